Context: an optimization exercise on an open-source flow, tuned for small area, a short achievable clock period and few clock cycles. The choices shown serve that exercise and are no tape-out recipe.
RTL that was checked went through simulation tests only; none was proved equivalent to the original.
Runs are listed by start time; runs that overlapped did not see each other's results, and the first one shown may already differ from the original design.
Some runs may be left out. An edit can pass the tests and still lose a function that they never use.
No functional check of the RTL was part of runs 2 to 4.
Power and IR drop assume default switching activity.

**flow/run.sh**
```bash
#!/bin/bash
# synth_recipe.tcl (not shown) runs the flow's synth.tcl, then flattens the netlist and writes it again
# the make line also repeats each setting of config.mk as NAME=value (left out here)
make -C /OpenROAD-flow-scripts/flow DESIGN_CONFIG=/design/flow/config.mk WORK_HOME=/design/flow/orfs CLKGATE_MAP_FILE= SYNTH_SCRIPT=/design/flow/synth_recipe.tcl finish
```
**flow/config.mk**
```make
export PLATFORM = sky130hd
export DESIGN_NAME = cpu
export DESIGN_NICKNAME = cpu
export VERILOG_FILES = /design/flow/design.v
export SDC_FILE = /design/flow/constraint.sdc
export NUM_CORES = 4
export LEC_CHECK = 0
export CAP_MARGIN = 20
export CORE_MARGIN = 2
export CORE_UTILIZATION = 40
export PLACE_DENSITY = 0.6
export SLEW_MARGIN = 20
```
**flow/constraint.sdc**
```tcl
create_clock -name core_clock -period 11.0 [get_ports {clk}]
set_input_delay 2.2000 -clock core_clock [delete_from_list [all_inputs] [get_ports {clk}]]
set_output_delay 2.2000 -clock core_clock [all_outputs]
set_load 0.01 [all_outputs]
```
**flow/design.v**
```verilog
module pc (
           input wire clk,
           input wire rst,
           input wire[31:0] pc,
           input wire jump,
           input wire [31:0] jump_addr,
           output reg [31:0] next_pc,
           output reg [31:0] o_pc,
           output reg        inst_valid    
       );
always @(*) begin
    if(jump)
        next_pc <= jump_addr;
    else
        next_pc <= pc+4;
end
always @ (posedge clk) begin
    if (rst) begin
        o_pc       <= 32'h0-4;
        inst_valid <= 1'b0;
    end
    else begin
        o_pc       <= next_pc;
        inst_valid <= 1'b1;
    end
end
endmodule
module id (
           input wire clk,
           input wire rst,
           input wire[31:0] pc,
           input wire[31:0] inst,
           input wire inst_valid,
           output reg[4:0] opcode,   
           output wire[31:0] reg_addr1,  
           output wire[31:0] reg_addr2,  
           input wire[31:0] reg_data1,
           input wire[31:0] reg_data2,
           input wire[31:0] last_data,
           input wire[4:0] last_rd,
           input wire last_we,
           output reg o_jump,
           output reg[4:0] rd,
           output reg[31:0] jump_addr,
           output reg[31:0] op1,
           output reg[31:0] op2,
           output reg[4:0] o_opcode
       );
assign reg_addr1 = inst[19:15];
assign reg_addr2 = inst[24:20];
always @(*) begin
    casex(inst)
        32'bxxxxxxxxxxxxxxxxxxxxxxxxx1101111: opcode <= 5'b10000;   
        32'bxxxxxxxxxxxxxxxxx000xxxxx1100011: opcode <= 5'b10001;   
        32'bxxxxxxxxxxxxxxxxx010xxxxx0000011: opcode <= 5'b10100;   
        32'bxxxxxxxxxxxxxxxxx010xxxxx0100011: opcode <= 5'b10101;   
        32'bxxxxxxxxxxxxxxxxx000xxxxx0010011: opcode <= 5'b01100;   
        32'b0000000xxxxxxxxxx000xxxxx0110011: opcode <= 5'b01101;   
        32'b0100000xxxxxxxxxx000xxxxx0110011: opcode <= 5'b01110;   
        32'b0000000xxxxxxxxxx001xxxxx0110011: opcode <= 5'b01000;   
        32'b0000000xxxxxxxxxx100xxxxx0110011: opcode <= 5'b00110;   
        32'b0000000xxxxxxxxxx101xxxxx0110011: opcode <= 5'b01001;   
        32'b0000000xxxxxxxxxx110xxxxx0110011: opcode <= 5'b00101;   
        32'b0000000xxxxxxxxxx111xxxxx0110011: opcode <= 5'b00100;   
        default:  opcode <= 5'b11111;   
    endcase
end
reg[31:0] tmp_pc;
reg[4:0] tmp_reg1;
reg[4:0] tmp_reg2;
reg[31:0] imm_I;
reg[31:0] imm_B;
reg[31:0] imm_S;
reg[31:0] imm_J;
always @(posedge clk) begin
    tmp_pc   <= pc;
    tmp_reg1 <= reg_addr1;
    tmp_reg2 <= reg_addr2;
    imm_I <= {{21{inst[31:31]}}, inst[30:20]};
    imm_B <= {{20{inst[31:31]}}, inst[ 7: 7], inst[30:25], inst[11:8], 1'b0};
    imm_S <= {{21{inst[31:31]}}, inst[30:25], inst[11:7]};
    imm_J <= {{12{inst[31:31]}}, inst[19:12], inst[20:20], inst[30:25], inst[24:21], 1'b0};
    if (rst || o_jump || !inst_valid)
        o_opcode <= 5'b11111;
    else
        o_opcode <= opcode;
    rd       <= inst[11:7];
end
reg[31:0] r1;
reg[31:0] r2;
always @(*) begin
    if(tmp_reg1==last_rd && last_we && last_rd!=5'd0) begin
        r1 <= last_data;
    end
    else
        r1 <= reg_data1;
    if(tmp_reg2==last_rd && last_we && last_rd!=5'd0) begin
        r2 <= last_data;
    end
    else
        r2 <= reg_data2;
end
always @(*) begin
    if (o_opcode == 5'b10000) begin       
        o_jump    <= 1;
        jump_addr <= tmp_pc + imm_J;
        op1       <= tmp_pc;
        op2       <= 4;
    end
    else if (o_opcode == 5'b10001) begin  
        if (r1==r2)
            o_jump    <= 1;
        else
            o_jump    <= 0;
        jump_addr <= tmp_pc + imm_B;
        op1       <= 0;
        op2       <= 0;
    end
    else if (o_opcode == 5'b10101) begin  
        o_jump    <= 0;
        jump_addr <= 0;
        op1       <= r1+imm_S;
        op2       <= r2;        
    end
    else if (o_opcode == 5'b10100) begin  
        o_jump    <= 0;
        jump_addr <= 0;
        op1       <= r1+imm_I;      
        op2       <= 0;
    end
    else if (o_opcode==5'b01100 ) begin  
        o_jump    <= 0;
        jump_addr <= 0;
        op1       <= r1;
        op2       <= imm_I;
    end
    else begin  
        o_jump    <= 0;
        jump_addr <= 0;
        op1       <= r1;
        op2       <= r2;
    end
end
endmodule
module micro_inst (
           input  wire          clk,
           input  wire          rst,
           input  wire[4:0]     opcode,
           input wire jump,
           input wire inst_valid,
           output reg          mem_re,
           output reg          mem_we,
           output reg          reg_we
       );
always @(posedge clk) begin
    if (rst || jump || !inst_valid) begin
        mem_re <= 0;
        mem_we <= 0;
        reg_we <= 0;
    end
    else begin
        if (opcode == 5'b10100)   
            mem_re <= 1;
        else
            mem_re <= 0;
        if (opcode == 5'b10101)   
            mem_we <= 1;
        else
            mem_we <= 0;
        case (opcode)
            5'b10000: reg_we <= 1; 			 
            5'b10001: reg_we <= 0; 		     
            5'b10100: reg_we <= 1; 			 
            5'b10101: reg_we <= 0; 			 
            5'b01100: reg_we <= 1;  		 
            5'b01101: reg_we <= 1;  		 
            5'b01110: reg_we <= 1;  		 
            5'b01000: reg_we <= 1;	         
            5'b00110: reg_we <= 1; 		     
            5'b01001: reg_we <= 1;  	     
            5'b00101: reg_we <= 1;  		 
            5'b00100: reg_we <= 1;  		 
            default:  reg_we <= 0;
        endcase
    end
end
endmodule
module register(
           input   wire        clk,                   
           input   wire        reg_we,                   
           input   wire[4:0]   write_addr,             
           input   wire[31:0]  write_data,            
           input   wire[4:0]   read_addr1,             
           input   wire[4:0]   read_addr2,            
           output  reg [31:0]  read_data1,             
           output  reg [31:0]  read_data2             
       );
reg [31:0] reg_file [1:31];
reg[4:0]  r1;
reg[4:0]  r2;
always @ (posedge clk) begin
    if (reg_we && write_addr != 5'd0) begin
        reg_file[write_addr] <= write_data;
    end
    r1 <= read_addr1;
    r2 <= read_addr2;
end
always @(*) begin
    read_data1 <= (r1 == 5'd0) ? 32'b0 : reg_file[r1];
    read_data2 <= (r2 == 5'd0) ? 32'b0 : reg_file[r2];
end
endmodule
module alu (
           input wire clk,
           input wire [31:0] op1,
           input wire [31:0] op2,
           input wire [4:0] op,
           output reg [31:0] alu_out
       );
always @(posedge clk) begin
    case (op)
        5'b10000: alu_out <= op1 +  op2; 		 
        5'b10001: alu_out <= 32'b0; 		     
        5'b10100: alu_out <= 32'b0; 			 
        5'b10101: alu_out <= 32'b0; 			 
        5'b01100: alu_out <= op1 +  op2;  		 
        5'b01101: alu_out <= op1 +  op2;  		 
        5'b01110: alu_out <= op1 -  op2;  		 
        5'b01000: alu_out <= op1 << op2[4:0];	 
        5'b00110: alu_out <= op1 ^  op2; 		 
        5'b01001: alu_out <= op1 >> op2[4:0];  	 
        5'b00101: alu_out <= op1 |  op2;  		 
        5'b00100: alu_out <= op1 &  op2;  		 
        default:  alu_out <= 32'b0;
    endcase
end
endmodule
module mem(
           input	wire		clk,
           input	wire		rst,
           input	wire		mem_re,
           input	wire		mem_we,
           input	wire[31:0]	mem_addr,
           input	wire[31:0]	mem_data_in,
           output	wire[31:0]	mem_data_out,
           output	reg		    o_mem_re,
           output	wire		dmem_re,
           output	wire		dmem_we,
           output	wire[31:0]	dmem_addr,
           output	wire[31:0]	dmem_wdata,
           input	wire[31:0]	dmem_rdata
       );
assign dmem_re      = mem_re;
assign dmem_we      = mem_we;
assign dmem_addr    = mem_addr;
assign dmem_wdata   = mem_data_in;
assign mem_data_out = dmem_rdata;
always @ (posedge clk) begin
    if (rst)
        o_mem_re <= 1'b0;
    else
        o_mem_re <= mem_re;
end
endmodule
module pre_wb (
           input   wire         clk,
           input   wire         rst,
           input   wire         mem_re,
           input   wire         reg_we,
           input   wire[31:0]   alu_out,
           input   wire[31:0]   mem_data_out,
           input   wire[4:0]    reg_addr,
           output  reg[4:0]    o_reg_addr,
           output  reg[31:0]    mem_out,
           output  reg          o_reg_we
       );
always @(*) begin
    if (mem_re) begin
        mem_out <= mem_data_out;
    end else begin
        mem_out <= alu_out;
    end
end
always @(posedge clk) begin
    o_reg_addr <= reg_addr;
    if (rst)
        o_reg_we <= 1'b0;
    else
        o_reg_we <= reg_we;
end
endmodule
module cpu (
           input  wire        clk,
           input  wire        rst,
           output wire [31:0] imem_addr,
           input  wire [31:0] imem_rdata,
           output wire        dmem_re,
           output wire        dmem_we,
           output wire [31:0] dmem_addr,
           output wire [31:0] dmem_wdata,
           input  wire [31:0] dmem_rdata
       );
wire jump;
wire inst_valid;
wire mem_re, o_mem_re, mem_we, reg_we, o_reg_we;
wire[31:0] pc, next_pc;  
wire[31:0] jump_addr, inst;
wire[31:0] reg_data1, reg_data2, reg_addr1, reg_addr2;
wire[31:0] op1, op2, alu_out, mem_data_out, mem_out;
wire[4:0] opcode, o_opcode;
wire[4:0] rd, o_rd;
pc the_pc(
       .clk(clk), .rst(rst), .pc(pc), .jump(jump), .jump_addr(jump_addr),
       .next_pc(next_pc),
       .o_pc(pc), .inst_valid(inst_valid)  
   );
assign imem_addr = next_pc;
assign inst      = imem_rdata;
id the_id(
       .clk(clk), .rst(rst), .pc(pc), .inst(inst), .inst_valid(inst_valid),
       .reg_data1(reg_data1), .reg_data2(reg_data2), .last_rd(o_rd), .last_data(mem_out), .last_we(o_reg_we),
       .opcode(opcode),.reg_addr1(reg_addr1), .reg_addr2(reg_addr2),
       .o_jump(jump), .jump_addr(jump_addr), .rd(rd), .op1(op1), .op2(op2), .o_opcode(o_opcode) 
   );
micro_inst the_micro_inst(
               .clk(clk), .rst(rst), .opcode(opcode),.jump(jump), .inst_valid(inst_valid),
               .mem_re(mem_re), .mem_we(mem_we), .reg_we(reg_we)  
           );
register the_register(
             .clk(clk), .read_addr1(reg_addr1[4:0]), .read_addr2(reg_addr2[4:0]), .reg_we(o_reg_we), .write_addr(o_rd), .write_data(mem_out),
             .read_data1(reg_data1), .read_data2(reg_data2)  
         );
alu the_alu(
        .clk(clk), .op1(op1), .op2(op2), .op(o_opcode),
        .alu_out(alu_out)  
    );
mem the_mem(
        .clk(clk), .rst(rst), .mem_re(mem_re), .mem_we(mem_we), .mem_addr(op1), .mem_data_in(op2),
        .mem_data_out(mem_data_out), .o_mem_re(o_mem_re), 
        .dmem_re(dmem_re), .dmem_we(dmem_we), .dmem_addr(dmem_addr), .dmem_wdata(dmem_wdata), .dmem_rdata(dmem_rdata)
    );
pre_wb the_pre_wb(
           .clk(clk), .rst(rst), .alu_out(alu_out), .mem_re(o_mem_re), .mem_data_out(mem_data_out), .reg_addr(rd), .reg_we(reg_we),
           .mem_out(mem_out),  
           .o_reg_addr(o_rd), .o_reg_we(o_reg_we)   
       );
endmodule
```
==> impl_metrics.json, run 1 <==
{
  "syn_area_um2": 66200,
  "syn_area_per_cell_um2": 12.6,
  "register_area_um2": 32600,
  "final_antenna_net_count": 0,
  "numPortBuffers": 163,
  "drcViolationCount": 0,
  "maxCapViolCount": 0,
  "multi_input_area_um2": 31800,
  "cp-start-kind": "register",
  "pre_cts_ws_ps": 996,
  "ios": 164,
  "htree_levels": 3,
  "clk_pin_slew_ps": 60,
  "rr_worst_depth": 27,
  "async_flop_share": 0,
  "path_class": "register to primary output",
  "hold_viol": 0,
  "die-area_um2": 169000,
  "synth_seq_cells": 1129,
  "cts_tree": "yes",
  "cts_setup_buffers": 0,
  "setup_ws_ps": 666,
  "antenna_found_initial": 14,
  "worst_pin_slew_ps": 1200,
  "dpl.hpwl_um": 191000,
  "final.min_clock_period_ps": 10330,
  "wire_per_inst_um": 36.0,
  "start_util": 0.402,
  "post_dp_cell_area_um2": 70800,
  "viasPerCell": 6.74,
  "crit_path_max_fanout": 27,
  "grt_pass1_wl_um": 383000,
  "core-area_um2": 165000,
  "synth_cells": 5244,
  "cts_resized": 0,
  "ys.flop_type": "edfxtp_1",
  "synth_top_cells_by_area": "edfxtp_1 (45%), mux4_2 (13%), mux2i_1 (4.3%), dfxtp_1 (4.1%), ha_1 (3.4%)",
  "first_pass_iters": 7,
  "reg2reg_slack_ps": 1880,
  "seq_area_frac_synth": 0.491,
  "rsz0062_at_grt": "no",
  "place_congestion": 1.01,
  "final_area_um2": 75000,
  "drive_above_1_share": 0.180,
  "final_nets": 5631,
  "synth_cell_type_count": 108,
  "grt_max_degree": 91,
  "synth_edf_count": 992,
  "crit_arrival_ps": 8130,
  "finalCritPeriodShare": 0.939,
  "crit_start": "the_register.r1[0]$_DFF_P_",
  "timing.rr.start": "the_register.r1[1]$_DFF_P_",
  "clock_latency_ps": 800,
  "yosys_warnings": 7,
  "setup_viol": 0,
  "drv_slew": 0,
  "final.setup.tns_ps": 0,
  "area_delta_synth_final_pct": 13.2,
  "chipWidth_um": 411,
  "synth_top_area_share": 0.450,
  "final_common_cell": "edfxtp_1",
  "grt.total_usage": 0.320,
  "cts.sinks": 1129,
  "wl_um": 277000,
  "clockBufferDepth": 3,
  "layout_common_cells": "edfxtp_1 (992), mux4_2 (393), nor2_1 (349)",
  "status": "timing/DRC/antenna clean",
  "power.leakage_nw": 24.3,
  "slew_headroom": 0.192,
  "holdBufCountCts": 0,
  "cp.required_ps": 8800,
  "grt_overflow_total": 0,
  "synth_area_leader_cell": "edfxtp_1",
  "cts_made_buffers": 121,
  "clock_skew_ps": 81.7,
  "drt_iter0_drc": 7896,
  "max_clock_freq_mhz": 96.8,
  "vias": 51800,
  "rr_endpoint": "the_alu.alu_out[28]$_DFF_P_",
  "endpoint_kind": "primary output",
  "hold_path.class": "register to register",
  "grt_pass1_vias": 49300,
  "p_per_area_nw_per_um2": 156,
  "ir_drop_mv": 0.245,
  "fillers": 14800,
  "die_h_um": 411,
  "crit_end": "dmem_addr[30]",
  "hold_slack_ps": 360,
  "cts_root_buf": "clkbuf_16",
  "rows": 149
}
-- per-layer routing --
metal  vias up  global-route usage  wire (um)
li1      21200                   -          -
met2      3477               0.489     123000
met1     26300               0.418     104000
met3       749              0.0813      31100
met4        12               0.177      18300
met5         -                   0         79
-- synthesized netlist by cell type (67+ instances only) --
cell type / instances
dfxtp_1: 137
o21ai_0: 179
buf_2: 71
mux4_2: 393
o22ai_1: 75
xnor2_1: 109
a21o_1: 86
a21oi_1: 302
a211oi_1: 111
mux2i_1: 283
xor2_1: 67
a22oi_1: 131
inv_1: 108
clkbuf_1: 188
nor2_1: 385
edfxtp_1: 992
ha_1: 181
nand2_1: 284
nand3_1: 102
-- power by group --
part	internal [mW]	leakage (nW)	switching (mW)
Sequential	4.69	8.84	0.176
Clock	2.43	2.02	1.81
Combinational	1.05	13.4	1.56
Total	8.17	24.3	3.55
-- per-stage QoR --
stage          utilization  power, mW  cells
2_1_floorplan            -       6.51   5244
3_3_place_gp         0.430       7.50   7444
3_5_place_dp         0.430       7.49   7444
4_1_cts              0.455       11.7   7673
5_1_grt              0.455       12.1   7674
6_report             0.455       11.7   7681
-- worst min path at each step --
stage                                    startpoint                        to  slack [ps]  cells past startpoint
after floorplan           the_pc.o_pc[0]$_SDFF_PP0_  the_id.tmp_pc[0]$_DFF_P_         330                      0
after global placement    the_pc.o_pc[0]$_SDFF_PP0_  the_id.tmp_pc[0]$_DFF_P_         340                      0
after detailed placement  the_pc.o_pc[0]$_SDFF_PP0_  the_id.tmp_pc[0]$_DFF_P_         350                      0
after CTS                 the_pc.o_pc[0]$_SDFF_PP0_  the_id.tmp_pc[0]$_DFF_P_         360                      0
after global routing      the_pc.o_pc[0]$_SDFF_PP0_  the_id.tmp_pc[0]$_DFF_P_         370                      0
final                     the_pc.o_pc[0]$_SDFF_PP0_  the_id.tmp_pc[0]$_DFF_P_         360                      0
-- layout make-up --
class                           count  area share
Antenna cell                        7    0.000233
Clock buffer                      141      0.0419
Clock inverter                     88      0.0131
Inverter                          117     0.00585
Multi-Input combinational cell   3641       0.423
Sequential cell                  1129       0.434
Tap cell                         2189      0.0365
Timing Repair Buffer              369      0.0450
-- registers in the layout, summed over array words and instances (netlist names), 5 cells and up --
signal	flops
the_alu.alu_out	32
the_id.imm_I	7
the_id.o_opcode	5
the_id.tmp_pc	32
the_pc.o_pc	32
the_pre_wb.o_reg_addr	5
the_register.reg_file	992
-- logic make-up after synthesis --
group           count (synthesis)  synth area share
simple gates                 1156            0.0836
flops                        1129             0.491
xor+xnor                      176            0.0233
buf+inv                       474            0.0346
mux                           735             0.187
fa+ha+maj                     186            0.0357
compound gates               1388             0.145
-- critical path, cell delays in order, from the launching register on --
cell	delay [ps]
dfxtp_4	820
buf_4	510
mux4_2	550
a22o_1	250
a221o_1	420
a221oi_1	640
inv_2	110
ha_1	600
nand4_1	320
nor4_1	900
nand2_1	210
a31o_2	310
a21boi_0	180
o31ai_1	90
o22ai_1	620
inv_1	200
clkdlybuf4s50_1	530
Testbench counts, summed over its fixed seeds: cycles 25,263.
==> inputs of run 2 (changes only) <==
==> flow/design.v (replaced) <==
module cpu (
    input  wire        clk,
    input  wire        rst,
    output wire [31:0] imem_addr,
    input  wire [31:0] imem_rdata,
    output wire        dmem_re,
    output wire        dmem_we,
    output wire [31:0] dmem_addr,
    output wire [31:0] dmem_wdata,
    input  wire [31:0] dmem_rdata
);
reg  [31:2] pcf;             
reg  [31:2] pc_f2;           
reg         v_f2;
reg  [31:0] ir;              
reg  [31:2] pc_d;
reg  [31:2] tgt_d;
reg         unc_d;           
reg         v_d;
reg         stall;           
reg  [31:0] op1, op2;        
reg  [31:2] tgt_e;
reg         v_e, bq_e, ld_e, wr_e, st_e;
reg  [4:0]  rd_e;
reg         sub_e;
reg  [5:0]  sel_e;           
reg  [31:0] res_m;           
reg  [4:0]  rd_m;
reg         wr_m, ld_m;
reg  [31:0] rf [1:31];
wire [31:0] sum  = op1 + op2 + {31'b0, sub_e};
wire [31:0] shl  = op1 << op2[4:0];
wire [31:0] shr  = op1 >> op2[4:0];
wire [31:0] alu  = ({32{sel_e[0]}} & sum) | ({32{sel_e[1]}} & shl) |
                   ({32{sel_e[2]}} & shr) | ({32{sel_e[3]}} & (op1 ^ op2)) |
                   ({32{sel_e[4]}} & (op1 | op2)) | ({32{sel_e[5]}} & (op1 & op2));
wire        misp = v_e & bq_e & (op1 == op2);
assign dmem_addr  = op1;
assign dmem_wdata = op2;
assign dmem_we    = st_e;
assign dmem_re    = ld_e;
wire [6:0] opc = ir[6:0];
wire d_jal = ir[3];
wire d_beq = ir[6] & ~ir[2];
wire d_ld  = ~ir[5] & ~ir[4];
wire d_st  = ~ir[6] & ir[5] & ~ir[4];
wire d_imm = ~ir[5] & ir[4];                   
wire d_r   = ir[5] & ir[4];                    
wire d_wr  = (~ir[5] | ir[4] | ir[2]) & (ir[11:7] != 5'd0);
wire [4:0] rs1 = ir[19:15];
wire [4:0] rs2 = ir[24:20];
wire [4:0] rd  = ir[11:7];
wire [2:0] f3  = ir[14:12];
wire e_fw = v_e & wr_e;                        
function [31:0] rdreg(input [4:0] a);
    rdreg = (a == 5'd0) ? 32'b0 : rf[a];
endfunction
wire [31:0] rf1 = rdreg(rs1);
wire [31:0] rf2 = rdreg(rs2);
wire [31:0] m_val = ld_m ? dmem_rdata : res_m;
wire hit_e1 = e_fw & (rd_e == rs1);
wire hit_e2 = e_fw & (rd_e == rs2);
wire hit_m1 = wr_m & (rd_m == rs1);
wire hit_m2 = wr_m & (rd_m == rs2);
wire [31:0] v1 = hit_e1 ? alu : hit_m1 ? m_val : rf1;
wire [31:0] v2 = hit_e2 ? alu : hit_m2 ? m_val : rf2;
wire [31:0] base = hit_m1 ? res_m : rf1;       
wire [31:0] imm_i = {{20{ir[31]}}, ir[31:20]};
wire [31:0] imm_s = {{20{ir[31]}}, ir[31:25], ir[11:7]};
wire [31:0] addr  = base + (d_st ? imm_s : imm_i);
wire [31:2] link  = pc_d + 30'd1;
wire        d_sub = d_r & ir[30] & (f3 == 3'b000);
wire go_d = v_d & ~stall & ~misp;              
wire [31:0] in = imem_rdata;
wire f_jal = in[3];
wire f_beq = in[6] & ~in[2];
wire f_unc = f_jal | (f_beq & (in[19:15] == in[24:20]));
wire [31:0] imm_j = {{12{in[31]}}, in[19:12], in[20], in[30:21], 1'b0};
wire [31:0] imm_b = {{20{in[31]}}, in[7], in[30:25], in[11:8], 1'b0};
wire [31:2] f_tgt = pc_f2 + (f_jal ? imm_j[31:2] : imm_b[31:2]);
wire redir = v_d & unc_d;
wire [31:2] fa = redir ? tgt_d : pcf;
assign imem_addr = {fa, 2'b00};
wire [31:0] nx_ir  = stall ? ir : in;
wire        nx_v   = stall ? (v_d & ~misp) : (v_f2 & ~redir & ~misp);
wire        nx_jal = nx_ir[3];
wire        nx_unc = stall ? unc_d : f_unc;
wire        nx_mem = ~nx_ir[6] & ~nx_ir[4];    
wire        nx_u2  = nx_ir[5] & ~nx_ir[4] | nx_ir[5] & ~nx_ir[2];  
wire [4:0]  nx_rs1 = nx_ir[19:15];
wire [4:0]  nx_rs2 = nx_ir[24:20];
wire        e_ld_nx = go_d & d_ld & d_wr;
wire        e_wr_nx = go_d & d_wr;
wire stall_nx = nx_v & ~nx_unc & (
      (e_ld_nx & ((~nx_jal & nx_rs1 == rd) | (nx_u2 & nx_rs2 == rd))) |
      (e_wr_nx & nx_mem & nx_rs1 == rd) |
      (v_e & ld_e & wr_e & nx_mem & nx_rs1 == rd_e));
always @(posedge clk) begin
    if (wr_m)
        rf[rd_m] <= m_val;
    pc_f2 <= fa;
    pcf   <= misp ? tgt_e : stall_nx ? fa : fa + 30'd1;
    if (!stall) begin
        ir    <= in;
        pc_d  <= pc_f2;
        tgt_d <= f_tgt;
        unc_d <= f_unc;
    end
    op1   <= d_jal ? {link, 2'b00} : (d_ld | d_st) ? addr : v1;
    op2   <= d_imm ? imm_i : d_jal ? 32'b0 : d_sub ? ~v2 : v2;
    tgt_e <= tgt_d;
    bq_e  <= d_beq & ~unc_d;
    rd_e  <= rd;
    sub_e <= d_sub;
    sel_e <= {d_r & f3 == 3'b111, d_r & f3 == 3'b110, d_r & f3 == 3'b100,
              d_r & f3 == 3'b101, d_r & f3 == 3'b001,
              d_jal | d_imm | d_r & f3 == 3'b000};
    wr_e  <= d_wr;
    st_e  <= go_d & d_st & ~rst;
    ld_e  <= go_d & d_ld & ~rst;
    res_m <= alu;
    rd_m  <= rd_e;
    ld_m  <= ld_e;
    wr_m  <= v_e & wr_e & ~rst;
    if (rst) begin
        pcf   <= 30'd0;
        v_f2  <= 1'b0;
        v_d   <= 1'b0;
        v_e   <= 1'b0;
        stall <= 1'b0;
    end else begin
        v_f2  <= ~misp;
        v_d   <= nx_v;
        v_e   <= go_d;
        stall <= stall_nx;
    end
end
endmodule
--- a/flow/config.mk
+++ b/flow/config.mk
@@ -5,8 +5,10 @@
 export SDC_FILE = /design/flow/constraint.sdc
 export NUM_CORES = 4
 export LEC_CHECK = 0
+export ABC_CLOCK_PERIOD_IN_PS = 3000
 export CAP_MARGIN = 20
 export CORE_MARGIN = 2
 export CORE_UTILIZATION = 40
 export PLACE_DENSITY = 0.6
+export SETUP_SLACK_MARGIN = 5
 export SLEW_MARGIN = 20
==> run 2 against run 1 <==
Compared with the run above:
- still clean on timing, DRC and antenna
- final cell count is 6.1% lower
- routed wire length down 16%
- sequential cell count is 167 higher
- first-iteration DRC count shrank 26%
- die area is 3.6% higher
- via count fell by 11%
- critical path type is now register to register
==> impl_metrics.json, run 2 <==
{
  "grt_pass1_vias": 45000,
  "synth_cells": 4805,
  "finalCritPeriodShare": 0.538,
  "htree_levels": 4,
  "power.leakage_nw": 26.4,
  "async_flop_share": 0,
  "setup_viol": 0,
  "multi_input_area_um2": 30000,
  "wire_per_inst_um": 32.0,
  "synth_seq_cells": 1296,
  "crit_arrival_ps": 6600,
  "seq_area_frac_synth": 0.533,
  "vias": 46200,
  "synth_top_cells_by_area": "edfxtp_1 (47%), mux4_2 (20%), dfxtp_1 (6.7%), mux2i_1 (3.3%), ha_1 (2.3%)",
  "fillers": 15000,
  "cts_tree": "yes",
  "grt_max_degree": 99,
  "drv_slew": 0,
  "first_pass_iters": 6,
  "drt_iter0_drc": 5826,
  "hold_slack_ps": 369,
  "synth_common_cells": "edfxtp_1 (1067), mux4_2 (615), nand2_1 (308), nor2_1 (286), a21oi_1 (236)",
  "path_class": "register to register",
  "cp-start-kind": "register",
  "synth_most_common_cell": "edfxtp_1",
  "cts_made_buffers": 137,
  "largest_register_ffs": 992,
  "max_clock_freq_mhz": 169,
  "place_congestion": 0.950,
  "clock_latency_ps": 800,
  "crit_path_max_fanout": 75,
  "endpoint_kind": "register",
  "drive_above_1_share": 0.213,
  "worst_pin_slew_ps": 1080,
  "slew_headroom": 0.279,
  "final.setup.tns_ps": 0,
  "p_per_area_nw_per_um2": 178,
  "chipWidth_um": 418,
  "top_register": "rf",
  "cts.sinks": 1296,
  "syn_area_per_cell_um2": 14.3,
  "final.min_clock_period_ps": 5920,
  "ys.flop_type": "edfxtp_1",
  "syn_area_um2": 68700,
  "die-area_um2": 175000,
  "cp.required_ps": 11680,
  "wl_um": 231000,
  "clk_pin_slew_ps": 60,
  "final_nets": 5072,
  "totalPowerFinal_mw": 13.8,
  "dpl.hpwl_um": 149000,
  "die_h_um": 418,
  "synth_cell_type_count": 96,
  "ios": 164,
  "setup_ws_ps": 5080,
  "grt.total_usage": 0.260,
  "clock_skew_ps": 38.1,
  "rsz0062_at_grt": "no",
  "ir_drop_mv": 0.124,
  "cts_root_buf": "clkbuf_16",
  "hold_path.class": "register to register",
  "start_util": 0.401,
  "drcViolationCount": 0,
  "maxCapViolCount": 0,
  "synth_top_area_share": 0.467,
  "num_antenna_cells": 0,
  "grt_pass1_wl_um": 328000,
  "final_common_cell": "edfxtp_1",
  "clockBufferDepth": 3,
  "numPortBuffers": 159,
  "antenna_found_initial": 4,
  "rows": 152,
  "synth_area_leader_cell": "edfxtp_1",
  "viasPerCell": 6.40,
  "final_antenna_net_count": 0,
  "layout_common_cells": "edfxtp_1 (1067), mux4_2 (615), nand2_1 (308)",
  "hold_viol": 0,
  "grt_overflow_total": 0,
  "yosys_warnings": 1,
  "core-area_um2": 171000,
  "area_delta_synth_final_pct": 12.4,
  "register_area_um2": 36700,
  "synth_edf_count": 1067,
  "pre_cts_ws_ps": 4160,
  "status": "timing/DRC/antenna clean"
}
## run 2: changes by cell type after synthesis, moves of 54 or more
cell	before	now
mux4_2	393	615
a22oi_1	131	16
nor2_1	385	286
dfxtp_1	137	229
edfxtp_1	992	1067
inv_1	108	180
a21oi_1	302	236
mux2i_1	283	224
ha_1	181	127
## run 2: area by class of cell
cell class                      count  share of cell area
Clock buffer                      178              0.0483
Clock inverter                     68             0.00869
Inverter                          183             0.00891
Multi-Input combinational cell   2989               0.389
Sequential cell                  1296               0.475
Tap cell                         2233              0.0362
Timing Repair Buffer              268              0.0340
## run 2: timing repair
item / 4_1_cts / 5_1_grt
pin swaps: 0 / 1
gates resized for setup: 8 / 16
gates cloned: 1 / 2
setup buffers: 1 / 2
endpoints found under the setup margin: 16 / 11
hold buffers: 0 / 0
## run 2: path summary, 6_finish.rpt
path         cells past startpoint            endpoint           startpoint  slack (ps)
max                             13  pcf[15]$_SDFF_PP0_       op2[2]$_DFF_P_        5080
min                              0   tgt_e[16]$_DFF_P_  tgt_d[16]$_DFFE_PN_         370
max reg2reg                     13  pcf[15]$_SDFF_PP0_       op2[2]$_DFF_P_        5080
min reg2reg                      0   tgt_e[16]$_DFF_P_  tgt_d[16]$_DFFE_PN_         370
## run 2: worst max-delay path, stage by stage (launching register included)
cell and delay [ps]:
dfxtp_1 290, buf_4 280, inv_2 90, buf_4 570, ha_1 440, nor4_1 850
nand4_1 720, nor3_4 300, buf_4 650, nor3_1 140, o21a_1 310, or4_1 590
nor4b_1 160, a311o_1 330
## run 2: cells by family (layout without fill, tap and decap cells)
group	Yosys count	in the layout	share of synthesized area
and+or+nand+nor	988	988	0.0673
DFF	1296	1296	0.533
adders and majority gates	131	131	0.0243
muxes	893	893	0.244
AOI/OAI and AO/OA	852	852	0.0822
other	1	2	0.0000546
xor gates and xnor gates	123	123	0.0157
buffers and inverters	521	697	0.0336
## run 2: metrics by stage
stage	instance area (um2)	utilization	std cells
floorplan	68700	-	4806
global placement	72600	0.424	6963
detailed placement	72600	0.424	6963
CTS	77100	0.450	7211
global route	77200	0.451	7215
finish	77200	0.451	7215
## run 2: per-layer routing
layer | global-route usage | vias up | part of all wire
met5 | 0 | - | 0.000056
met1 | 0.352 | 23900 | 0.39
met3 | 0.0388 | 448 | 0.082
li1 | - | 19400 | -
met2 | 0.418 | 2426 | 0.48
met4 | 0.114 | 2 | 0.047
## run 2: report_power, final
group / leakage, nW / switching [mW] / internal (mW)
logic: 12.5 / 1.83 / 1.02
registers: 11.7 / 0.302 / 5.98
clock network: 2.14 / 1.98 / 2.66
==> inputs of run 3 (changes only) <==
==> flow/design.v (replaced) <==
module ks_add #(parameter W = 32) (
    input  wire [W-1:0] a,
    input  wire [W-1:0] b,
    input  wire         cin,
    output wire [W-1:0] s
);
localparam L = $clog2(W);
wire [W-1:0] g [0:L];
wire [W-1:0] p [0:L];
wire [W-1:0] p0 = a ^ b;
assign g[0] = (a & b) | {{(W-1){1'b0}}, p0[0] & cin};
assign p[0] = p0;
genvar k, i;
generate
    for (k = 0; k < L; k = k + 1) begin : lvl
        for (i = 0; i < W; i = i + 1) begin : bt
            if (i >= (1 << k)) begin : m
                assign g[k+1][i] = g[k][i] | (p[k][i] & g[k][i-(1<<k)]);
                assign p[k+1][i] = p[k][i] & p[k][i-(1<<k)];
            end else begin : c
                assign g[k+1][i] = g[k][i];
                assign p[k+1][i] = p[k][i];
            end
        end
    end
endgenerate
assign s = p0 ^ {g[L][W-2:0], cin};
endmodule
module cpu (
    input  wire        clk,
    input  wire        rst,
    output wire [31:0] imem_addr,
    input  wire [31:0] imem_rdata,
    output wire        dmem_re,
    output wire        dmem_we,
    output wire [31:0] dmem_addr,
    output wire [31:0] dmem_wdata,
    input  wire [31:0] dmem_rdata
);
reg  [31:2] pcf;             
reg  [31:2] pc_f2;           
reg         v_f2;
reg  [31:0] ir;              
reg  [31:2] pc_d;
reg  [31:2] tgt_d;
reg         unc_d;           
reg         v_d;
reg  [31:1] s1_d, s2_d;      
reg         stall;           
reg  [31:0] op1, op2, sd_e;  
reg  [31:2] tgt_e;
reg         v_e, bq_e, ld_e, st_e, wr_e;
reg  [4:0]  rd_e;
reg         sub_e;
reg  [5:0]  sel_e;           
reg  [31:0] res_m, wd_m;     
reg         re_m, we_m, ld_m, wr_m;
reg  [4:0]  rd_m;
reg  [31:0] res_w;           
reg         ld_w, wr_w;
reg  [4:0]  rd_w;
reg  [31:0] rf [1:31];
assign dmem_addr  = res_m;
assign dmem_wdata = wd_m;
assign dmem_we    = we_m;
assign dmem_re    = re_m;
wire [31:0] sum;
ks_add #(32) u_sum (.a(op1), .b(op2), .cin(sub_e), .s(sum));
wire [31:0] shl  = op1 << op2[4:0];
wire [31:0] shr  = op1 >> op2[4:0];
wire [31:0] alu  = ({32{sel_e[0]}} & sum) | ({32{sel_e[1]}} & shl) |
                   ({32{sel_e[2]}} & shr) | ({32{sel_e[3]}} & (op1 ^ op2)) |
                   ({32{sel_e[4]}} & (op1 | op2)) | ({32{sel_e[5]}} & (op1 & op2));
wire        misp = v_e & bq_e & (op1 == op2);
wire d_jal = ir[3];
wire d_beq = ir[6] & ~ir[2];
wire d_ld  = ~ir[5] & ~ir[4];
wire d_st  = ~ir[6] & ir[5] & ~ir[4];
wire d_imm = ~ir[5] & ir[4];                   
wire d_r   = ir[5] & ir[4];                    
wire d_wr  = (~ir[5] | ir[4] | ir[2]) & (ir[11:7] != 5'd0);
wire [4:0] rs1 = ir[19:15];
wire [4:0] rs2 = ir[24:20];
wire [4:0] rd  = ir[11:7];
wire [2:0] f3  = ir[14:12];
reg  [31:0] rf1, rf2;
integer j;
always @(*) begin
    rf1 = 32'b0;
    rf2 = 32'b0;
    for (j = 1; j < 32; j = j + 1) begin
        rf1 = rf1 | ({32{s1_d[j]}} & rf[j]);
        rf2 = rf2 | ({32{s2_d[j]}} & rf[j]);
    end
end
wire [31:0] w_val = ld_w ? dmem_rdata : res_w;
wire e_fw   = v_e & wr_e;
wire hit_e1 = e_fw & (rd_e == rs1);
wire hit_e2 = e_fw & (rd_e == rs2);
wire hit_m1 = wr_m & (rd_m == rs1);
wire hit_m2 = wr_m & (rd_m == rs2);
wire hit_w1 = wr_w & (rd_w == rs1);
wire hit_w2 = wr_w & (rd_w == rs2);
wire [31:0] v1 = hit_e1 ? alu : hit_m1 ? res_m : hit_w1 ? w_val : rf1;
wire [31:0] v2 = hit_e2 ? alu : hit_m2 ? res_m : hit_w2 ? w_val : rf2;
wire [31:0] imm_i = {{20{ir[31]}}, ir[31:20]};
wire [31:0] imm_s = {{20{ir[31]}}, ir[31:25], ir[11:7]};
wire [31:2] link;
ks_add #(30) u_link (.a(pc_d), .b(30'd0), .cin(1'b1), .s(link));
wire        d_sub = d_r & ir[30] & (f3 == 3'b000);
wire go_d = v_d & ~stall & ~misp;              
wire [31:0] in = imem_rdata;
wire f_jal = in[3];
wire f_beq = in[6] & ~in[2];
wire f_unc = f_jal | (f_beq & (in[19:15] == in[24:20]));
wire [31:0] imm_j = {{12{in[31]}}, in[19:12], in[20], in[30:21], 1'b0};
wire [31:0] imm_b = {{20{in[31]}}, in[7], in[30:25], in[11:8], 1'b0};
wire [31:2] f_tgt;
ks_add #(30) u_tgt (.a(pc_f2), .b(f_jal ? imm_j[31:2] : imm_b[31:2]), .cin(1'b0), .s(f_tgt));
wire redir = v_d & unc_d;
wire [31:2] fa = redir ? tgt_d : pcf;
assign imem_addr = {fa, 2'b00};
wire [31:2] fa_inc;
ks_add #(30) u_inc (.a(fa), .b(30'd0), .cin(1'b1), .s(fa_inc));
wire [31:0] nx_ir  = stall ? ir : in;
wire        nx_v   = stall ? (v_d & ~misp) : (v_f2 & ~redir & ~misp);
wire        nx_unc = stall ? unc_d : f_unc;
wire        nx_u1  = ~nx_ir[3];                                    
wire        nx_u2  = nx_ir[5] & ~nx_ir[4] | nx_ir[5] & ~nx_ir[2];  
wire [4:0]  nx_rs1 = nx_ir[19:15];
wire [4:0]  nx_rs2 = nx_ir[24:20];
wire        ld_nx_e = go_d & d_ld & d_wr;      
wire        ld_nx_m = v_e & ld_e & wr_e;       
wire stall_nx = nx_v & ~nx_unc & (
      (ld_nx_e & ((nx_u1 & nx_rs1 == rd)   | (nx_u2 & nx_rs2 == rd))) |
      (ld_nx_m & ((nx_u1 & nx_rs1 == rd_e) | (nx_u2 & nx_rs2 == rd_e))));
always @(posedge clk) begin
    if (wr_w)
        rf[rd_w] <= w_val;
    pc_f2 <= fa;
    pcf   <= misp ? tgt_e : stall_nx ? fa : fa_inc;
    if (!stall) begin
        ir    <= in;
        pc_d  <= pc_f2;
        tgt_d <= f_tgt;
        unc_d <= f_unc;
        for (j = 1; j < 32; j = j + 1) begin
            s1_d[j] <= (in[19:15] == j);
            s2_d[j] <= (in[24:20] == j);
        end
    end
    op1   <= d_jal ? {link, 2'b00} : v1;
    op2   <= d_jal ? 32'b0 : d_imm | d_ld ? imm_i : d_st ? imm_s : d_sub ? ~v2 : v2;
    sd_e  <= v2;
    tgt_e <= tgt_d;
    bq_e  <= d_beq & ~unc_d;
    ld_e  <= d_ld;
    st_e  <= d_st;
    wr_e  <= d_wr;
    rd_e  <= rd;
    sub_e <= d_sub;
    sel_e <= {d_r & f3 == 3'b111, d_r & f3 == 3'b110, d_r & f3 == 3'b100,
              d_r & f3 == 3'b101, d_r & f3 == 3'b001,
              ~d_r | f3 == 3'b000};
    res_m <= alu;
    wd_m  <= sd_e;
    rd_m  <= rd_e;
    ld_m  <= ld_e;
    res_w <= res_m;
    rd_w  <= rd_m;
    ld_w  <= ld_m;
    if (rst) begin
        pcf   <= 30'd0;
        v_f2  <= 1'b0;
        v_d   <= 1'b0;
        v_e   <= 1'b0;
        stall <= 1'b0;
        re_m  <= 1'b0;
        we_m  <= 1'b0;
        wr_m  <= 1'b0;
        wr_w  <= 1'b0;
    end else begin
        v_f2  <= ~misp;
        v_d   <= nx_v;
        v_e   <= go_d;
        stall <= stall_nx;
        re_m  <= v_e & ld_e;
        we_m  <= v_e & st_e;
        wr_m  <= v_e & wr_e;
        wr_w  <= wr_m;
    end
end
endmodule
==> flow/flow/run.sh (new file) <==
#!/bin/bash
# Standard layout, with timing repair aimed below the design's period
# (a larger setup slack margin).  Each step's log is in orfs/logs/.
set -euo pipefail
bash standard.sh SETUP_SLACK_MARGIN=${MARGIN:-7.3} finish > run_make.log 2>&1
==> flow/standard.sh (new file) <==
#!/bin/bash
# synth_recipe.tcl (not shown) runs the flow's synth.tcl, then flattens the netlist and writes it again
# the make line also repeats each setting of config.mk as NAME=value (left out here)
make -C /OpenROAD-flow-scripts/flow DESIGN_CONFIG=/design/flow/config.mk WORK_HOME=/design/flow/orfs CLKGATE_MAP_FILE= SYNTH_SCRIPT=/design/flow/synth_recipe.tcl "${@:-finish}"
==> flow/config.mk (replaced) <==
export PLATFORM = sky130hd
export DESIGN_NAME = cpu
export DESIGN_NICKNAME = cpu
export VERILOG_FILES = /design/flow/design.v
export SDC_FILE = /design/flow/constraint.sdc
export NUM_CORES = 4
export LEC_CHECK = 0
export CAP_MARGIN = 20
export CORE_MARGIN = 2
export CORE_UTILIZATION = 40
export PLACE_DENSITY = 0.6
export SLEW_MARGIN = 20
removed: flow/run.sh
==> run 3 against run 2 <==
Compared with the run above:
- synthesized cell count increased by 6.4%
- sequential share of layout area up 3.9 points
- synthesized area decreased by 4.3%
- final cell count increased by 7.1%
- clock power is 14% higher
- cell area grew 2.8%
- non-clock buffer count rose by 239
- first-iteration DRC count rose by 120%
- sequential cell count increased by 167
- combinational power is 18% lower
- maximum frequency increased by 36%
==> impl_metrics.json, run 3 <==
{
  "chipWidth_um": 409,
  "setup_viol": 0,
  "largest_register_ffs": 992,
  "viasPerCell": 7.33,
  "multi_input_area_um2": 25300,
  "seq_area_frac_synth": 0.618,
  "grt_max_degree": 82,
  "numPortBuffers": 159,
  "grt_overflow_total": 0,
  "grt_use_met1": 0.471,
  "power.leakage_nw": 27.8,
  "final_common_cell": "edfxtp_1",
  "async_flop_share": 0,
  "synth_cells": 5111,
  "grtUsageMet3": 0.137,
  "synth_seq_cells": 1463,
  "cp.required_ps": 8800,
  "synth_most_common_cell": "edfxtp_1",
  "clockBufferDepth": 3,
  "ys.flop_type": "edfxtp_1",
  "final.setup.tns_ps": 0,
  "status": "timing/DRC/antenna clean",
  "gr-max-usage-layer": "met2",
  "timing.rr.start": "s1_d[20]$_DFFE_PN_",
  "grt_pass1_vias": 52400,
  "final_nets": 5575,
  "area_delta_synth_final_pct": 20.7,
  "synth_edf_count": 1130,
  "die-area_um2": 168000,
  "syn_area_per_cell_um2": 12.9,
  "maxCapViolCount": 0,
  "synth_top_cells_by_area": "edfxtp_1 (52%), dfxtp_1 (10%), a221oi_1 (6.0%), a22o_1 (6.0%), mux4_2 (1.9%)",
  "core-area_um2": 163000,
  "grt.total_usage": 0.359,
  "hold_viol": 0,
  "cts_tree": "yes",
  "place_congestion": 1.00,
  "drive_above_1_share": 0.207,
  "max_clock_freq_mhz": 230,
  "hold_slack_ps": 317,
  "drt_iter0_drc": 12900,
  "drcViolationCount": 0,
  "clock_latency_ps": 820,
  "cts_made_buffers": 155,
  "ios": 164,
  "yosys_warnings": 3,
  "antenna_found_initial": 13,
  "final_antenna_net_count": 0,
  "worst_pin_slew_ps": 1330,
  "cp-start-kind": "register",
  "rows": 148,
  "wl_um": 313000,
  "register_area_um2": 40700,
  "final_area_um2": 79300,
  "layout_common_cells": "edfxtp_1 (1130), a22o_1 (447), a221oi_1 (446)",
  "syn_area_um2": 65700,
  "hold_path.class": "register to register",
  "p_per_area_nw_per_um2": 183,
  "fillers": 14200,
  "final.min_clock_period_ps": 4350,
  "top_register": "rf",
  "crit_path_max_fanout": 7,
  "synth_cell_type_count": 88,
  "synth_area_leader_cell": "edfxtp_1",
  "reg2reg_slack_ps": 7050,
  "start_util": 0.403,
  "clock_skew_ps": 35.4,
  "post_dp_cell_area_um2": 70200,
  "synth_top_area_share": 0.516,
  "final_util": 0.487,
  "totalPowerFinal_mw": 14.5,
  "finalCritPeriodShare": 0.395,
  "synth_common_cells": "edfxtp_1 (1130), a221oi_1 (450), a22o_1 (447), dfxtp_1 (333), nor2_1 (328)",
  "slew_headroom": 0.104,
  "grt_pass1_wl_um": 421000,
  "crit_start": "unc_d$_DFF_P_",
  "die_h_um": 409,
  "path_class": "register to primary output",
  "clk_pin_slew_ps": 60,
  "vias": 56600,
  "htree_levels": 4,
  "first_pass_iters": 11,
  "drv_slew": 0,
  "worstHoldStart": "sd_e[17]$_DFF_P_",
  "dpl.hpwl_um": 175000,
  "wire_per_inst_um": 40.6,
  "crit_arrival_ps": 2150,
  "endpoint_kind": "primary output",
  "ir_drop_mv": 0.163,
  "cts_root_buf": "clkbuf_16",
  "rsz0062_at_grt": "yes",
  "met2_usage": 0.494,
  "cts.sinks": 1463
}
run 3: path summary, 6_finish.rpt:
kind                            to  depth (start not counted)
hold / removal    wd_m[17]$_DFF_P_                          0
setup / recovery      imem_addr[7]                          6
setup reg to reg   op1[23]$_DFF_P_                          9
hold reg to reg   wd_m[17]$_DFF_P_                          0
run 3: area by class of cell:
| cell class | count | area share |
|---|---|---|
| clock buffer | 199 | 0.0537 |
| tap | 2175 | 0.0343 |
| timing repair buffer | 507 | 0.0611 |
| antenna | 11 | 0.000347 |
| multi-input combinational | 3137 | 0.319 |
| clock inverter | 88 | 0.0103 |
| inverter | 146 | 0.00708 |
| sequential | 1463 | 0.514 |
run 3: through the flow:
stage               instances  worst slack, ps
floorplan                5112             6040
global placement         7237             5010
detailed placement       7237             5010
CTS                      7661             6640
global route             7716             6630
finish                   7726             6650
run 3: kinds of logic (layout without fill, tap and decap cells):
kind of cell    after synthesis  count (layout)  synth area share
compound gates             1587            1587             0.192
flops                      1463            1463             0.618
simple gates               1102            1105            0.0796
buf+inv                     518             940            0.0307
mux                         181             184            0.0392
xor+xnor                    160             160            0.0213
fa+ha+maj                    99              99            0.0192
other cells                   1              13         0.0000571
run 3: report_power, final:
part | internal (mW) | total, mW | switching, mW
Clock | 3.00 | 5.31 | 2.31
Sequential | 6.52 | 6.82 | 0.301
Combinational | 0.812 | 2.35 | 1.54
run 3: repair_timing:
action / 4_1_cts / 5_1_grt
setup buffers: 124 / 46
hold buffers: 0 / 0
setup endpoints to repair: 345 / 156
gates cloned: 13 / 6
pin swaps: 115 / 83
gates resized for setup: 723 / 183
run 3: metal layers:
layer / routed length, um / vias up
met3: 51100 / 1493
met1: 111000 / 27800
met4: 26100 / 10
met5: 80 / -
li1: - / 21300
met2: 125000 / 6014
run 3: critical path, stage by stage, from the launching register on:
cell and delay [ps]:
dfxtp_4 400, and2_4 220, buf_12 120, buf_16 130, mux2i_4 250, inv_2 80, buf_6 120
==> inputs of run 4 (changes only) <==
--- a/flow/design.v
+++ b/flow/design.v
@@ -4,7 +4,7 @@
     input  wire         cin,
     output wire [W-1:0] s
 );
-localparam L = $clog2(W);
+localparam L = (W > 16) ? 5 : (W > 8) ? 4 : (W > 4) ? 3 : (W > 2) ? 2 : 1;
 wire [W-1:0] g [0:L];
 wire [W-1:0] p [0:L];
 wire [W-1:0] p0 = a ^ b;
@@ -43,7 +43,6 @@
 reg  [31:0] ir;              
 reg  [31:2] pc_d;
 reg  [31:2] tgt_d;
-reg         unc_d;           
 reg         v_d;
 reg  [31:1] s1_d, s2_d;      
 reg         stall;           
@@ -117,14 +116,13 @@
 wire [31:0] imm_b = {{20{in[31]}}, in[7], in[30:25], in[11:8], 1'b0};
 wire [31:2] f_tgt;
 ks_add #(30) u_tgt (.a(pc_f2), .b(f_jal ? imm_j[31:2] : imm_b[31:2]), .cin(1'b0), .s(f_tgt));
-wire redir = v_d & unc_d;
-wire [31:2] fa = redir ? tgt_d : pcf;
-assign imem_addr = {fa, 2'b00};
-wire [31:2] fa_inc;
-ks_add #(30) u_inc (.a(fa), .b(30'd0), .cin(1'b1), .s(fa_inc));
+wire redir = v_f2 & f_unc & ~stall & ~misp;
+assign imem_addr = {pcf, 2'b00};
+wire [31:2] pcf_inc;
+ks_add #(30) u_inc (.a(pcf), .b(30'd0), .cin(1'b1), .s(pcf_inc));
 wire [31:0] nx_ir  = stall ? ir : in;
-wire        nx_v   = stall ? (v_d & ~misp) : (v_f2 & ~redir & ~misp);
-wire        nx_unc = stall ? unc_d : f_unc;
+wire        nx_v   = stall ? (v_d & ~misp) : (v_f2 & ~misp);
+wire        nx_unc = ~stall & f_unc;           
 wire        nx_u1  = ~nx_ir[3];                                    
 wire        nx_u2  = nx_ir[5] & ~nx_ir[4] | nx_ir[5] & ~nx_ir[2];  
 wire [4:0]  nx_rs1 = nx_ir[19:15];
@@ -137,13 +135,12 @@
 always @(posedge clk) begin
     if (wr_w)
         rf[rd_w] <= w_val;
-    pc_f2 <= fa;
-    pcf   <= misp ? tgt_e : stall_nx ? fa : fa_inc;
+    pc_f2 <= pcf;
+    pcf   <= misp ? tgt_e : redir ? f_tgt : stall_nx ? pcf : pcf_inc;
     if (!stall) begin
         ir    <= in;
         pc_d  <= pc_f2;
         tgt_d <= f_tgt;
-        unc_d <= f_unc;
         for (j = 1; j < 32; j = j + 1) begin
             s1_d[j] <= (in[19:15] == j);
             s2_d[j] <= (in[24:20] == j);
@@ -153,7 +150,7 @@
     op2   <= d_jal ? 32'b0 : d_imm | d_ld ? imm_i : d_st ? imm_s : d_sub ? ~v2 : v2;
     sd_e  <= v2;
     tgt_e <= tgt_d;
-    bq_e  <= d_beq & ~unc_d;
+    bq_e  <= d_beq & (rs1 != rs2);
     ld_e  <= d_ld;
     st_e  <= d_st;
     wr_e  <= d_wr;
@@ -180,7 +177,7 @@
         wr_m  <= 1'b0;
         wr_w  <= 1'b0;
     end else begin
-        v_f2  <= ~misp;
+        v_f2  <= ~misp & ~redir;
         v_d   <= nx_v;
         v_e   <= go_d;
         stall <= stall_nx;
==> flow/flow/run.sh (replaced) <==
#!/bin/bash
# Standard layout, with timing repair aimed below the design's period
# (a larger setup slack margin).  Each step's log is in orfs/logs/.
set -euo pipefail
bash standard.sh SETUP_SLACK_MARGIN=${MARGIN:-7.5} finish > run_make.log 2>&1
==> run 4 against run 3 <==
Compared with the run above:
- still clean
- register-to-register slack better by 190 ps
- clock skew is 18 ps higher
- maximum frequency is 1.1% lower
- critical path type is now input pin to register
- sequential cell count is 1 lower
- final cell count is 1.8% higher
- via count is 2.7% higher
==> impl_metrics.json, run 4 <==
{
  "status": "timing/DRC/antenna clean",
  "clk_pin_slew_ps": 60,
  "syn_area_per_cell_um2": 12.7,
  "hold_path.class": "register to register",
  "cts_root_buf": "clkbuf_16",
  "start_util": 0.403,
  "top_register": "rf",
  "synth_area_leader_cell": "edfxtp_1",
  "p_per_area_nw_per_um2": 180,
  "cp-start-kind": "input pin",
  "timing.rr.start": "s1_d[28]$_DFFE_PN_",
  "dpl.hpwl_um": 175000,
  "core-area_um2": 165000,
  "synth_seq_cells": 1462,
  "area_delta_synth_final_pct": 20.7,
  "cp_slowest_stage_delay_ps": 300,
  "max_clock_freq_mhz": 227,
  "grt.total_usage": 0.360,
  "setup_viol": 0,
  "yosys_warnings": 3,
  "die_h_um": 412,
  "cp_cell_sequence": "buf_12, buf_6, buf_6, buf_4, nand2_2, nand2_2, ha_4, buf_4, nand2_2, a21oi_1, o21ai_0, nand2_1, o311ai_4, a21boi_2, and4_4, mux2_4, nand2_2, a21oi_2",
  "cts_made_buffers": 154,
  "synth_top_cells_by_area": "edfxtp_1 (51%), dfxtp_1 (10%), a221oi_1 (6.0%), a22o_1 (5.9%), nor2_1 (2.1%)",
  "cts_tree": "yes",
  "grt_overflow_total": 0,
  "clock_skew_ps": 53.2,
  "grt_pass1_vias": 53500,
  "cts.sinks": 1462,
  "final_nets": 5706,
  "final_antenna_net_count": 0,
  "ios": 164,
  "final_common_cell": "edfxtp_1",
  "place_congestion": 1.01,
  "chipWidth_um": 412,
  "drive_above_1_share": 0.221,
  "drcViolationCount": 0,
  "wire_per_inst_um": 40.7,
  "slew_headroom": 0.140,
  "final.setup.tns_ps": 0,
  "cp.required_ps": 11630,
  "synth_top_area_share": 0.511,
  "syn_area_um2": 66500,
  "final_util": 0.486,
  "grt_pass1_wl_um": 427000,
  "ir_drop_mv": 0.135,
  "synth_edf_count": 1130,
  "worst_pin_slew_ps": 1290,
  "crit_arrival_ps": 5030,
  "seqPwrFrac": 0.468,
  "drt_iter0_drc": 14200,
  "layout_common_cells": "edfxtp_1 (1130), a221oi_1 (452), a22o_1 (448)",
  "htree_levels": 4,
  "crit_start": "imem_rdata[3]",
  "maxCapViolCount": 0,
  "crit_slowest_cell": "ha_4",
  "hold_viol": 0,
  "clockBufferDepth": 3,
  "finalCritPeriodShare": 0.400,
  "path_class": "input pin to register",
  "crit_path_max_fanout": 6,
  "power.leakage_nw": 27.8,
  "clock_latency_ps": 830,
  "synth_common_cells": "edfxtp_1 (1130), a221oi_1 (453), a22o_1 (448), nor2_1 (369), dfxtp_1 (332)",
  "synth_most_common_cell": "edfxtp_1",
  "ys.flop_type": "edfxtp_1",
  "cp_common_cell": "nand2_2",
  "synth_cell_type_count": 86,
  "rsz0062_at_grt": "yes",
  "rows": 149,
  "wl_um": 320000,
  "numPortBuffers": 159,
  "internal_power_mw": 10.3,
  "antenna_found_initial": 6,
  "vias": 58100,
  "holdBufCountCts": 0,
  "worstHoldStart": "sd_e[15]$_DFF_P_",
  "endpoint_kind": "register",
  "first_pass_iters": 11,
  "drv_slew": 0,
  "async_flop_share": 0,
  "clkPwrFrac": 0.364,
  "seq_area_frac_synth": 0.611,
  "grt_max_degree": 69,
  "largest_register_ffs": 992,
  "p_comb_frac": 0.168,
  "viasPerCell": 7.39,
  "synth_cells": 5253,
  "die-area_um2": 169000,
  "switching_share": 0.287,
  "net-switching-power_mw": 4.14,
  "final.min_clock_period_ps": 4400
}
run 4: path summary, 6_finish.rpt:
kind | to | depth (start not counted) | slack, ps
setup / recovery | pcf[31]$_SDFFE_PP0P_ | 18 | 6600
hold / removal | wd_m[15]$_DFF_P_ | 0 | 320
setup reg to reg | op1[21]$_DFF_P_ | 11 | 7240
hold reg to reg | wd_m[15]$_DFF_P_ | 0 | 320
run 4: area by class of cell:
type | count | area, um2
Fill cell | 14200 | 84800
Clock buffer | 198 | 4130
Antenna cell | 8 | 20.0
Clock inverter | 86 | 870
Timing Repair inverter | 2 | 16.3
Sequential cell | 1462 | 40900
Timing Repair Buffer | 528 | 4810
Multi-Input combinational cell | 3253 | 26200
Tap cell | 2189 | 2740
Inverter | 140 | 566
run 4: cell families (layout without fill, tap and decap cells):
group           Yosys count  in the layout  synth area share
xor+xnor                164            164            0.0216
compound gates         1664           1664             0.196
buf+inv                 551            954            0.0327
fa+ha+maj                99             99            0.0190
mux                     170            182            0.0386
other cells               1             10         0.0000564
flops                  1462           1462             0.611
simple gates           1142           1142            0.0816
run 4: what timing repair did:
item	in CTS	in global routing
buffers inserted	119	67
pin swaps	97	114
gates cloned	13	10
gates resized for setup	955	216
endpoints found under the setup margin	491	214
run 4: routing by layer:
layer  up-vias  share of wire  GRT usage
met4         8          0.091      0.239
met1     28200           0.34      0.463
met5         -        0.00046    0.00509
met2      6409           0.39      0.490
met3      1680           0.18      0.153
li1      21800              -          -
run 4: power groups by stage:
stage,combinational [mW],sequential (mW),clock (mW)
floorplan,1.11,6.71,0
global placement,1.88,6.84,0
detailed placement,1.89,6.84,0
CTS,2.16,6.74,5.26
global route,2.50,6.77,5.47
finish,2.42,6.77,5.27
run 4: critical path, delay by kind of cell:
kind	cells	cell delay, ps
adders and majority gates	1	300
and+or+nand+nor	6	770
AOI/OAI and AO/OA	5	860
buffers and inverters	5	580
muxes	1	300
run 4: through the flow:
| stage | std cells | setup slack (ps) | instance area [um2] | hold WS [ps] | power [mW] |
|---|---|---|---|---|---|
| after global placement | 7361 | 4780 | 70900 | 311 | 8.71 |
| after global routing | 7858 | 6600 | 80200 | 329 | 14.7 |
| after detailed placement | 7361 | 4810 | 70900 | 312 | 8.73 |
| after CTS | 7777 | 6820 | 78500 | 317 | 14.2 |
| after floorplan | 5254 | 5940 | 66800 | 310 | 7.82 |
| final | 7866 | 6600 | 80200 | 319 | 14.5 |
==> inputs of run 5 (changes only) <==
--- a/flow/design.v
+++ b/flow/design.v
@@ -42,7 +42,7 @@
 reg         v_f2;
 reg  [31:0] ir;              
 reg  [31:2] pc_d;
-reg  [31:2] tgt_d;
+reg         unc_d;           
 reg         v_d;
 reg  [31:1] s1_d, s2_d;      
 reg         stall;           
@@ -107,22 +107,23 @@
 wire [31:2] link;
 ks_add #(30) u_link (.a(pc_d), .b(30'd0), .cin(1'b1), .s(link));
 wire        d_sub = d_r & ir[30] & (f3 == 3'b000);
+wire [31:0] imm_j = {{12{ir[31]}}, ir[19:12], ir[20], ir[30:21], 1'b0};
+wire [31:0] imm_b = {{20{ir[31]}}, ir[7], ir[30:25], ir[11:8], 1'b0};
+wire [31:2] tgt_d;
+ks_add #(30) u_tgt (.a(pc_d), .b(d_jal ? imm_j[31:2] : imm_b[31:2]), .cin(1'b0), .s(tgt_d));
 wire go_d = v_d & ~stall & ~misp;              
 wire [31:0] in = imem_rdata;
 wire f_jal = in[3];
 wire f_beq = in[6] & ~in[2];
 wire f_unc = f_jal | (f_beq & (in[19:15] == in[24:20]));
-wire [31:0] imm_j = {{12{in[31]}}, in[19:12], in[20], in[30:21], 1'b0};
-wire [31:0] imm_b = {{20{in[31]}}, in[7], in[30:25], in[11:8], 1'b0};
-wire [31:2] f_tgt;
-ks_add #(30) u_tgt (.a(pc_f2), .b(f_jal ? imm_j[31:2] : imm_b[31:2]), .cin(1'b0), .s(f_tgt));
-wire redir = v_f2 & f_unc & ~stall & ~misp;
-assign imem_addr = {pcf, 2'b00};
-wire [31:2] pcf_inc;
-ks_add #(30) u_inc (.a(pcf), .b(30'd0), .cin(1'b1), .s(pcf_inc));
+wire redir = v_d & unc_d;
+wire [31:2] fa = pcf;
+assign imem_addr = {fa, 2'b00};
+wire [31:2] fa_inc;
+ks_add #(30) u_inc (.a(fa), .b(30'd0), .cin(1'b1), .s(fa_inc));
 wire [31:0] nx_ir  = stall ? ir : in;
-wire        nx_v   = stall ? (v_d & ~misp) : (v_f2 & ~misp);
-wire        nx_unc = ~stall & f_unc;           
+wire        nx_v   = stall ? (v_d & ~misp) : (v_f2 & ~redir & ~misp);
+wire        nx_unc = stall ? unc_d : f_unc;
 wire        nx_u1  = ~nx_ir[3];                                    
 wire        nx_u2  = nx_ir[5] & ~nx_ir[4] | nx_ir[5] & ~nx_ir[2];  
 wire [4:0]  nx_rs1 = nx_ir[19:15];
@@ -135,22 +136,22 @@
 always @(posedge clk) begin
     if (wr_w)
         rf[rd_w] <= w_val;
-    pc_f2 <= pcf;
-    pcf   <= misp ? tgt_e : redir ? f_tgt : stall_nx ? pcf : pcf_inc;
+    pc_f2 <= fa;
+    pcf   <= misp ? tgt_e : redir ? tgt_d : stall_nx ? fa : fa_inc;
     if (!stall) begin
         ir    <= in;
         pc_d  <= pc_f2;
-        tgt_d <= f_tgt;
-        for (j = 1; j < 32; j = j + 1) begin
-            s1_d[j] <= (in[19:15] == j);
-            s2_d[j] <= (in[24:20] == j);
-        end
+        unc_d <= f_unc;
+    end
+    for (j = 1; j < 32; j = j + 1) begin
+        s1_d[j] <= (nx_rs1 == j);
+        s2_d[j] <= (nx_rs2 == j);
     end
     op1   <= d_jal ? {link, 2'b00} : v1;
     op2   <= d_jal ? 32'b0 : d_imm | d_ld ? imm_i : d_st ? imm_s : d_sub ? ~v2 : v2;
     sd_e  <= v2;
     tgt_e <= tgt_d;
-    bq_e  <= d_beq & (rs1 != rs2);
+    bq_e  <= d_beq & ~unc_d;
     ld_e  <= d_ld;
     st_e  <= d_st;
     wr_e  <= d_wr;
==> flow/flow/run.sh (replaced) <==
#!/bin/bash
# Standard layout, with timing repair aimed below the design's period
# (a larger setup slack margin), and port buffers of a plain buffer cell.
# Each step's log is in orfs/logs/; make's own output is in run_make.log.
set -euo pipefail
bash standard.sh SETUP_SLACK_MARGIN=${MARGIN:-7.5} \
  "BUFFER_PORTS_ARGS=-buffer_cell sky130_fd_sc_hd__buf_4" finish > run_make.log 2>&1
--- a/flow/config.mk
+++ b/flow/config.mk
@@ -7,6 +7,8 @@
 export LEC_CHECK = 0
 export CAP_MARGIN = 20
 export CORE_MARGIN = 2
-export CORE_UTILIZATION = 40
-export PLACE_DENSITY = 0.6
+export CORE_UTILIZATION = 52
+export CTS_CLUSTER_DIAMETER = 150
+export CTS_CLUSTER_SIZE = 20
+export PLACE_DENSITY = 0.66
 export SLEW_MARGIN = 20
==> run 5 against run 4 <==
Compared with the run above:
- maximum frequency grew 15%
- clock skew shrank 7.9 ps
- count of clock-buffer cells in the layout shrank 85
- via count shrank 5.2%
- power shrank 18%
- global-route usage grew 9.8 points
- sequential power shrank 3.4%
- sequential cell count shrank 29
- first-iteration DRC count shrank 6.1%
- core utilization grew 10 points
- synthesized area shrank 2.7%
==> impl_metrics.json, run 5 <==
{
  "die-area_um2": 127000,
  "largest_register_ffs": 992,
  "drcViolationCount": 0,
  "cts.sinks": 1433,
  "grt_pass1_wl_um": 403000,
  "setup_viol": 0,
  "synth_edf_count": 1038,
  "grt_overflow_total": 0,
  "wire_per_inst_um": 43.5,
  "maxCapViolCount": 0,
  "synth_top_area_share": 0.482,
  "crit_end": "pcf[26]$_SDFFE_PP0P_",
  "final_antenna_net_count": 0,
  "syn_area_per_cell_um2": 12.6,
  "cp-start-kind": "input pin",
  "numPortBuffers": 159,
  "hold_slack_ps": 331,
  "synth_area_leader_cell": "edfxtp_1",
  "drv_slew": 0,
  "crit_path_max_fanout": 6,
  "endpoint_kind": "register",
  "grt_pass1_vias": 50700,
  "rsz0062_at_grt": "yes",
  "htree_levels": 3,
  "max_clock_freq_mhz": 262,
  "synth_seq_cells": 1433,
  "rows": 129,
  "hold_path.class": "register to register",
  "chipWidth_um": 357,
  "seq_area_frac_synth": 0.604,
  "clockBufferDepth": 3,
  "ios": 164,
  "timing.rr.start": "s1_d[16]$_DFF_P_",
  "final_nets": 5383,
  "cts_made_buffers": 82,
  "vias": 55100,
  "dpl.hpwl_um": 170000,
  "cp.required_ps": 11640,
  "ir_drop_mv": 0.134,
  "synth_cells": 5115,
  "top_register": "rf",
  "finalCritPeriodShare": 0.347,
  "totalPowerFinal_mw": 11.8,
  "rr_endpoint": "op1[24]$_DFF_P_",
  "synth_top_cells_by_area": "edfxtp_1 (48%), dfxtp_1 (12%), a221oi_1 (6.1%), a22o_1 (6.0%), nor2_1 (2.2%)",
  "syn_area_um2": 64700,
  "slew_headroom": 0.0846,
  "layout_common_cells": "edfxtp_1 (1038), a221oi_1 (446), a22o_1 (440)",
  "fillers": 9804,
  "start_util": 0.524,
  "worstHoldStart": "sd_e[8]$_DFF_P_",
  "clk_pin_slew_ps": 90,
  "wl_um": 300000,
  "final.min_clock_period_ps": 3810,
  "antenna_found_initial": 7,
  "setup_ws_ps": 7190,
  "synth_most_common_cell": "edfxtp_1",
  "worst_pin_slew_ps": 1360,
  "core-area_um2": 123000,
  "pre_cts_ws_ps": 5420,
  "p_per_area_nw_per_um2": 163,
  "rr_worst_depth": 10,
  "reg2reg_slack_ps": 7280,
  "die_h_um": 357,
  "clock_skew_ps": 45.3,
  "grt_max_degree": 76,
  "final.setup.tns_ps": 0,
  "yosys_warnings": 3,
  "path_class": "input pin to register",
  "cts_tree": "yes",
  "drive_above_1_share": 0.183,
  "power.leakage_nw": 24.8,
  "ys.flop_type": "edfxtp_1",
  "final_common_cell": "edfxtp_1",
  "status": "timing/DRC/antenna clean",
  "area_delta_synth_final_pct": 12.2,
  "async_flop_share": 0,
  "cts_root_buf": "clkbuf_16",
  "grt.total_usage": 0.458,
  "clock_latency_ps": 740,
  "holdBufCountCts": 0,
  "synth_cell_type_count": 100,
  "crit_arrival_ps": 4450,
  "hold_viol": 0,
  "crit_start": "imem_rdata[18]",
  "synth_common_cells": "edfxtp_1 (1038), a221oi_1 (447), a22o_1 (440), dfxtp_1 (395), nor2_1 (371)",
  "place_congestion": 1.06,
  "viasPerCell": 7.99,
  "drt_iter0_drc": 13300,
  "first_pass_iters": 13
}
==> run 5: changes by cell type after synthesis, moves of 14 or more <==
cell,delta
edfxtp_1,-92
a22oi_1,+23
clkbuf_1,-30
o21ai_0,-54
a21oi_1,-19
a211oi_1,+40
dfxtp_1,+63
xor2_1,-18
nand2_1,-35
o21ai_1,+14
xnor2_1,+20
==> run 5: worst min-delay path by stage <==
stage,endpoint,slack (ps),cells after the start
2_1_floorplan,ld_w$_DFF_P_,310,0
3_3_place_gp,wd_m[1]$_DFF_P_,310,0
3_5_place_dp,wd_m[29]$_DFF_P_,310,0
4_1_cts,ld_w$_DFF_P_,330,0
5_1_grt,ld_w$_DFF_P_,340,0
6_report,wd_m[8]$_DFF_P_,330,0
==> run 5: worst max-delay path: stages <==
cell	delay [ps]
buf_8	100
mux2i_4	200
inv_2	90
xnor2_1	190
nand4_1	120
or3_1	370
a21oi_2	150
o21bai_2	110
buf_4	150
a211oi_4	190
buf_6	180
buf_8	150
a21oi_2	40
a211oi_2	200
==> run 5: kinds of logic after synthesis <==
group | count (synthesis) | synth area share
AND/OR/NAND/NOR | 1091 | 0.0799
XOR/XNOR | 166 | 0.0225
AO/OA/AOI/OAI | 1643 | 0.201
adder cells (fa/ha/maj) | 99 | 0.0195
other | 1 | 0.0000580
flip-flops | 1433 | 0.604
buffers and inverters | 513 | 0.0329
multiplexers | 169 | 0.0397
==> run 5: repair_timing <==
item,4_1_cts,5_1_grt
pin swaps,35,41
resized for setup,253,157
cloned,10,3
setup endpoints to repair,221,183
setup buffers,60,30
==> run 5: report_power, final <==
part | total, mW | switching [mW] | internal (mW)
Combinational | 2.02 | 1.35 | 0.671
Sequential | 6.54 | 0.285 | 6.26
Clock | 3.25 | 1.84 | 1.40
Total | 11.8 | 3.48 | 8.33
==> run 5: through the flow <==
stage          std cells   util  cell area, um2
5_1_grt             6892  0.587           72500
3_3_place_gp        6665  0.548           67700
6_report            6896  0.587           72500
4_1_cts             6858  0.580           71600
2_1_floorplan       5116      -           64700
3_5_place_dp        6667  0.548           67700
==> run 5: metal layers <==
metal / track usage / vias to the layer above / wire length, um
met5: 0.0115 / - / 218
met4: 0.284 / 10 / 26600
met3: 0.196 / 1547 / 56300
li1: - / 20800 / -
met2: 0.609 / 6172 / 115000
met1: 0.611 / 26500 / 102000
==> run 5: final cells by class <==
type / count / area (um2) / share of cell area
Sequential cell: 1433 / 39400 / 0.544
Clock inverter: 8 / 105 / 0.00145
Multi-Input combinational cell: 3170 / 24700 / 0.341
Tap cell: 1637 / 2050 / 0.0282
Clock buffer: 113 / 2190 / 0.0302
Timing Repair Buffer: 397 / 3520 / 0.0486
Inverter: 134 / 515 / 0.00711
Antenna cell: 4 / 10.0 / 0.000138
Testbench counts for the RTL of run 5, summed over its fixed seeds: cycles 29,272.
==> inputs of run 6 (changes only) <==
--- a/flow/design.v
+++ b/flow/design.v
@@ -46,6 +46,7 @@
 reg         v_d;
 reg  [31:1] s1_d, s2_d;      
 reg         stall;           
+reg         stall1;          
 reg  [31:0] op1, op2, sd_e;  
 reg  [31:2] tgt_e;
 reg         v_e, bq_e, ld_e, st_e, wr_e;
@@ -118,6 +119,7 @@
 wire f_unc = f_jal | (f_beq & (in[19:15] == in[24:20]));
 wire redir = v_d & unc_d;
 wire [31:2] fa = pcf;
+wire restart = stall & ~stall1;
 assign imem_addr = {fa, 2'b00};
 wire [31:2] fa_inc;
 ks_add #(30) u_inc (.a(fa), .b(30'd0), .cin(1'b1), .s(fa_inc));
@@ -137,7 +139,7 @@
     if (wr_w)
         rf[rd_w] <= w_val;
     pc_f2 <= fa;
-    pcf   <= misp ? tgt_e : redir ? tgt_d : stall_nx ? fa : fa_inc;
+    pcf   <= misp ? tgt_e : redir ? tgt_d : restart ? pc_f2 : fa_inc;
     if (!stall) begin
         ir    <= in;
         pc_d  <= pc_f2;
@@ -173,12 +175,14 @@
         v_d   <= 1'b0;
         v_e   <= 1'b0;
         stall <= 1'b0;
+        stall1 <= 1'b0;
         re_m  <= 1'b0;
         we_m  <= 1'b0;
         wr_m  <= 1'b0;
         wr_w  <= 1'b0;
     end else begin
-        v_f2  <= ~misp & ~redir;
+        v_f2  <= ~misp & ~redir & ~restart;
+        stall1 <= stall;
         v_d   <= nx_v;
         v_e   <= go_d;
         stall <= stall_nx;
==> run 6 against run 5 <==
Compared with the run above:
- sequential share of layout area up 0.36 points
- synthesized cell count up 0.66%
- sequential power about the same
- core utilization down 0.40 points
- cell area fell by 0.68%
- sequential cell count grew 1
- first-iteration DRC count up 1.0%
- final cell count grew 0.61%
- power up 0.42%
- synthesized area is 0.12% lower
- hold slack got worse by 19 ps
- combinational power about the same
==> impl_metrics.json, run 6 <==
{
  "cts_made_buffers": 81,
  "cp_cell_sequence": "buf_4, a22o_1, a221oi_1, nand4_1, nor3_1, nor3_1, a211oi_2, o21ai_0, o21ai_0, nand4_1",
  "core-area_um2": 123000,
  "grt_pass1_vias": 50900,
  "ys.flop_type": "edfxtp_1",
  "cts_tree": "yes",
  "syn_area_um2": 64600,
  "power.leakage_nw": 24.4,
  "slew_headroom": 0.0997,
  "grt_max_degree": 65,
  "dpl.hpwl_um": 173000,
  "holdBufCountCts": 0,
  "synth_cells": 5149,
  "async_flop_share": 0,
  "final_nets": 5398,
  "crit_arrival_ps": 4260,
  "fillers": 9922,
  "maxCapViolCount": 0,
  "rsz0062_at_grt": "yes",
  "status": "timing/DRC/antenna clean",
  "crit_path_max_fanout": 22,
  "worst_pin_slew_ps": 1340,
  "start_util": 0.523,
  "vias": 55500,
  "cts_root_buf": "clkbuf_16",
  "syn_area_per_cell_um2": 12.5,
  "hold_viol": 0,
  "path_class": "register to register",
  "grt_pass1_wl_um": 406000,
  "rows": 129,
  "synth_common_cells": "edfxtp_1 (1038), dfxtp_1 (396), a221oi_1 (369), a22o_1 (362), nor2_1 (353)",
  "clockBufferDepth": 3,
  "drive_above_1_share": 0.169,
  "ir_drop_mv": 0.189,
  "wl_um": 302000,
  "clk_pin_slew_ps": 100,
  "cts.sinks": 1434,
  "final_util": 0.583,
  "viasPerCell": 8.00,
  "drcViolationCount": 0,
  "seq_area_frac_synth": 0.605,
  "htree_levels": 3,
  "synth_cell_type_count": 86,
  "cp_slowest_stage_delay_ps": 620,
  "final.setup.tns_ps": 0,
  "die_h_um": 356,
  "numPortBuffers": 159,
  "antenna_found_initial": 11,
  "wire_per_inst_um": 43.5,
  "hold_path.class": "register to register",
  "ios": 164,
  "grt_overflow_total": 0,
  "synth_top_area_share": 0.483,
  "first_pass_iters": 13,
  "layout_common_cells": "edfxtp_1 (1038), a221oi_1 (368), a22o_1 (362)",
  "largest_register_ffs": 992,
  "max_clock_freq_mhz": 273,
  "die-area_um2": 127000,
  "yosys_warnings": 3,
  "p_per_area_nw_per_um2": 165,
  "cp.required_ps": 11600,
  "setup_viol": 0,
  "crit_slowest_cell": "dfxtp_2",
  "final_common_cell": "edfxtp_1",
  "synth_top_cells_by_area": "edfxtp_1 (48%), dfxtp_1 (12%), a221oi_1 (5.0%), a22o_1 (4.9%), mux4_2 (2.2%)",
  "synth_seq_cells": 1434,
  "drt_iter0_drc": 13400,
  "synth_area_leader_cell": "edfxtp_1",
  "clock_latency_ps": 750,
  "synth_most_common_cell": "edfxtp_1",
  "finalCritPeriodShare": 0.333,
  "top_register": "rf",
  "final_antenna_net_count": 0,
  "cp-start-kind": "register",
  "area_delta_synth_final_pct": 11.5,
  "drv_slew": 0,
  "place_congestion": 1.03,
  "endpoint_kind": "register",
  "grt.total_usage": 0.464,
  "synth_edf_count": 1038,
  "final.min_clock_period_ps": 3660,
  "clock_skew_ps": 34.0,
  "chipWidth_um": 356
}
[run 6: changes by cell type in the layout (fill, tap and decap cells not counted), sizes merged, moves of 40 or more]
cell	previous run	this run
a22oi	29	185
a22o	440	362
a221oi	448	371
a21oi	211	164
o21ai	111	157
a211oi	133	93
nor3	149	109
[run 6: logic make-up after synthesis]
logic type | after synthesis | share of synthesized area
xor+xnor | 159 | 0.0216
buf+inv | 491 | 0.0295
mux | 199 | 0.0441
simple gates | 1126 | 0.0829
other cells | 1 | 0.0000581
fa+ha+maj | 99 | 0.0195
compound gates | 1640 | 0.197
flops | 1434 | 0.605
[run 6: routing by layer]
metal  routed length (um)  GRT usage  vias to the layer above  share of wire
met5                  146    0.00704                        -        0.00048
met4                25200      0.271                       12          0.083
met3                58300      0.226                     1588           0.19
met2               114000      0.606                     6320           0.38
met1               104000      0.618                    26700           0.34
li1                     -          -                    20900              -
[run 6: path summary, 6_finish.rpt]
check	slack [ps]	start	endpoint	cells past startpoint
max reg2reg	7340	s2_d[29]$_DFF_P_	op2[29]$_SDFF_PP0_	10
max	7340	s2_d[29]$_DFF_P_	op2[29]$_SDFF_PP0_	10
min	310	sd_e[27]$_DFF_P_	wd_m[27]$_DFF_P_	0
min reg2reg	310	sd_e[27]$_DFF_P_	wd_m[27]$_DFF_P_	0
[run 6: area by class of cell]
type,count,area (um2),area share
sequential,1434,39400,0.547
multi-input combinational,3225,24500,0.340
timing repair buffer,366,3120,0.0433
clock buffer,134,2380,0.0331
tap,1637,2050,0.0284
inverter,124,480,0.00667
antenna,16,40.0,0.000556
clock inverter,1,8.76,0.000122
timing repair inverter,1,5.00,0.0000695
[run 6: through the flow]
step / power, mW / hold slack, ps / instances / cell area, um2 / worst slack (ps)
6_report: 11.9 / 312 / 6938 / 72000 / 7340
5_1_grt: 12.1 / 335 / 6922 / 72000 / 7430
4_1_cts: 11.6 / 318 / 6905 / 71500 / 7370
3_5_place_dp: 8.35 / 314 / 6720 / 67900 / 5930
3_3_place_gp: 8.33 / 310 / 6720 / 67900 / 5990
2_1_floorplan: 7.48 / 310 / 5150 / 64600 / 7460
[run 6: timing repair]
item                       in CTS  in global routing
gates cloned                    8                  2
buffers inserted               42                 15
resized for setup             204                 95
setup endpoints to repair     214                 97
pin swaps                      17                 16
[run 6: worst max-delay path, delay by kind of cell (launching register included)]
family                 cells  cell delay (ps)
AOI/OAI and AO/OA          5             1390
and+or+nand+nor            4              960
DFF                        1              620
buffers and inverters      1              530
[run 6: power by group]
part	leakage, nW	internal [mW]	switching, mW	total (mW)
clock	1.15	1.49	1.80	3.29
sequential	12.9	6.26	0.275	6.53
combinational	10.4	0.677	1.36	2.04
total	24.4	8.42	3.44	11.9
Testbench counts for the RTL of run 6, summed over its fixed seeds: cycles 29,421.

-- separate check: timing with driven ports --
The results above use ideal ports. As a check the final layouts listed here were re-extracted and re-timed, cells and wires unchanged.
Step 1 sets driving cells, clkbuf_16 on the clock port and buf_2 on the other inputs (assumed; they add their load-dependent delay and slew).
Step 2 times the ports against the registers' clock, not the clock port: input delays grow and output delays shrink by t, the midpoint of the rising clock arrivals with the driver on.
Three values: no drivers, after step 1, after step 2; two values: the first two.
| run | t (ns) | setup slack, ns | worst hold slack (ns) | clock arrival spread, ns | pins driven straight from the clock port |
|---|---|---|---|---|---|
| run 1 | 0.840 | 0.666 / 0.582 / 0.793 | 0.360 / 0.360 / 0.360 | 0.081 / 0.082 | 1 |
| run 2 | 0.869 | 5.081 / 5.081 / 4.675 | 0.369 / 0.369 / 0.369 | 0.041 / 0.041 | 1 |
| run 3 | 0.893 | 6.650 / 6.558 / 6.023 | 0.317 / 0.317 / 0.317 | 0.040 / 0.040 | 1 |
| run 4 | 0.885 | 6.601 / 6.634 / 5.749 | 0.319 / 0.319 / 0.319 | 0.058 / 0.058 | 1 |
| run 5 | 0.805 | 7.186 / 7.231 / 6.426 | 0.331 / 0.331 / 0.331 | 0.046 / 0.046 | 1 |
| run 6 | 0.811 | 7.337 / 7.337 / 6.628 | 0.312 / 0.312 / 0.312 | 0.034 / 0.034 | 1 |
After both steps setup and hold are still met in every run listed. For run 4, which loses most, drivers alone change the setup slack by +0.033 ns; drivers and shift together by -0.852 ns.
